Background: an optimization exercise with open tools, aiming at small area. Do not read the settings as production practice.
Where RTL was checked, it was by simulation tests only, not by an equivalence proof against the original.
Runs are listed by start time; runs that overlapped did not see each other's results, and the first one shown may already differ from the original design.
Not every run is shown, and edits may drop behaviour that the tests do not exercise.
No functional check of the RTL was part of runs 1, 2 and 9.
In runs 7 to 11 the design's own scripts or RTL, not TritonCTS, make the clock network.
The clock input has no modelled driver; a real chip could not lean on it and would need a root buffer or a full tree.
Power is estimated from default activity; no workload was simulated.

==> flow/run.sh <==
#!/bin/bash
# synth_recipe.tcl (not shown) runs the flow's synth.tcl, then flattens the netlist and writes it again
# the make line also repeats each setting of config.mk as NAME=value (left out here)
make -C /OpenROAD-flow-scripts/flow DESIGN_CONFIG=/design/flow/config.mk WORK_HOME=/design/flow/orfs CLKGATE_MAP_FILE= SYNTH_SCRIPT=/design/flow/synth_recipe.tcl finish
==> flow/config.mk <==
export PLATFORM = sky130hd
export DESIGN_NAME = Watch
export DESIGN_NICKNAME = Watch
export VERILOG_FILES = /design/flow/design.v
export SDC_FILE = /design/flow/constraint.sdc
export NUM_CORES = 4
export LEC_CHECK = 0
export CAP_MARGIN = 20
export CORE_MARGIN = 2
export CORE_UTILIZATION = 40
export PLACE_DENSITY = 0.6
export SLEW_MARGIN = 20
==> flow/constraint.sdc <==
create_clock -name core_clock -period 10.0 [get_ports {CLK_IN}]
set_input_delay 2.0000 -clock core_clock [delete_from_list [all_inputs] [get_ports {CLK_IN}]]
set_output_delay 2.0000 -clock core_clock [all_outputs]
set_load 0.01 [all_outputs]
==> flow/design.v <==
module Prescaler (clk_in, rst, clk_1kHz, clk_100Hz, clk_10Hz, clk_1Hz, clk_c,
                  tick_1kHz, tick_100Hz, tick_10Hz, tick_1Hz, tick_c);
parameter main_clock = 32768;
parameter custom_clock = 4096;
reg [31:0] count_1kHz;
reg [31:0] count_100Hz;
reg [31:0] count_10Hz;
reg [31:0] count_1Hz;
reg [31:0] count_c;
input clk_in;
input rst;
output reg clk_1kHz;
output reg clk_100Hz;
output reg clk_10Hz;
output reg clk_1Hz;
output reg clk_c;
output tick_1kHz;
output tick_100Hz;
output tick_10Hz;
output tick_1Hz;
output tick_c;
wire wrap_1kHz  = (count_1kHz  == (main_clock/1000/2)-1);
wire wrap_100Hz = (count_100Hz == (main_clock/100/2)-1);
wire wrap_10Hz  = (count_10Hz  == (main_clock/10/2)-1);
wire wrap_1Hz   = (count_1Hz   == (main_clock/2)-1);
wire wrap_c     = (count_c     == (main_clock/custom_clock/2)-1);
assign tick_1kHz  = wrap_1kHz  & ~clk_1kHz;
assign tick_100Hz = wrap_100Hz & ~clk_100Hz;
assign tick_10Hz  = wrap_10Hz  & ~clk_10Hz;
assign tick_1Hz   = wrap_1Hz   & ~clk_1Hz;
assign tick_c     = wrap_c     & ~clk_c;
always @(posedge clk_in)
	begin
		if (~rst)
			begin
				count_1kHz <= 0;
				count_100Hz <= 0;
				count_10Hz <= 0;
				count_1Hz <= 0;
				count_c <= 0;
				clk_1kHz <= 0;
				clk_100Hz <= 0;
				clk_10Hz <= 0;
				clk_1Hz <= 0;
				clk_c <= 0;
			end
		else
			begin
				if (wrap_1kHz)
					begin
						clk_1kHz <= ~clk_1kHz;
						count_1kHz <= 0;
					end
				else
					count_1kHz <= count_1kHz + 1;
				if (wrap_100Hz)
					begin
						clk_100Hz <= ~clk_100Hz;
						count_100Hz <= 0;
					end
				else
					count_100Hz <= count_100Hz + 1;
				if (wrap_10Hz)
					begin
						clk_10Hz <= ~clk_10Hz;
						count_10Hz <= 0;
					end
				else
					count_10Hz <= count_10Hz + 1;
				if (wrap_1Hz)
					begin
						clk_1Hz <= ~clk_1Hz;
						count_1Hz <= 0;
					end
				else
					count_1Hz <= count_1Hz + 1;
				if (wrap_c)
					begin
						clk_c <= ~clk_c;
						count_c <= 0;
					end
				else
					count_c <= count_c + 1;
			end
	end
endmodule
module Mux_Prescaler (SEL, CLK_NORMAL, CLK_FAST, CLK_REL);
	input 				SEL;
	input 				CLK_NORMAL;
	input 				CLK_FAST;
	output reg			CLK_REL;
	always @(*) 
	begin
		if(~SEL)
			CLK_REL = CLK_FAST;			 
		else
			CLK_REL = CLK_NORMAL;    
	end
endmodule
module Mux_Display (SEG_A, SEG_B, SEG_C, SEG_D, SEG_E, SEG_F, SEG_G, EN_1, EN_2, EN_3, EN_4,
						  DISPLAY_S0, DISPLAY_S1, DISPLAY_M0, DISPLAY_M1, DISPLAY_H0, DISPLAY_H1, EN_S0, EN_S1, EN_M0, EN_M1, EN_H0, EN_H1,
						  S_HM, CLK_IN, EN, RST);
	input			[6:0]	DISPLAY_S0;
	input			[6:0]	DISPLAY_S1;
	input			[6:0]	DISPLAY_M0;
	input			[6:0]	DISPLAY_M1;
	input			[6:0]	DISPLAY_H0;
	input			[6:0]	DISPLAY_H1;
	input 				S_HM;
	input 				CLK_IN;
	input 				EN;
	input 				RST;
	input 				EN_S0;
	input 				EN_S1;
	input 				EN_M0;
	input 				EN_M1;
	input 				EN_H0;
	input 				EN_H1;
	output reg			SEG_A, SEG_B, SEG_C, SEG_D, SEG_E, SEG_F, SEG_G;
	output reg			EN_1, EN_2, EN_3, EN_4;
	reg	[1:0]	count;
	always @ (posedge CLK_IN)
	begin
		if(RST)
			begin
				EN_1 <= 1;
				EN_2 <= 1;
				EN_3 <= 1;
				EN_4 <= 1;
				{SEG_G, SEG_F, SEG_E, SEG_D, SEG_C, SEG_B, SEG_A} <= 7'b1111111;
				count <= 0;
			end
		else if(~EN)
			begin
			end
		else if(~S_HM)
			begin
				if(count == 2'd0)
					begin
						EN_1 <= EN_S0;
						EN_2 <= 1;
						EN_3 <= 1;
						EN_4 <= 1;
						SEG_A	<= DISPLAY_S0[0];
						SEG_B	<= DISPLAY_S0[1];
						SEG_C	<= DISPLAY_S0[2];
						SEG_D	<= DISPLAY_S0[3];
						SEG_E	<= DISPLAY_S0[4];
						SEG_F	<= DISPLAY_S0[5];
						SEG_G	<= DISPLAY_S0[6];
						count <= count + 1;
					end
				else
					begin
						EN_1 <= 1;
						EN_2 <= EN_S1;
						EN_3 <= 1;
						EN_4 <= 1;
						SEG_A	<= DISPLAY_S1[0];
						SEG_B	<= DISPLAY_S1[1];
						SEG_C	<= DISPLAY_S1[2];
						SEG_D	<= DISPLAY_S1[3];
						SEG_E	<= DISPLAY_S1[4];
						SEG_F	<= DISPLAY_S1[5];
						SEG_G	<= DISPLAY_S1[6];
						count <= 0;
					end
			end
		else
			begin
				if(count == 2'd0)
					begin
						EN_1 <= EN_M0;
						EN_2 <= 1;
						EN_3 <= 1;
						EN_4 <= 1;
						SEG_A	<= DISPLAY_M0[0];
						SEG_B	<= DISPLAY_M0[1];
						SEG_C	<= DISPLAY_M0[2];
						SEG_D	<= DISPLAY_M0[3];
						SEG_E	<= DISPLAY_M0[4];
						SEG_F	<= DISPLAY_M0[5];
						SEG_G	<= DISPLAY_M0[6];
						count <= count + 1;
					end
				else if(count == 2'd1)
					begin
						EN_1 <= 1;
						EN_2 <= EN_M1;
						EN_3 <= 1;
						EN_4 <= 1;
						SEG_A	<= DISPLAY_M1[0];
						SEG_B	<= DISPLAY_M1[1];
						SEG_C	<= DISPLAY_M1[2];
						SEG_D	<= DISPLAY_M1[3];
						SEG_E	<= DISPLAY_M1[4];
						SEG_F	<= DISPLAY_M1[5];
						SEG_G	<= DISPLAY_M1[6];
						count <= count + 1;
					end
				else if(count == 2'd2)
					begin
						EN_1 <= 1;
						EN_2 <= 1;
						EN_3 <= EN_H0;
						EN_4 <= 1;
						SEG_A	<= DISPLAY_H0[0];
						SEG_B	<= DISPLAY_H0[1];
						SEG_C	<= DISPLAY_H0[2];
						SEG_D	<= DISPLAY_H0[3];
						SEG_E	<= DISPLAY_H0[4];
						SEG_F	<= DISPLAY_H0[5];
						SEG_G	<= DISPLAY_H0[6];
						count <= count + 1;
					end
				else if(count == 2'd3)
					begin
						EN_1 <= 1;
						EN_2 <= 1;
						EN_3 <= 1;
						EN_4 <= EN_H1;
						SEG_A	<= DISPLAY_H1[0];
						SEG_B	<= DISPLAY_H1[1];
						SEG_C	<= DISPLAY_H1[2];
						SEG_D	<= DISPLAY_H1[3];
						SEG_E	<= DISPLAY_H1[4];
						SEG_F	<= DISPLAY_H1[5];
						SEG_G	<= DISPLAY_H1[6];
						count <= 0;
					end					
			end		
	end
	endmodule
module Counter_9 (CLK_IN, EN, CLK_OUT, RST, BCD_A, BCD_B, BCD_C, BCD_D);
	input 				CLK_IN;
	input 				EN;
	input 				RST;
	output				CLK_OUT;
	output				BCD_A;
	output				BCD_B;
	output				BCD_C;
	output				BCD_D;
	reg 			[3:0]	count;
	always @ (posedge CLK_IN)
	begin
		if (RST)
			count <= 0;
		else if (EN)
			begin
				if (count == 4'd9)
					count <= 0;
				else
					count <= count + 1;
			end
	end
	assign CLK_OUT = EN & (count == 4'd9);
	assign BCD_A = count[0];
	assign BCD_B = count[1];
	assign BCD_C = count[2];	
	assign BCD_D = count[3];
endmodule
module Counter_5 (CLK_IN, EN, CLK_OUT, RST, BCD_A, BCD_B, BCD_C, BCD_D);
	input 				CLK_IN;
	input 				EN;
	input 				RST;
	output				CLK_OUT;
	output				BCD_A;
	output				BCD_B;
	output				BCD_C;
	output				BCD_D;
	reg 			[3:0]	count;
	always @ (posedge CLK_IN)
	begin
		if (RST)
			count <= 0;
		else if (EN)
			begin
				if (count == 4'd5)
					count <= 0;
				else
					count <= count + 1;
			end
	end
	assign CLK_OUT = EN & (count == 4'd5);
	assign BCD_A = count[0];
	assign BCD_B = count[1];
	assign BCD_C = count[2];	
	assign BCD_D = count[3];
endmodule
module Display (A, B, C, D, SEG_A, SEG_B, SEG_C, SEG_D, SEG_E, SEG_F, SEG_G, EN_4);
	input				A, B, C, D;
	output reg			SEG_A, SEG_B, SEG_C, SEG_D, SEG_E, SEG_F, SEG_G;
	output				EN_4;
	always @ (*)
	begin
		case ({D, C, B, A})
			4'd0:    {SEG_G, SEG_F, SEG_E, SEG_D, SEG_C, SEG_B, SEG_A} = 7'b1000000;
			4'd1:    {SEG_G, SEG_F, SEG_E, SEG_D, SEG_C, SEG_B, SEG_A} = 7'b1111001;
			4'd2:    {SEG_G, SEG_F, SEG_E, SEG_D, SEG_C, SEG_B, SEG_A} = 7'b0100100;
			4'd3:    {SEG_G, SEG_F, SEG_E, SEG_D, SEG_C, SEG_B, SEG_A} = 7'b0110000;
			4'd4:    {SEG_G, SEG_F, SEG_E, SEG_D, SEG_C, SEG_B, SEG_A} = 7'b0011001;
			4'd5:    {SEG_G, SEG_F, SEG_E, SEG_D, SEG_C, SEG_B, SEG_A} = 7'b0010010;
			4'd6:    {SEG_G, SEG_F, SEG_E, SEG_D, SEG_C, SEG_B, SEG_A} = 7'b0000010;
			4'd7:    {SEG_G, SEG_F, SEG_E, SEG_D, SEG_C, SEG_B, SEG_A} = 7'b1111000;
			4'd8:    {SEG_G, SEG_F, SEG_E, SEG_D, SEG_C, SEG_B, SEG_A} = 7'b0000000;
			4'd9:    {SEG_G, SEG_F, SEG_E, SEG_D, SEG_C, SEG_B, SEG_A} = 7'b0010000;
			default: {SEG_G, SEG_F, SEG_E, SEG_D, SEG_C, SEG_B, SEG_A} = 7'b1111111;
		endcase
	end
	assign EN_4 = 1'b0;
endmodule
module Reset_24 (EN, BCD_H0, BCD_H1, BCD_M0, BCD_M1, BCD_S0, BCD_S1, RST);
	input 				EN;
	input	[3:0]			BCD_H0;
	input	[3:0]			BCD_H1;
	input	[3:0]			BCD_M0;
	input	[3:0]			BCD_M1;
	input	[3:0]			BCD_S0;
	input	[3:0]			BCD_S1;
	output reg			RST;
	always @ (*)
	begin
		RST = 0;
		if (EN)
		if (BCD_H1 == 4'd2)
			if (BCD_H0 == 4'd3)
				if (BCD_M1 == 4'd5)
					if (BCD_M0 == 4'd9)
						if (BCD_S1 == 4'd5)
							if (BCD_S0 == 4'd9)
								begin
									RST = 1;
								end
	end
endmodule
module Watch (CLK_IN, RST, N_F, S_HM, DISPLAY, DISPLAY_EN1, DISPLAY_EN2, DISPLAY_EN3, DISPLAY_EN4);
input 			CLK_IN;
input 			S_HM;
input 			N_F;
input 			RST;
output [6:0] 	DISPLAY;
output 		 	DISPLAY_EN1;
output 		 	DISPLAY_EN2;
output 		 	DISPLAY_EN3;
output 		 	DISPLAY_EN4;
wire 			clk_sel;
wire 			clk_sel_normal;
wire 			clk_sel_fast;
wire 			clk_display;
wire 			rst;
wire 			rst24;
wire	[3:0]	display_s0;
wire	[6:0]	Display_s0;
wire			En_S0;
wire 			seg1;
wire	[3:0]	display_s1;
wire	[6:0]	Display_s1;
wire			En_S1;
wire 			min0;
wire	[3:0]	display_m0;
wire	[6:0]	Display_m0;
wire			En_M0;
wire 			min1;
wire	[3:0]	display_m1;
wire	[6:0]	Display_m1;
wire			En_M1;
wire 			hor0;
wire	[3:0]	display_h0;
wire	[6:0]	Display_h0;
wire			En_H0;
wire 			hor1;
wire	[3:0]	display_h1;
wire	[6:0]	Display_h1;
wire			En_H1;
Prescaler pr1 (
	.clk_in(CLK_IN),
	.rst(RST),
	.tick_1Hz(clk_sel_normal),
	.tick_c(clk_sel_fast),	
	.tick_100Hz(clk_display)
	);
Mux_Prescaler mx1 (
	.SEL(N_F),
	.CLK_NORMAL(clk_sel_normal),
	.CLK_FAST(clk_sel_fast),
	.CLK_REL(clk_sel)	
	);
Mux_Display mx2 (
	.CLK_IN(CLK_IN),
	.EN(clk_display),
	.RST(~RST),
	.S_HM(S_HM),
	.DISPLAY_S0(Display_s0),
	.EN_S0(En_S0),
	.DISPLAY_S1(Display_s1),
	.EN_S1(En_S1),
	.DISPLAY_M0(Display_m0),
	.EN_M0(En_M0),
	.DISPLAY_M1(Display_m1),
	.EN_M1(En_M1),
	.DISPLAY_H0(Display_h0),
	.EN_H0(En_H0),
	.DISPLAY_H1(Display_h1),
	.EN_H1(En_H1),	
	.SEG_A(DISPLAY[0]), 
	.SEG_B(DISPLAY[1]), 
	.SEG_C(DISPLAY[2]), 
	.SEG_D(DISPLAY[3]), 
	.SEG_E(DISPLAY[4]), 
	.SEG_F(DISPLAY[5]), 
	.SEG_G(DISPLAY[6]),
	.EN_1(DISPLAY_EN1), 
	.EN_2(DISPLAY_EN2), 
	.EN_3(DISPLAY_EN3), 
	.EN_4(DISPLAY_EN4)
	);
Counter_9 ct1 (
	.CLK_IN(CLK_IN),
	.EN(clk_sel),
	.BCD_A(display_s0[0]),
	.BCD_B(display_s0[1]),
	.BCD_C(display_s0[2]),
	.BCD_D(display_s0[3]),	
	.CLK_OUT(seg1),
	.RST(rst)
	);
Display ds1 (
	.A(display_s0[0]),
	.B(display_s0[1]),
	.C(display_s0[2]),
	.D(display_s0[3]),
	.SEG_A(Display_s0[0]),
	.SEG_B(Display_s0[1]),
	.SEG_C(Display_s0[2]),
	.SEG_D(Display_s0[3]),
	.SEG_E(Display_s0[4]),
	.SEG_F(Display_s0[5]),
	.SEG_G(Display_s0[6]),
	.EN_4(En_S0)
	);
Counter_5 ct2 (
	.CLK_IN(CLK_IN),
	.EN(seg1),
	.BCD_A(display_s1[0]),
	.BCD_B(display_s1[1]),
	.BCD_C(display_s1[2]),
	.BCD_D(display_s1[3]),
	.CLK_OUT(min0),
	.RST(rst)	
	);
Display ds2 (
	.A(display_s1[0]),
	.B(display_s1[1]),
	.C(display_s1[2]),
	.D(display_s1[3]),
	.SEG_A(Display_s1[0]),
	.SEG_B(Display_s1[1]),
	.SEG_C(Display_s1[2]),
	.SEG_D(Display_s1[3]),
	.SEG_E(Display_s1[4]),
	.SEG_F(Display_s1[5]),
	.SEG_G(Display_s1[6]),
	.EN_4(En_S1)
	);
Counter_9 ct3 (
	.CLK_IN(CLK_IN),
	.EN(min0),
	.BCD_A(display_m0[0]),
	.BCD_B(display_m0[1]),
	.BCD_C(display_m0[2]),
	.BCD_D(display_m0[3]),
	.CLK_OUT(min1),
	.RST(rst)	
	);
Display ds3 (
	.A(display_m0[0]),
	.B(display_m0[1]),
	.C(display_m0[2]),
	.D(display_m0[3]),
	.SEG_A(Display_m0[0]),
	.SEG_B(Display_m0[1]),
	.SEG_C(Display_m0[2]),
	.SEG_D(Display_m0[3]),
	.SEG_E(Display_m0[4]),
	.SEG_F(Display_m0[5]),
	.SEG_G(Display_m0[6]),
	.EN_4(En_M0)
	);
Counter_5 ct4 (
	.CLK_IN(CLK_IN),
	.EN(min1),
	.BCD_A(display_m1[0]),
	.BCD_B(display_m1[1]),
	.BCD_C(display_m1[2]),
	.BCD_D(display_m1[3]),
	.CLK_OUT(hor0),
	.RST(rst)	
	);
Display ds4 (
	.A(display_m1[0]),
	.B(display_m1[1]),
	.C(display_m1[2]),
	.D(display_m1[3]),
	.SEG_A(Display_m1[0]),
	.SEG_B(Display_m1[1]),
	.SEG_C(Display_m1[2]),
	.SEG_D(Display_m1[3]),
	.SEG_E(Display_m1[4]),
	.SEG_F(Display_m1[5]),
	.SEG_G(Display_m1[6]),
	.EN_4(En_M1)
	);
Counter_9 ct5 (
	.CLK_IN(CLK_IN),
	.EN(hor0),
	.BCD_A(display_h0[0]),
	.BCD_B(display_h0[1]),
	.BCD_C(display_h0[2]),
	.BCD_D(display_h0[3]),
	.CLK_OUT(hor1),
	.RST(rst)	
	);
Display ds5 (
	.A(display_h0[0]),
	.B(display_h0[1]),
	.C(display_h0[2]),
	.D(display_h0[3]),
	.SEG_A(Display_h0[0]),
	.SEG_B(Display_h0[1]),
	.SEG_C(Display_h0[2]),
	.SEG_D(Display_h0[3]),
	.SEG_E(Display_h0[4]),
	.SEG_F(Display_h0[5]),
	.SEG_G(Display_h0[6]),
	.EN_4(En_H0)
	);
Counter_5 ct6 (
	.CLK_IN(CLK_IN),
	.EN(hor1),
	.BCD_A(display_h1[0]),
	.BCD_B(display_h1[1]),
	.BCD_C(display_h1[2]),
	.BCD_D(display_h1[3]),
	.RST(rst)
	);
Display ds6 (
	.A(display_h1[0]),
	.B(display_h1[1]),
	.C(display_h1[2]),
	.D(display_h1[3]),
	.SEG_A(Display_h1[0]),
	.SEG_B(Display_h1[1]),
	.SEG_C(Display_h1[2]),
	.SEG_D(Display_h1[3]),
	.SEG_E(Display_h1[4]),
	.SEG_F(Display_h1[5]),
	.SEG_G(Display_h1[6]),
	.EN_4(En_H1)
	);
Reset_24 rs1 (
	.EN(clk_sel), 
	.BCD_H0(display_h0), 
	.BCD_H1(display_h1), 
	.BCD_M0(display_m0), 
	.BCD_M1(display_m1), 
	.BCD_S0(display_s0), 
	.BCD_S1(display_s1), 
	.RST(rst24)
	);
assign rst = ~RST | rst24;
endmodule
==> results.txt, run 1 <==
STA classifies the critical path endpoint as a flip-flop. The initial core utilization came out at 0.404. The final count of hold timing violations came to 0. The final count of negative-setup-slack endpoints came out at 0.

Routability-driven placement finished with a final weighted congestion of 0.873. The total power density per cell area is 141 nW/um^2. STA classifies the critical path startpoint as an input pin. The H-tree generated during clock tree synthesis spans 4 levels.

In this run, the number of DRC markers left after iteration 0 of detailed routing was 406. Yosys attributes the largest share of cell area to dfxtp_1, nor2_1, ha_1, xor2_1, nand2_1. Traced cell by cell, the critical path runs through clkdlybuf4s50_1 > nand4b_1 > nor4_4 > o2111ai_2 > nor3_1 > a21oi_1 > nor2_1 > inv_1 > ha_1 > o31a_1 > o221a_2 > o21a_1. The number of buffers and inverters on the critical path is 2.

The placeable core region came out at 22400 sq um. For this run, design rule violations remaining after detail routing come to 0. Setup total negative slack on the finished layout was measured at 0 ns. The total leakage power came out at 0.00371 uW.

The async set-or-reset flop fraction in the synthesized netlist is 0. The number of cells in the design after placement came out at 1322. The synthesized instance count is 1065. The maximum net fanout on the critical path came out at 17. The slowest cell on the critical path is clkdlybuf4s50_1. The post-CTS repair timing setup buffer count is 0. The die covers 23900 sq um. The required arrival time at the worst endpoint is 10.32 ns. TritonCTS built the clock tree. The share of post-route cells with drive strength above 1 came out at 0.0598. The routed design could run at a clock period as short as 4.94 ns. The number of rows in the core area is 55. The total clock buffers created by CTS is 17.

The number of vias per cell after detailed routing came out at 5.26. The total global routing track utilization is 0.156. Among all cell types in the netlist, the one instantiated most often is dfxtp_1. The number of nets with antenna violations after routing came out at 0. The relative slew slack is 0.338. After detailed routing, the total wire length is 18.4 mm.

The number of enable flip-flop cells after synthesis came out at 0. Summed over all nets, the half-perimeter wirelength after detailed placement is 13.1 mm. After synthesis the cells add up to 9050 sq um.

The flow ran to the end and the layout has no timing, DRC or antenna violations. The leading area contributor after synthesis is dfxtp_1. The detailed-router iteration count before antenna repair is 5.

The worst vdd rail ir drop came out at 105 uV. The wire length of the first global-routing pass is 30.9 mm. The number of global-route vias before repair came out at 6459.

Broken down by cell family, the worst path's largest delay share belongs to simple AND/OR/NAND/NOR gates. The final period utilization came out at 0.494. Setup repair after global routing left no endpoint under its margin. The quantity of gates resized following cts came out at 0. The count of yosys warnings during synthesis came out at 7. The later pin in the worst-skew pair is clocked with a latency of 0.43 ns. The layout-stage area growth over the synthesis result is 10.4%. After detailed routing, the average wire length per cell comes to 13.5 microns. The largest buffer count on any clock path came out at 2.

The worst path arrival time is 5.26 ns. On the worst path, the slowest cell contributes a delay of 0.54 ns. The portion of the post-synthesis area used by sequential elements is 0.394. The number of register bits inferred by synthesis came out at 178. The max-slew violation total from the final report is 0. The class of the most critical hold timing path is reg2reg. The number of top-level pins came out at 15.

Max-cap violations in this run came to 0. The horizontal die dimension came out at 154 microns. The total overflow reported by the global router came out at 0. The number of nets handed over by synthesis was 1109. Based on the critical path, the design can be clocked at up to 0.203 GHz.

The total number of clock tree sinks is 178. The clock-pin slew reported for the worst setup and hold paths after clock tree synthesis is 0.07 ns. Sorting the synthesized cells by how often they occur yields dfxtp_1, nor2_1, nand2_1. The tree is rooted in a clkbuf_16. The worst setup path is of the in2reg kind.

Yosys mapped the design onto 70 distinct sky130hd cell types. After the last flow step, the layout net total stands at 1101. The dominant synthesized flop cell is dfxtp_1. The mean instance size in the synthesized netlist is 8.50 sq um. The count of hold-fix buffers inserted at cts is 0.

The initial antenna violation count came out at 0. The final setup skew came out at 0.0135 ns. The actual slew at the worst max-slew pin is 0.990 ns. The number of cells in the finished layout apart from fillers came out at 1356.

The die is 154 microns tall. The pin count of the biggest net entering global routing came out at 40. The portion of synthesized cell area occupied by the leading cell type came out at 0.394. The count of buffers inserted at the top-level ports came out at 14.

The number of vias in the routed layout came out at 7129.
metrics by stage:
step	total power, uW	worst slack, ns	area (sq um)	hold slack [ns]	utilization
after floorplan	766	5.54	9050	0.413	-
after global placement	777	4.76	9400	0.423	0.419
after detailed placement	777	4.65	9400	0.432	0.419
after CTS	1430	5.11	9980	0.450	0.445
after global routing	1460	4.74	9990	0.477	0.445
final	1410	5.06	9990	0.444	0.445
logic make-up after synthesis:
family | Yosys count | share of synthesized area
mux | 32 | 0.0453
flops | 178 | 0.394
simple gates | 441 | 0.245
buf+inv | 102 | 0.0460
fa+ha+maj | 40 | 0.0553
xor+xnor | 92 | 0.0890
compound gates | 180 | 0.126
sequential cells by signal, indices dropped and copies added, names as in the netlist, 2 cells and up:
register and cells:
pr1.count_100Hz 32, pr1.count_1Hz 32, pr1.count_c 32, mx2.DISPLAY_H0 7, mx2.DISPLAY_H1 7, mx2.DISPLAY_M0 7, mx2.DISPLAY_M1 7, mx2.DISPLAY_S0 7
mx2.DISPLAY_S1 7, ct1.count 4, ct2.count 4, ct3.count 4, ct4.count 4, ct5.count 4, ct6.count 4, mx2.count 2
path summary, 6_finish.rpt:
| check | slack [ns] | start | end | cells past startpoint |
|---|---|---|---|---|
| worst max-delay path | 5.06 | N_F | mx2.DISPLAY_H1[3]$_DFF_P_ | 12 |
| worst min-delay path | 0.44 | pr1.count_c[0]$_SDFF_PP0_ | pr1.count_c[0]$_SDFF_PP0_ | 1 |
| worst max register to register | 5.73 | ct1.count[3]$_SDFFE_PP0N_ | mx2.DISPLAY_H1[3]$_DFF_P_ | 12 |
| worst min register to register | 0.44 | pr1.count_c[0]$_SDFF_PP0_ | pr1.count_c[0]$_SDFF_PP0_ | 1 |
metal layers:
layer	global-route usage	up-vias	wire length [microns]
met5	0	-	0
met4	0.0613	0	399
met3	0.0258	27	619
met2	0.250	126	8210
met1	0.212	3292	9140
li1	-	3684	-
layout make-up:
type,instances,area (sq um)
sequential,178,3560
multi-input combinational,785,5090
inverter,54,203
timing repair buffer,21,196
tap,285,357
fill,2191,12400
clock inverter,14,141
clock buffer,18,439
antenna,1,2.50
report_power, final:
group          internal, uW  switching (uW)  total (uW)  leakage, uW
combinational          14.1            25.2        39.3      0.00199
sequential              715            5.64         721      0.00144
clock                   338             308         645     0.000280
total                  1070             339        1410      0.00371
layout by cell type, fill, tap and decap left out, types with 4 or more instances in the layout:
cell type and instances:
dfxtp_1 178, nor2_1 140, nand2_1 88, xor2_1 55, inv_1 54, o21ai_0 51, a21oi_1 48, nand3_1 47
ha_1 40, xnor2_1 37, and3_1 27, nor3_1 26, mux2i_1 23, nand4_1 18, nor4_1 17, clkbuf_16 17
or3_1 16, and2_1 14, clkdlybuf4s50_1 14, o211ai_1 9, nand2b_1 8, nor2b_1 8, o22ai_1 8, and4_1 7
mux4_2 7, a21o_1 6, buf_4 6, o21a_1 5, or4_1 4, nor3b_1 4, o2111ai_1 4, o31ai_1 4
inv_8 4
worst reg2reg max path: stages (launching register included):
cell and delay, ns:
dfxtp_1 0.46, nor4bb_1 0.80, nand2_1 0.21, nor4b_2 0.62, o2111ai_2 0.45, nor3_1 0.33, a21oi_1 0.08, nor2_1 0.22
inv_1 0.12, ha_1 0.24, o31a_1 0.28, o221a_2 0.25, o21a_1 0.10
==> run 2: changes to the inputs <==
==> flow/design.v (replaced) <==
module Watch (CLK_IN, RST, N_F, S_HM, DISPLAY, DISPLAY_EN1, DISPLAY_EN2, DISPLAY_EN3, DISPLAY_EN4);
input 			CLK_IN;
input 			S_HM;
input 			N_F;
input 			RST;
output [6:0] 	DISPLAY;
output 		 	DISPLAY_EN1;
output 		 	DISPLAY_EN2;
output 		 	DISPLAY_EN3;
output 		 	DISPLAY_EN4;
reg [14:0] pre;
reg [7:0]  ref_cnt;
wire tick_1hz  = &pre;
wire tick_fast = (pre[2:0] == 3'd3);
wire sec_tick  = N_F ? tick_1hz : tick_fast;
wire ref_wrap  = (ref_cnt == 8'd162);
wire ref_tick  = ref_wrap & ~pre[0];
always @(posedge CLK_IN) begin
	if (~RST) begin
		pre <= 15'h4000;
		ref_cnt <= 0;
	end else begin
		pre <= pre + 1'b1;
		ref_cnt <= ref_wrap ? 8'd0 : ref_cnt + 1'b1;
	end
end
reg [3:0] s0, m0, h0;
reg [2:0] s1, m1;
reg [1:0] h1;
wire c1 = sec_tick & s0[3] & s0[0];           
wire c2 = c1 & s1[2] & s1[0];                 
wire c3 = c2 & m0[3] & m0[0];                 
wire c4 = c3 & m1[2] & m1[0];                 
wire mid = c4 & h1[1] & h0[1] & h0[0];        
wire c5 = c4 & h0[3] & h0[0];                 
always @(posedge CLK_IN) begin
	if (~RST | mid) begin
		s0 <= 0; s1 <= 0; m0 <= 0; m1 <= 0; h0 <= 0; h1 <= 0;
	end else begin
		if (sec_tick) s0 <= c1 ? 4'd0 : s0 + 1'b1;
		if (c1) s1 <= c2 ? 3'd0 : s1 + 1'b1;
		if (c2) m0 <= c3 ? 4'd0 : m0 + 1'b1;
		if (c3) m1 <= c4 ? 3'd0 : m1 + 1'b1;
		if (c4) h0 <= c5 ? 4'd0 : h0 + 1'b1;
		if (c5) h1 <= h1 + 1'b1;
	end
end
reg [2:0] st;
reg [3:0] dig;
wire [1:0] cnt = (st == 3'd1) ? 2'd1 : (st == 3'd3) ? 2'd2 : (st == 3'd4) ? 2'd3 : 2'd0;
reg [2:0] st_n;
reg [3:0] dig_n;
always @(*) begin
	if (~S_HM) begin
		if (cnt == 2'd0) begin st_n = 3'd1; dig_n = s0; end
		else             begin st_n = 3'd2; dig_n = {1'b0, s1}; end
	end else begin
		case (cnt)
			2'd0: begin st_n = 3'd1; dig_n = m0; end
			2'd1: begin st_n = 3'd3; dig_n = {1'b0, m1}; end
			2'd2: begin st_n = 3'd4; dig_n = h0; end
			default: begin st_n = 3'd5; dig_n = {2'b0, h1}; end
		endcase
	end
end
always @(posedge CLK_IN) begin
	if (~RST)
		st <= 3'd0;
	else if (ref_tick)
		st <= st_n;
end
always @(posedge CLK_IN) begin
	if (ref_tick)
		dig <= dig_n;
end
wire [6:0] seg =
	(dig == 4'd0) ? 7'b1000000 :
	(dig == 4'd1) ? 7'b1111001 :
	(dig == 4'd2) ? 7'b0100100 :
	(dig == 4'd3) ? 7'b0110000 :
	(dig == 4'd4) ? 7'b0011001 :
	(dig == 4'd5) ? 7'b0010010 :
	(dig == 4'd6) ? 7'b0000010 :
	(dig == 4'd7) ? 7'b1111000 :
	(dig == 4'd8) ? 7'b0000000 : 7'b0010000;
assign DISPLAY = (st == 3'd0) ? 7'b1111111 : seg;
assign DISPLAY_EN1 = ~(st == 3'd1);
assign DISPLAY_EN2 = ~(st == 3'd2 || st == 3'd3);
assign DISPLAY_EN3 = ~(st == 3'd4);
assign DISPLAY_EN4 = ~(st == 3'd5);
endmodule
--- a/flow/config.mk
+++ b/flow/config.mk
@@ -5,6 +5,7 @@
 export SDC_FILE = /design/flow/constraint.sdc
 export NUM_CORES = 4
 export LEC_CHECK = 0
+export ABC_AREA = 1
 export CAP_MARGIN = 20
 export CORE_MARGIN = 2
 export CORE_UTILIZATION = 40
==> run 2 against run 1 <==
Effect of this change: final area shrank 71%; critical endpoint is now h0[1]$_SDFFE_PP0N_; still clean; setup slack gained 0.90 ns; largest power group unchanged; wire length shrank 74%; clock power shrank about 80%.
==> results.txt, run 2 <==
The arithmetic-cell share of the synthesized area counting full adders, half adders and majority gates came out at 0.0438. The clock-pin slew reported for the worst setup and hold paths after clock tree synthesis came out at 0.10 ns. The die covers 7090 sq um. The simple-gate share of the synthesized area is 0.292. The startpoint type of the worst setup path is an input pin. The worst slack on hold paths is 0.460 ns. The shortest period the worst path allows is 4.04 ns. The placeable core region came out at 6280 sq um.

The reported max-cap violation count came out at 0. From synthesis to final layout, the design area changed by 11.9%. Internal power comes to 272 uW. Of the total power, the share spent switching nets is 0.220. The number of nets with antenna violations after routing is 0. The final layout net count came out at 367. The count of buffers inserted at the top-level ports is 14.

Ranked by flip-flop count, first place goes to pre. The worst path arrival time is 4.24 ns. The quantity of gates resized following cts came out at 0. In this run the power density over the cells is 121 nW/um^2. The async set-or-reset flop fraction in the synthesized netlist came out at 0. The die span in y came out at 84.2 microns. The final setup skew came out at 0.00941 ns.

The wire length of the first global-routing pass came out at 9.07 mm. For this run, the total global-route usage over all layers was measured as 0.154. In the synthesized netlist, the cells that appear most often are nand2_1, inv_1, dfxtp_1. The post-CTS repair timing setup buffer count came out at 0. STA puts the critical path data required time at 10.20 ns. The synthesized instance count came out at 338. The setup path with the least slack is of type in2reg. The leading area contributor after synthesis is dfxtp_1. The number of antenna diodes in the final layout is 0. The largest buffer count on any clock path is 2.

Of the post-synthesis cell area, the dominant cell type holds 0.358. For this configuration, the core starts out at a cell density of 0.410. In this run the horizontal extent of the chip is 84.2 microns. Measured against its own limit, the worst slew margin works out to 0.574.

The total leakage power is 0.00114 uW. By area, the combinational part of the netlist is dominated by simple AND/OR/NAND/NOR gates. In the post-synthesis netlist, the biggest area contributors are dfxtp_1, nand2_1, inv_1, nor2_1, edfxtp_1. The fraction of synthesized cell area in xor and xnor cells came out at 0.0136. STA classifies the critical path endpoint as a flip-flop.

After synthesis the cells add up to 2570 sq um. Leaving out fill and tap cells, the most frequent cells in the layout are nand2_1, inv_1, dfxtp_1, nor2_1, a21oi_1. The mean instance size in the synthesized netlist came out at 7.61 sq um. The count of routing violations after the opening detailed-route iteration is 87. The number of cells in the finished layout apart from fillers is 432.

The share of power burned in combinational logic is 0.036. The final count of hold timing violations came out at 0. The post-synthesis compound-gate area fraction is 0.156. The share of post-route cells with drive strength above 1 is 0.0901.

For this run, the number of Yosys warnings is 1. The number of rows in the core area is 29. The pin count of the biggest net entering global routing came out at 18. Based on the critical path, the design can be clocked at up to 0.248 GHz. The flip-flop count of the largest register after layout came out at 15. The detail-routed net length per standard cell is 11.1 microns.

The first TritonRoute pass finished after 4 iterations. The total overflow reported by the global router is 0. The final weighted congestion in routability-driven placement is 0.806. The synthesized net count is 351. The number of enable flip-flop cells after synthesis is 4. The net switching power of the design is 76.8 uW. The share of total power in sequential cells is 0.589. The final count of negative-setup-slack endpoints is 0. TritonCTS built the clock tree. The detailed-placement wirelength estimate came out at 3.65 mm. The number of top-level pins came out at 15.

For this design, the sink count on the clock tree is 50. The H-tree generated during clock tree synthesis spans 2 levels. The count of hold-fix buffers inserted at cts is 0.

After synthesis the netlist holds a flip-flop and latch count of 50. Of the total power, the clock network draws 0.376. The initial antenna violation count came out at 0. The flow ran to the end and the layout has no timing, DRC or antenna violations. The number of vias in the routed layout is 2135.

In the final timing run, aggregate negative setup slack is 0 ns. The count of unique library cells instantiated by Yosys is 37. The number of global-route vias before repair came out at 2055.

The most frequent standard cell in the layout excluding fill and tap cells is nand2_1. The total clock buffers created by CTS came out at 5. The max-slew violation total from the final report came out at 0. The actual slew at the worst max-slew pin is 0.637 ns.

Yosys instantiated no cell more often than nand2_1. The largest registers in the layout are pre (15), ref_cnt (8). CTS placed an instance of clkbuf_8 at the clock tree root. Setup repair after global routing left no endpoint under its margin. In the synthesized netlist the dominant register cell turns out to be dfxtp_1. The path class of the tightest hold or removal check is reg2reg. The DRC violations left came out at 0. The maximum net fanout on the critical path is 17. The clock latency on the worst-skew pair came out at 0.30 ns. The worst vdd rail ir drop came out at 60.6 uV.

The fraction of synthesized area in multiplexers is 0. The share of the Yosys chip area taken by registers is 0.405. The total routed wirelength came out at 4.79 mm. The number of cells in the design after placement is 424. The number of vias per cell after detailed routing came out at 4.94. In the finished design, the share of the clock period the worst path needs comes to 0.404.
==> run 2: cell count changes after synthesis, moves of 27 or more <==
cell      change
a21oi_1      -29
and3_1       -27
clkbuf_1     -33
dfxtp_1     -132
ha_1         -31
nand3_1      -29
nor2_1      -102
o21ai_0      -35
xnor2_1      -37
xor2_1       -51
==> run 2: per-layer routing <==
metal  GRT usage  up-vias  share of wire
met2       0.240       26           0.43
met3      0.0354        5          0.032
li1            -     1145              -
met5           0        -              0
met4      0.0469        0          0.013
met1       0.213      959           0.52
==> run 2: area by class of cell <==
class | count | area (sq um)
fillers | 646 | 3400
multi-input cells | 231 | 1300
flip-flops and latches | 50 | 1040
inverters | 52 | 195
repair buffers | 14 | 140
well taps | 77 | 96.3
clock buffers | 6 | 93.8
clock inverters | 2 | 10.0
==> run 2: logic make-up (layout without fill, tap and decap cells) <==
family | after synthesis | in the layout
and+or+nand+nor | 157 | 157
buffers and inverters | 57 | 74
DFF | 50 | 50
adders and majority gates | 9 | 9
AOI/OAI and AO/OA | 61 | 61
xor gates and xnor gates | 4 | 4
==> run 2: power groups by stage <==
stage	Combinational, uW	Clock, uW	Sequential, uW
after floorplan	9.89	0	210
after CTS	12.6	135	205
final	12.4	131	205
after global routing	14.5	143	206
after detailed placement	12.5	0	210
after global placement	12.5	0	210
==> run 2: worst paths after layout <==
kind         slack (ns)         startpoint  cells after the start                  to
max                5.96                N_F                     12  h0[1]$_SDFFE_PP0N_
min                0.46  pre[0]$_SDFF_PN0_                      1   pre[0]$_SDFF_PN0_
max reg2reg        7.49  pre[0]$_SDFF_PN0_                     12  h0[1]$_SDFFE_PP0N_
min reg2reg        0.46  pre[0]$_SDFF_PN0_                      1   pre[0]$_SDFF_PN0_
==> run 2: per-stage QoR <==
step           utilization  total power, uW  setup WS [ns]  instance area [sq um]
6_report             0.458              349           5.96                   2880
5_1_grt              0.458              363           5.75                   2880
4_1_cts              0.458              353           5.95                   2880
3_5_place_dp         0.442              223           5.63                   2770
3_3_place_gp         0.442              222           5.67                   2770
2_1_floorplan            -              219           6.58                   2570
==> run 2: worst max-delay path, stage by stage <==
cell and delay (ns):
clkdlybuf4s50_1 0.48, nand2_1 0.05, nor2_1 0.09, nand2_1 0.09, o21ai_4 0.22, nand4_4 0.21, nor2_8 0.18, nand3_4 0.13
o21ai_4 0.53, inv_2 0.07, nand2_1 0.12, nor2_1 0.05
==> run 3: changes to the inputs <==
==> flow/design.v (replaced) <==
module Prescaler (clk_in, rst, tick_1Hz, tick_c, even);
input clk_in;
input rst;
output tick_1Hz;
output tick_c;
output even;
reg [14:0] pre;
wire [15:0] c;
assign c[0] = 1'b1;
genvar i;
generate for (i = 0; i < 15; i = i + 1) begin : g
	assign c[i+1] = c[i] & pre[i];
end endgenerate
always @(posedge clk_in)
	if (~rst) pre <= 15'h4000;
	else pre <= pre ^ c[14:0];
assign tick_1Hz = c[15];
assign tick_c = ~pre[2] & pre[1] & pre[0];    
assign even = ~pre[0];
endmodule
module Refresh (CLK_IN, RST, even, tick);
input CLK_IN;
input RST;
input even;
output tick;
reg [7:0] sr;
wire last = sr[0] & sr[1] & sr[3] & sr[6] & sr[7];
wire load = ~RST | last;
always @(posedge CLK_IN)
	if (load) sr <= 8'h03;
	else sr <= {sr[6:0], sr[4] ^ sr[7]};
assign tick = last & even;
endmodule
module Mux_Display (CLK_IN, RST, EN, S_HM, s0, s1, m0, m1, h0, h1, DISPLAY, EN_1, EN_2, EN_3, EN_4);
input CLK_IN;
input RST;
input EN;
input S_HM;
input [3:0] s0, m0, h0;
input [2:0] s1, m1;
input [1:0] h1;
output [6:0] DISPLAY;
output EN_1, EN_2, EN_3, EN_4;
reg [1:0] t;
reg [3:0] dig;
wire [1:0] cnt = (t == 2'd0) ? 2'd1 : (t == 2'd1) ? 2'd3 : (t == 2'd2 && dig[3]) ? 2'd2 : 2'd0;
reg [1:0] t_n;
reg [3:0] dig_n;
always @(*) begin
	if (~S_HM) begin
		if (cnt == 2'd0) begin t_n = 2'd0; dig_n = s0; end
		else             begin t_n = 2'd2; dig_n = {1'b0, s1}; end
	end else begin
		case (cnt)
			2'd0: begin t_n = 2'd0; dig_n = m0; end
			2'd1: begin t_n = 2'd2; dig_n = {1'b1, m1}; end
			2'd2: begin t_n = 2'd1; dig_n = h0; end
			default: begin t_n = 2'd3; dig_n = {2'b0, h1}; end
		endcase
	end
end
always @(posedge CLK_IN) begin
	if (~RST) begin
		t <= 2'd3;
		dig <= 4'd8;
	end else if (EN) begin
		t <= t_n;
		dig <= dig_n;
	end
end
wire blank = (t == 2'd3) & dig[3];
Display ds1 (.dig({dig[3] & ~t[1], dig[2:0]}), .blank(blank), .seg(DISPLAY));
assign EN_1 = ~(t == 2'd0);
assign EN_2 = ~(t == 2'd2);
assign EN_3 = ~(t == 2'd1);
assign EN_4 = ~((t == 2'd3) & ~dig[3]);
endmodule
module Timekeeper (CLK_IN, RST, tick, s0, s1, m0, m1, h0, h1);
input CLK_IN;
input RST;
input tick;
output reg [3:0] s0, m0, h0;
output reg [2:0] s1, m1;
output reg [1:0] h1;
wire c1 = tick & s0[3] & s0[0];           
wire c2 = c1 & s1[2] & s1[0];             
wire c3 = c2 & m0[3] & m0[0];             
wire c4 = c3 & m1[2] & m1[0];             
wire mid = c4 & h1[1] & h0[1] & h0[0];    
wire c5 = c4 & h0[3] & h0[0];             
wire clr = ~RST | mid;
always @(posedge CLK_IN) begin
	if (clr) begin
		s0 <= 0; s1 <= 0; m0 <= 0; m1 <= 0; h0 <= 0; h1 <= 0;
	end else begin
		if (tick) s0 <= c1 ? 4'd0 : s0 + 1'b1;
		if (c1) s1 <= c2 ? 3'd0 : s1 + 1'b1;
		if (c2) m0 <= c3 ? 4'd0 : m0 + 1'b1;
		if (c3) m1 <= c4 ? 3'd0 : m1 + 1'b1;
		if (c4) h0 <= c5 ? 4'd0 : h0 + 1'b1;
		if (c5) h1 <= h1 + 1'b1;
	end
end
endmodule
module Display (dig, blank, seg);
input [3:0] dig;
input blank;
output [6:0] seg;
wire [6:0] s =
	(dig == 4'd0) ? 7'b1000000 :
	(dig == 4'd1) ? 7'b1111001 :
	(dig == 4'd2) ? 7'b0100100 :
	(dig == 4'd3) ? 7'b0110000 :
	(dig == 4'd4) ? 7'b0011001 :
	(dig == 4'd5) ? 7'b0010010 :
	(dig == 4'd6) ? 7'b0000010 :
	(dig == 4'd7) ? 7'b1111000 :
	(dig == 4'd8) ? 7'b0000000 : 7'b0010000;
assign seg = blank ? 7'b1111111 : s;
endmodule
module Watch (CLK_IN, RST, N_F, S_HM, DISPLAY, DISPLAY_EN1, DISPLAY_EN2, DISPLAY_EN3, DISPLAY_EN4);
input 			CLK_IN;
input 			S_HM;
input 			N_F;
input 			RST;
output [6:0] 	DISPLAY;
output 		 	DISPLAY_EN1;
output 		 	DISPLAY_EN2;
output 		 	DISPLAY_EN3;
output 		 	DISPLAY_EN4;
wire tick_1hz, tick_fast, even, ref_tick;
wire [3:0] s0, m0, h0;
wire [2:0] s1, m1;
wire [1:0] h1;
Prescaler pr1 (.clk_in(CLK_IN), .rst(RST), .tick_1Hz(tick_1hz), .tick_c(tick_fast), .even(even));
Refresh rf1 (.CLK_IN(CLK_IN), .RST(RST), .even(even), .tick(ref_tick));
Timekeeper tk1 (.CLK_IN(CLK_IN), .RST(RST), .tick(N_F ? tick_1hz : tick_fast),
	.s0(s0), .s1(s1), .m0(m0), .m1(m1), .h0(h0), .h1(h1));
Mux_Display mx2 (.CLK_IN(CLK_IN), .RST(RST), .EN(ref_tick), .S_HM(S_HM),
	.s0(s0), .s1(s1), .m0(m0), .m1(m1), .h0(h0), .h1(h1),
	.DISPLAY(DISPLAY), .EN_1(DISPLAY_EN1), .EN_2(DISPLAY_EN2), .EN_3(DISPLAY_EN3), .EN_4(DISPLAY_EN4));
endmodule
==> flow/flow/run.sh (new file) <==
#!/bin/bash
# Own flow: the standard layout, with an area-only ABC mapping script for the
# combinational logic and single-strength port buffers.
set -euo pipefail
here=$(pwd)
rm -rf "$here/scripts_area"
cp -r "$FLOW_HOME/scripts" "$here/scripts_area"
cp "$here/flow/abc_area.script" "$here/scripts_area/abc_area.script"
bash standard.sh SCRIPTS_DIR="$here/scripts_area" ADDER_MAP_FILE= synth > "$here/synth.log" 2>&1
bash standard.sh BUFFER_PORTS_ARGS="-buffer_cell sky130_fd_sc_hd__buf_1" CTS_ARGS="$(cat "$here/flow/cts_args")" > "$here/layout.log" 2>&1
==> flow/flow/abc_area.script (new file) <==
strash
dch -f
map -a
mfs2
amap
topo
==> flow/flow/cts_args (new file) <==
-sink_clustering_enable -repair_clock_nets -dont_use_dummy_load -buf_list sky130_fd_sc_hd__clkbuf_8
==> flow/standard.sh (new file) <==
#!/bin/bash
# synth_recipe.tcl (not shown) runs the flow's synth.tcl, then flattens the netlist and writes it again
# the make line also repeats each setting of config.mk as NAME=value (left out here)
make -C /OpenROAD-flow-scripts/flow DESIGN_CONFIG=/design/flow/config.mk WORK_HOME=/design/flow/orfs CLKGATE_MAP_FILE= SYNTH_SCRIPT=/design/flow/synth_recipe.tcl "${@:-finish}"
removed: flow/run.sh
==> run 3 against run 2 <==
Effect of this change: sequential share of layout area grew 8.4 points; global-route usage fell by 0.25 points; setup slack lost 0.54 ns; still clean; clock skew increased by 0.0082 ns; sequential power down 3%; largest cell class is now sequential cells; flip-flop and latch count is 1 lower.
==> results.txt, run 3 <==
The first global-routing pass estimated 6.50 mm of wire. The max-slew violation total from the final report was 0. The worst stage delay on the critical path came out at 0.45 ns. The synthesized design contains 0 enable-type register cells. The number of top-level pins is 15. Averaged over all synthesized cells, the footprint is 8.11 sq um. The worst register-to-register path has a depth of 19. The analysis attributes to cell leakage a power of 0.000729 uW. The flip-flop count of the largest register after layout is 15. The number of nets with antenna violations after routing came out at 0.

The largest buffer count on any clock path came out at 2. For this design, the CTS-stage hold fixing added 0 buffers. The die span in y is 74.5 microns. The final count of hold timing violations is 0. The most critical setup path has its startpoint at N_F. The required arrival time at the worst endpoint came out at 10.15 ns. The final count of negative-setup-slack endpoints came out at 0.

The floorplan has 25 rows. The total clock buffers created by CTS is 5. The launch instance of the worst register-to-register path is pr1.pre[0]$_SDFF_PN0_. The portion of the post-synthesis area used by sequential elements is 0.494. The number of H-tree branching levels came out at 2.

The core region is 4750 sq um. The total global routing track utilization came out at 0.151. The detailed router finished its first iteration with 112 violations. In the final layout, the registers with the most flip-flops are pr1.pre (15), rf1.sr (8). The detailed-placement wirelength estimate came out at 2.82 mm. The worst vdd rail ir drop is 96.5 uV.

The switching part of the total is 0.205. The endpoint identified for the worst register-to-register timing path is tk1.m0[2]$_SDFFE_PP0N_. The count of buffers inserted at the top-level ports is 14. Counting distinct cell types in the post-synthesis netlist gives 29.

The kind of critical path is in2reg. The worst hold path was traced through 2 stages. The critical path goes through buf_1 > clkinv_1 > o21ai_0 > o21a_1 > nand3_1 > nor3_1 > clkinv_1 > nor3_1 > nand3_1 > clkinv_1 > nand3_1 > o21ai_1 > buf_4 > nor4b_1. At the pin with the least slew margin, the transition time is 0.519 ns. The number of global-route vias before repair came to 1490. Dividing total power by cell area gives a power density of 141 nW/um^2. After layout, the minimum clock period comes to 4.58 ns. The most frequent standard cell in the layout excluding fill and tap cells is dfxtp_1. The synthesized area came out at 1990 sq um. The reported max-cap violation count is 0. The number of register bits inferred by synthesis is 49. The number of vias per cell after detailed routing is 5.08. The total routed wirelength came out at 3.65 mm. The overall power after layout is 309 uW. In the final routed layout, each cell accounts on average for 11.0 microns.

The internal portion of total power is 246 uW. Setup repair after global routing left no endpoint under its margin. The clock-pin slew reported for the worst setup and hold paths after clock tree synthesis is 0.07 ns. The worst hold path belongs to the class reg2reg.

The destination of the worst hold path is rf1.sr[7]$_SDFF_PP0_. After synthesis, the share of flip-flops with an asynchronous set or reset is 0. Ranked by total cell area, the synthesized netlist is headed by dfxtp_1, nor2_1, clkinv_1, nor3_1, and3_1. Of the total power, the clock network draws 0.327. The synthesized instance count came out at 245. TritonCTS built the clock tree. The final instance area is 2200 sq um. The synthesized net count came out at 249. The final layout net count is 271. The commonest cells after synthesis are dfxtp_1, nor2_1, clkinv_1. The origin of the worst min-delay path is rf1.sr[6]$_SDFF_PP0_. The slowest cell on the critical path is o21ai_1. The top cell types in the final layout, fill and taps aside, are dfxtp_1, nor2_1, clkinv_1, nor3_1, buf_1. Yosys instantiated no cell more often than dfxtp_1.

The initial antenna violation count was 0. The detailed-router iteration count before antenna repair is 4. The pin count of the biggest net entering global routing is 17.

The relative slew slack is 0.652. Setup slack on the critical path of the routed design comes to 5.42 ns. The quantity of gates resized following cts came out at 0. Data on the critical path arrives at its endpoint at 4.73 ns. STA classifies the critical path endpoint as a flip-flop. The clock root buffer is clkbuf_8. The analysis attributes to net switching a power of 63.5 uW.

The share of total power dissipated in sequential elements is 0.644. Of the cells placed in the final design, the portion with a size suffix greater than 1 is 0.0226. Summing over every cut layer, the via total after detailed routing is 1687. The setup slack of the most critical reg-to-reg path came out at 5.45 ns. The final period utilization is 0.458. The maximum net fanout on the critical path is 11. The final setup skew came out at 0.0176 ns. The clock latency on the worst-skew pair came out at 0.30 ns.

The dominant synthesized flop cell is dfxtp_1. The horizontal die dimension came out at 74.5 microns. The diode insertion count for antenna repair came out at 0.

The die footprint is 5550 sq um. The final weighted congestion in routability-driven placement is 0.769. The portion of synthesized cell area occupied by the leading cell type came out at 0.494. The leading area contributor after synthesis is dfxtp_1. The DRC violations left is 0.

For this configuration, the core starts out at a cell density of 0.418. The instance area after placement came out at 2130 sq um. The layout-stage area growth over the synthesis result came out at 10.7%.

The worst slack on hold paths came out at 0.423 ns. The post-CTS repair timing setup buffer count came out at 0. The worst setup path is launched from an input pin. CTS saw 49 sinks. The flow ran to the end and the layout has no timing, DRC or antenna violations. Of the total power, combinational logic draws 0.029. The total overflow reported by the global router came out at 0.

The final setup TNS is 0 ns. The register name with the most flops is pr1.pre. The count of yosys warnings during synthesis came out at 4. Timing would allow up to 0.218 GHz. The worst slack at placement is 5.08 ns. The filler cells instantiated in the layout total 504.
run 3: cell count changes after synthesis, sizes merged, moves of 5 or more:
cell	change
nand3	-13
nor3	+12
clkinv	+35
nand4	-5
o21ai	-5
ha	-9
a21oi	-24
and3	+12
nor3b	-5
a31oi	+5
inv	-52
nand2	-54
run 3: cells by family (layout without fill, tap and decap cells):
group	Yosys count	in the layout	synth area share
DFF	49	49	0.494
and+or+nand+nor	113	113	0.268
AOI/OAI and AO/OA	48	48	0.172
buffers and inverters	35	55	0.0661
run 3: worst max path at each step:
stage / end / slack [ns] / depth (start not counted)
3_3_place_gp: tk1.h0[2]$_SDFFE_PP0N_ / 4.82 / 13
3_5_place_dp: tk1.m0[2]$_SDFFE_PP0N_ / 5.08 / 14
4_1_cts: tk1.m0[2]$_SDFFE_PP0N_ / 5.39 / 14
6_report: tk1.m0[2]$_SDFFE_PP0N_ / 5.42 / 14
5_1_grt: tk1.m0[2]$_SDFFE_PP0N_ / 4.84 / 19
2_1_floorplan: tk1.h0[2]$_SDFFE_PP0N_ / 5.09 / 12
run 3: layout make-up:
| type | instances | area [sq um] | share of cell area |
|---|---|---|---|
| Multi-Input combinational cell | 161 | 875 | 0.398 |
| Clock buffer | 5 | 68.8 | 0.0313 |
| Timing Repair Buffer | 15 | 60.1 | 0.0273 |
| Inverter | 35 | 131 | 0.0597 |
| Tap cell | 67 | 83.8 | 0.0381 |
| Sequential cell | 49 | 981 | 0.446 |
run 3: per-layer routing:
metal | routed length [microns] | vias to the layer above | part of all wire | global-route usage
li1 | - | 912 | - | -
met1 | 1870 | 739 | 0.51 | 0.202
met2 | 1540 | 32 | 0.42 | 0.240
met3 | 201 | 4 | 0.055 | 0.0407
met4 | 36 | 0 | 0.0099 | 0.0476
met5 | 0 | - | 0 | 0
run 3: power by group through the flow:
stage	registers [uW]	logic [uW]	clock network, uW
after floorplan	204	6.06	0
after global routing	200	10.3	113
final	199	8.97	101
after CTS	199	9.11	107
after detailed placement	204	9.07	0
after global placement	204	8.79	0
run 3: critical path, delay by kind of cell:
| kind | cells | cell delay [ns] |
|---|---|---|
| AO/OA/AOI/OAI | 3 | 0.72 |
| buffers and inverters | 5 | 0.67 |
| AND/OR/NAND/NOR | 6 | 1.33 |
run 3: per-stage QoR:
| stage | cells | utilization |
|---|---|---|
| 4_1_cts | 332 | 0.463 |
| 6_report | 332 | 0.463 |
| 3_5_place_dp | 327 | 0.448 |
| 2_1_floorplan | 245 | - |
| 3_3_place_gp | 326 | 0.447 |
| 5_1_grt | 332 | 0.463 |
==> run 4: changes to the inputs <==
==> flow/flow/run.sh (replaced) <==
#!/bin/bash
set -euo pipefail
here=$(pwd)
rm -rf "$here/scripts_area"
cp -r "$FLOW_HOME/scripts" "$here/scripts_area"
cp "$here/flow/abc_area.script" "$here/scripts_area/abc_area.script"
bash standard.sh SCRIPTS_DIR="$here/scripts_area" ADDER_MAP_FILE= synth > "$here/synth.log" 2>&1
knobs=(BUFFER_PORTS_ARGS="-buffer_cell sky130_fd_sc_hd__buf_1" CTS_ARGS="$(cat "$here/flow/cts_args")")
bash standard.sh "${knobs[@]}" cts > "$here/layout_to_cts.log" 2>&1
res="$here/orfs/results/$FLOW_PLATFORM/Watch/base"
IN_DB="$res/4_cts.odb" OUT_DB="$res/4_cts_unrooted.odb" CLK_PORT=CLK_IN \
  openroad -no_init -exit "$here/flow/unroot.tcl" > "$here/unroot.log" 2>&1
mv "$res/4_cts_unrooted.odb" "$res/4_cts.odb"
bash standard.sh "${knobs[@]}" > "$here/layout_from_cts.log" 2>&1
==> flow/flow/unroot.tcl (new file) <==
read_db $::env(IN_DB)
set block [ord::get_db_block]
set clk [$block findNet $::env(CLK_PORT)]
set loads {}
foreach it [$clk getITerms] { lappend loads $it }
if {[llength $loads] != 1} { puts "UNROOT: clock port has [llength $loads] loads, left as is"; write_db $::env(OUT_DB); exit }
set root [[lindex $loads 0] getInst]
set master [[$root getMaster] getName]
if {![string match "*clkbuf*" $master]} { puts "UNROOT: root is $master, left as is"; write_db $::env(OUT_DB); exit }
set out_net ""
foreach it [$root getITerms] {
  if {[$it isOutputSignal]} { set out_net [$it getNet] }
}
set leaves {}
foreach it [$out_net getITerms] {
  if {[$it getInst] != $root} { lappend leaves $it }
}
set ok 1
foreach it $leaves {
  if {![string match "*clkbuf*" [[[$it getInst] getMaster] getName]]} { set ok 0 }
}
if {!$ok || [llength $leaves] > 4} { puts "UNROOT: [llength $leaves] loads after the root, left as is"; write_db $::env(OUT_DB); exit }
foreach it $leaves {
  $it disconnect
  $it connect $clk
}
puts "UNROOT: removed root [$root getName] ($master), [llength $leaves] leaf buffers on the clock port"
odb::dbInst_destroy $root
odb::dbNet_destroy $out_net
write_db $::env(OUT_DB)
==> run 4 against run 3 <==
Effect of this change: still clean on timing, DRC and antenna; hold slack hardly changed; cell count decreased by 0.30%; via count is 0.12% lower; clock skew grew 0.00053 ns; die area unchanged; synthesized cell count unchanged; area after synthesis unchanged; flip-flop and latch count is the same; setup slack got worse by 0.16 ns; non-clock buffer count unchanged; wire length decreased by 0.63%; largest cell class unchanged.
==> results.txt, run 4 <==
The initial antenna violation count came out at 0. The reported max-cap violation count came out at 0. The number of vias in the routed layout is 1685.

The final count of hold timing violations was 0. The worst path meets setup with 5.26 ns of slack. The flow ran to the end and the layout has no timing, DRC or antenna violations. The shortest period the worst path allows came out at 4.74 ns. In the synthesized netlist the dominant register cell turns out to be dfxtp_1. After the first detailed-routing iteration, the DRC count stood at 120. The worst vdd rail ir drop is 96.8 uV. The mean instance size in the synthesized netlist came out at 8.11 sq um. The post-CTS repair timing setup buffer count came out at 0. The worst setup path is captured at a flip-flop. Yosys mapped a number of flops with a built-in enable equal to 0.

The number of global-route vias before repair is 1479. The worst path arrival time is 4.74 ns. The layout-stage area growth over the synthesis result came out at 10.0%.

After synthesis, the most frequently instantiated cells are dfxtp_1, nor2_1, clkinv_1. Entering global routing, the biggest net connects 17 pins. The detailed-placement wirelength estimate is 2.82 mm. The internal portion of total power came out at 237 uW. The clock power share came out at 0.286. The maximum net fanout on the critical path is 11.

The portion of the post-synthesis area used by sequential elements came out at 0.494. In the final layout, the share of cells above drive strength 1 is 0.0189. The die is 74.5 microns wide.

The kind of critical path is in2reg. The final period utilization came out at 0.474. The library cell used most frequently in the layout, excluding fill and tap cells, is dfxtp_1.

After synthesis, the cell types taking the most area are dfxtp_1, nor2_1, clkinv_1, nor3_1, and3_1. The min-delay analysis places its worst path in the category reg2reg. The detailed-router iteration count before antenna repair came out at 4.

The relative slew slack came out at 0.640. The actual slew at the worst max-slew pin came out at 0.537 ns. The number of antenna diodes in the final layout is 0.

The final count of negative-setup-slack endpoints is 0. The synthesized net count is 249. The required arrival time at the worst endpoint is 10.00 ns.

The number of top-level pins is 15. After global routing the overflow that remains totals 0. On the final layout, the worst clock skew is 0.0181 ns.

The startpoint type of the worst setup path is an input pin. The placeable core region is 4750 sq um. The die footprint came out at 5550 sq um.

In the layout the commonest cells are dfxtp_1, nor2_1, clkinv_1, nor3_1, buf_1. The initial utilization of the core area, before any placement, comes to 0.418. The maximum achievable frequency is 0.211 GHz. The first global-routing pass estimated 6.47 mm of wire. Yosys printed 4 warnings. The max-slew violation total from the final report is 0. The total leakage power is 0.000722 uW.

The register name with the most flops is pr1.pre. The net switching power of the design is 54.4 uW. The synthesized design spends more area on one cell type than any other, namely dfxtp_1. The count of unique library cells instantiated by Yosys came out at 29. The number of rows in the core area is 25. The final standard cell utilization of the core is 0.460. The filler cells instantiated in the layout total 505.

In the global route stage, overall resource usage came out at 0.148. The clock-pin slew reported for the worst setup and hold paths after clock tree synthesis came out at 0.07 ns. The die span in y came out at 74.5 microns. The detail route stage leaves a number of antenna-violating nets equal to 0. The share of power burned in combinational logic is 0.031.

The detail-routed net length per standard cell is 11.0 microns. The final setup TNS came out at 0 ns. Hold repair after CTS inserted 0 buffers. The portion of synthesized cell area occupied by the leading cell type came out at 0.494.

Setup repair after global routing left no endpoint under its margin. Prior to clock tree synthesis, the placed netlist has a worst setup slack of 5.08 ns. The synthesized area is 1990 sq um. The async set-or-reset flop fraction in the synthesized netlist is 0.

The quantity of gates resized following cts is 0. Synthesis produced 245 cells. The final weighted congestion in routability-driven placement came out at 0.769. The count of buffers inserted at the top-level ports is 14. The DRC violations left came out at 0. In the final design database the tool counted 270 nets. The register with the most flip-flops in the layout has 15 of them.

In the final layout, the registers with the most flip-flops are pr1.pre (15), rf1.sr (8). The later pin in the worst-skew pair is clocked with a latency of 0.15 ns. The total power density per cell area is 133 nW/um^2. In the post-synthesis netlist, the cell with the most instances is dfxtp_1. Of the total power, the share spent switching nets is 0.186. Counting every sink on the clock net gives 49. For this block, the routed nets add up to 3.63 mm of wire. Dividing the detail-routed via count by the number of cells gives 5.09. The number of register bits inferred by synthesis came out at 49. The share of total power dissipated in sequential elements is 0.684.
[run 4: cell counts after synthesis]
No cell type changed its count.
[run 4: final cells by class]
cell class	count	area, sq um	area share
flip-flops and latches	49	981	0.449
multi-input cells	161	875	0.400
well taps	67	83.8	0.0384
inverters	35	131	0.0601
repair buffers	15	60.1	0.0275
clock buffers	4	55.1	0.0252
[run 4: cell families (layout without fill, tap and decap cells)]
family / Yosys count / after routing / share of synthesized area
buffers and inverters: 35 / 54 / 0.0661
AO/OA/AOI/OAI: 48 / 48 / 0.172
AND/OR/NAND/NOR: 113 / 113 / 0.268
flip-flops: 49 / 49 / 0.494
[run 4: critical path, stage by stage]
cell,delay (ns)
buf_1,0.08
clkinv_1,0.06
o21ai_0,0.07
o21a_1,0.20
nand3_1,0.16
nor3_1,0.35
clkinv_1,0.14
nor3_1,0.41
nand3_1,0.20
clkinv_1,0.12
nand3_1,0.13
o21ai_1,0.47
buf_4,0.28
nor4b_1,0.07
[run 4: per-layer routing]
metal  GRT usage  up-vias  wire length [microns]  part of all wire
met4      0.0357        0                     42             0.012
met1       0.202      739                   1900              0.52
met5           0        -                      0                 0
met2       0.240       30                   1520              0.42
li1            -      912                      -                 -
met3      0.0325        4                    169             0.047
[run 4: final timing paths]
check	from	slack [ns]	end	cells after the start
hold / removal	rf1.sr[6]$_SDFF_PP0_	0.42	rf1.sr[7]$_SDFF_PP0_	2
setup reg to reg	pr1.pre[0]$_SDFF_PN0_	5.44	tk1.m0[2]$_SDFFE_PP0N_	19
setup / recovery	N_F	5.26	tk1.m0[2]$_SDFFE_PP0N_	14
hold reg to reg	rf1.sr[6]$_SDFF_PP0_	0.42	rf1.sr[7]$_SDFF_PP0_	2
[run 4: power groups by stage]
stage / logic, uW / registers, uW / clock network, uW
6_report: 8.97 / 199 / 83.3
5_1_grt: 10.3 / 200 / 94.0
4_1_cts: 9.11 / 199 / 107
3_5_place_dp: 9.07 / 204 / 0
3_3_place_gp: 8.79 / 204 / 0
2_1_floorplan: 6.06 / 204 / 0
[run 4: per-stage QoR]
step,instances,power (uW),area [sq um],hold slack [ns]
global placement,326,213,2120,0.415
global route,331,304,2190,0.463
detailed placement,327,213,2130,0.424
finish,331,292,2190,0.423
floorplan,245,210,1990,0.404
CTS,332,315,2200,0.431
==> run 5: changes to the inputs <==
--- a/flow/config.mk
+++ b/flow/config.mk
@@ -9,5 +9,6 @@
 export CAP_MARGIN = 20
 export CORE_MARGIN = 2
 export CORE_UTILIZATION = 40
+export GPL_TIMING_DRIVEN = 0
 export PLACE_DENSITY = 0.6
 export SLEW_MARGIN = 20
==> run 5 against run 4 <==
Effect of this change: power is 0.24% lower; cell count is 0.30% lower; still clean on timing, DRC and antenna; setup slack worse by 0.096 ns; global-route usage is 0.080 points higher; highest routed layer unchanged; via count is 0.18% lower; combinational power is 1% lower.
==> results.txt, run 5 <==
The DRC violations left is 0. The number of nets with antenna violations after routing is 0. The shortest period the worst path allows came out at 4.84 ns. The post-CTS repair timing setup buffer count came out at 0. Entering global routing, the biggest net connects 19 pins. The maximum achievable frequency is 0.207 GHz.

The diode insertion count for antenna repair is 0. dfxtp_1 takes more of the synthesized area than any other cell. The detailed-router iteration count before antenna repair is 4. The final period utilization came out at 0.484. The total number of clock tree sinks is 49. The number of vias in the routed layout is 1682. At the end of routability-driven placement, the weighted congestion stood at 0.808. The length in cells of the worst reg-to-reg path is 18. The critical path ends at tk1.h0[2]$_SDFFE_PP0N_. After clock tree synthesis, the clock-pin slew on the worst setup and hold paths is 0.07 ns.

The initial antenna violation count is 0. The number of enable flip-flop cells after synthesis is 0. The most frequent standard cell in the layout excluding fill and tap cells is dfxtp_1. The number of fill cells is 501. The final instance area came out at 2180 sq um.

Counting every net in the synthesized netlist gives 249. The worst slack at placement is 4.93 ns. The worst hold path belongs to the class reg2reg.

Yosys printed 4 warnings. The worst vdd rail ir drop is 82.8 uV. Counting flops with an async set or reset pin after synthesis yields a share of 0.

The worst setup path is launched from an input pin. The instance area after placement came out at 2130 sq um. The most common cell in the synthesized netlist is dfxtp_1.

In this run the worst setup path begins at N_F. The mean instance size in the synthesized netlist came out at 8.11 sq um. The final count of negative-setup-slack endpoints came out at 0. The number of top-level pins is 15. The final count of hold timing violations came to 0.

The portion of synthesized cell area occupied by the leading cell type is 0.494. The final setup skew is 0.0310 ns. The placeable core region came out at 4750 sq um. Counting flops per register, the top entry is pr1.pre.

The relative slew slack came out at 0.520. At the worst endpoint, the arrival time is 4.82 ns. In this run the critical register-to-register path is launched from pr1.pre[0]$_SDFF_PN0_. Max-cap violations in this run came to 0. The net count of the finished layout is 269.

The die span in y is 74.5 microns. Setup repair after global routing left no endpoint under its margin. The initial core utilization is 0.418. The worst-case setup margin in the final layout is 5.16 ns. The count of hold-fix buffers inserted at cts is 0. The first global-routing pass estimated 6.49 mm of wire. In the final timing run, aggregate negative setup slack is 0 ns. The detailed-placement wirelength estimate is 2.79 mm. The number of rows in the core area came out at 25. The required arrival time at the worst endpoint is 9.98 ns. In the final layout, the registers with the most flip-flops are pr1.pre (15), rf1.sr (8). The layout-stage area growth over the synthesis result is 9.82%. The share of the Yosys chip area taken by registers is 0.494. Overall power consumption after layout is estimated at 291 uW. For flop-to-flop paths, the worst setup slack is 5.33 ns. The endpoint identified for the worst register-to-register timing path is tk1.h0[2]$_SDFFE_PP0N_. The max-slew violation total from the final report is 0. The number of register bits inferred by synthesis is 49. The flip-flop count of the largest register after layout is 15.

The total overflow left after global routing is 0. The actual slew at the worst max-slew pin came out at 0.721 ns. In this run the worst path has a maximum fanout of 18. After detailed routing, the number of vias per cell comes to 5.10. The synthesized area is 1990 sq um. The total power density per cell area is 133 nW/um^2.

Counting every instance in the synthesized netlist gives 245. The dominant synthesized flop cell is dfxtp_1. The worst setup path is of the in2reg kind. The count of routing violations after the opening detailed-route iteration is 117.

The number of global-route vias before repair came out at 1479. Port buffering added 14 buffers. In the post-synthesis netlist, the biggest area contributors are dfxtp_1, nor2_1, clkinv_1, nor3_1, and3_1. The later pin in the worst-skew pair is clocked with a latency of 0.15 ns. The total global routing track utilization is 0.149.

For this block, the routed nets add up to 3.67 mm of wire. Summed over all cells, the static leakage comes to 0.000719 uW. In the layout the commonest cells are dfxtp_1, nor2_1, clkinv_1, nor3_1, buf_1.

The share of post-route cells with drive strength above 1 is 0.0190. STA classifies the critical path endpoint as a flip-flop. The count of unique library cells instantiated by Yosys came out at 29.

The quantity of gates resized following cts came out at 0. Once layout is complete, the utilization of the core stands at 0.459. By count the netlist is led by dfxtp_1, nor2_1, clkinv_1. The detail-routed net length per standard cell came out at 11.1 microns. The horizontal die dimension is 74.5 microns. The die footprint came out at 5550 sq um. The run finished with no timing, DRC or antenna violations.
-- run 5: cell count changes in the layout (fill, tap and decap cells not counted), sizes merged --
cell  change
buf       -1
-- run 5: per-layer routing --
metal,part of all wire,up-vias,global-route usage
met5,0,-,0
met4,0.019,0,0.0595
met3,0.034,6,0.0244
met2,0.44,22,0.238
met1,0.51,757,0.201
li1,-,897,-
-- run 5: kinds of logic (layout without fill, tap and decap cells) --
group / Yosys count / count (layout) / share of synthesized area
flops: 49 / 49 / 0.494
buf+inv: 35 / 53 / 0.0661
simple gates: 113 / 113 / 0.268
compound gates: 48 / 48 / 0.172
-- run 5: how the worst min path moves through the flow --
stage | end | depth (start not counted) | slack (ns) | start
2_1_floorplan | rf1.sr[7]$_SDFF_PP0_ | 2 | 0.40 | rf1.sr[6]$_SDFF_PP0_
6_report | rf1.sr[7]$_SDFF_PP0_ | 2 | 0.43 | rf1.sr[6]$_SDFF_PP0_
3_3_place_gp | rf1.sr[7]$_SDFF_PP0_ | 2 | 0.41 | rf1.sr[6]$_SDFF_PP0_
4_1_cts | rf1.sr[7]$_SDFF_PP0_ | 2 | 0.43 | rf1.sr[6]$_SDFF_PP0_
3_5_place_dp | rf1.sr[7]$_SDFF_PP0_ | 2 | 0.42 | rf1.sr[6]$_SDFF_PP0_
5_1_grt | rf1.sr[6]$_SDFF_PP0_ | 1 | 0.45 | rf1.sr[5]$_SDFF_PP0_
-- run 5: report_power, final --
part / internal [uW] / switching (uW)
clock: 36.6 / 46.1
sequential: 198 / 1.67
combinational: 2.78 / 6.11
total: 237 / 53.9
-- run 5: per-stage QoR --
stage,std cells,hold WS [ns]
floorplan,245,0.404
global placement,326,0.414
global route,330,0.445
detailed placement,326,0.417
finish,330,0.426
CTS,331,0.430
-- run 5: layout make-up --
| class | count | area, sq um | share of cell area |
|---|---|---|---|
| tap | 67 | 83.8 | 0.0384 |
| sequential | 49 | 981 | 0.450 |
| multi-input combinational | 161 | 878 | 0.403 |
| timing repair buffer | 14 | 52.6 | 0.0241 |
| inverter | 35 | 131 | 0.0602 |
| clock buffer | 4 | 55.1 | 0.0252 |
-- run 5: critical path, stage by stage --
cell       delay (ns)
buf_1            0.08
clkinv_1         0.08
o21ai_0          0.09
o21a_1           0.20
nand3_1          0.16
nor3_1           0.35
clkinv_1         0.15
nor3_1           0.46
nand3_1          0.20
clkinv_1         0.13
nand3_1          0.15
o21ai_2          0.60
a2111oi_0        0.15
==> run 6: changes to the inputs <==
--- a/flow/design.v
+++ b/flow/design.v
@@ -62,14 +62,13 @@
 always @(posedge CLK_IN) begin
 	if (~RST) begin
 		t <= 2'd3;
-		dig <= 4'd8;
+		dig <= 4'd12;
 	end else if (EN) begin
 		t <= t_n;
 		dig <= dig_n;
 	end
 end
-wire blank = (t == 2'd3) & dig[3];
-Display ds1 (.dig({dig[3] & ~t[1], dig[2:0]}), .blank(blank), .seg(DISPLAY));
+Display ds1 (.dig({dig[3] & (t != 2'd2), dig[2:0]}), .seg(DISPLAY));
 assign EN_1 = ~(t == 2'd0);
 assign EN_2 = ~(t == 2'd2);
 assign EN_3 = ~(t == 2'd1);
@@ -102,11 +101,10 @@
 	end
 end
 endmodule
-module Display (dig, blank, seg);
+module Display (dig, seg);
 input [3:0] dig;
-input blank;
 output [6:0] seg;
-wire [6:0] s =
+assign seg =
 	(dig == 4'd0) ? 7'b1000000 :
 	(dig == 4'd1) ? 7'b1111001 :
 	(dig == 4'd2) ? 7'b0100100 :
@@ -115,8 +113,8 @@
 	(dig == 4'd5) ? 7'b0010010 :
 	(dig == 4'd6) ? 7'b0000010 :
 	(dig == 4'd7) ? 7'b1111000 :
-	(dig == 4'd8) ? 7'b0000000 : 7'b0010000;
-assign seg = blank ? 7'b1111111 : s;
+	(dig == 4'd8) ? 7'b0000000 :
+	(dig == 4'd9) ? 7'b0010000 : 7'b1111111;
 endmodule
 module Watch (CLK_IN, RST, N_F, S_HM, DISPLAY, DISPLAY_EN1, DISPLAY_EN2, DISPLAY_EN3, DISPLAY_EN4);
 input 			CLK_IN;
==> run 6 against run 5 <==
Effect of this change: largest power group unchanged; power rose by 0.58%; non-clock buffer count did not move; hold slack improved by 0.0093 ns; die area fell by 0.19%; critical endpoint is now tk1.m0[0]$_SDFFE_PP0N_; clock power rose by 2%; fmax fell by 10%.
==> results.txt, run 6 <==
The reported max-cap violation count is 0. The relative slew slack is 0.505. The total routed wirelength came out at 3.72 mm. The dominant synthesized flop cell is dfxtp_1.

Setup repair after global routing left no endpoint under its margin. The setup slack of the most critical reg-to-reg path came out at 4.77 ns. The launch instance of the worst register-to-register path is pr1.pre[0]$_SDFF_PN0_. The wire length of the first global-routing pass came out at 6.50 mm.

The portion of synthesized cell area occupied by the leading cell type came out at 0.495. In this design, the largest share of critical-path delay is due to simple AND/OR/NAND/NOR gates. Dividing the final minimum period by the clock period gives 0.539. The commonest cells after synthesis are dfxtp_1, nor2_1, clkinv_1.

The most frequent standard cell in the layout excluding fill and tap cells is dfxtp_1. From bottom edge to top edge, the die measures 74.4 microns. On the critical path, the stage with the largest delay is an instance of o21ai_2.

The most critical setup path has its startpoint at N_F. The count of unique library cells instantiated by Yosys came out at 28. The total power density per cell area is 134 nW/um^2. The number of nets with antenna violations after routing came out at 0. The detail-routed net length per standard cell is 11.3 microns.

The final standard cell utilization of the core is 0.458. The die footprint is 5540 sq um. The clock-pin slew reported for the worst setup and hold paths after clock tree synthesis is 0.09 ns. The max-slew violation total from the final report came out at 0. The number of top-level pins came out at 15.

The diode insertion count for antenna repair came out at 0. The maximum net fanout on the critical path came out at 18. The count of cell instances traversed by the critical path is 13. The critical path in this run is classified as in2reg. The total global routing track utilization is 0.151. The total leakage power is 0.000756 uW. The maximum achievable frequency came out at 0.185 GHz. After layout, the worst setup slack is 4.61 ns. The synthesized instance count came out at 244. More flip-flops sit in one register than any other, and that register is pr1.pre. Dividing the detail-routed via count by the number of cells gives 5.19. In the layout the commonest cells are dfxtp_1, nor2_1, clkinv_1, nor3_1, and3_1. The final count of negative-setup-slack endpoints is 0. The portion of the post-synthesis area used by sequential elements is 0.495.

Averaged over all synthesized cells, the footprint is 8.13 sq um. The actual slew at the worst max-slew pin is 0.742 ns. The worst setup path is captured at a flip-flop.

The largest registers in the layout are pr1.pre (15), rf1.sr (8). The die is 74.4 microns wide. In the synthesized netlist the async set-or-reset flop fraction comes to 0. The worst vdd rail ir drop is 83.7 uV.

The worst stage delay on the critical path came out at 0.61 ns. The number of enable flip-flop cells after synthesis came out at 0. The clock latency on the worst-skew pair is 0.15 ns. The detailed-placement wirelength estimate came out at 2.82 mm. The most common cell in the synthesized netlist is dfxtp_1.

The share of post-route cells with drive strength above 1 is 0.0191. Of all cell types, the one taking the most synthesized area is dfxtp_1. The placeable core region is 4750 sq um. The final count of hold timing violations is 0.

The worst slack at placement is 4.45 ns. The post-CTS repair timing setup buffer count is 0. Entering global routing, the biggest net connects 19 pins. Yosys printed 4 warnings. The number of rows in the core area came out at 25. The synthesized design contains 49 register bits. The final setup TNS came out at 0 ns. The total number of clock tree sinks is 49.

The final weighted congestion in routability-driven placement came out at 0.739. Port buffering added 14 buffers. Global routing finished with a remaining overflow of 0. The initial antenna violation count came out at 0. The flip-flop count of the largest register after layout came out at 15. The synthesized area came out at 1980 sq um. Walking the worst path, the cells encountered are buf_1 > clkinv_1 > o21ai_0 > o21ai_0 > nor3_1 > clkinv_1 > nor3_1 > clkinv_1 > nor3_1 > and3_1 > nand3_1 > o21ai_2 > a221oi_1.

The number of buffers and inverters on the critical path is 4. The required arrival time at the worst endpoint is 9.98 ns. The endpoint identified for the worst register-to-register timing path is tk1.m0[0]$_SDFFE_PP0N_. The layout-stage area growth over the synthesis result came out at 9.84%. The flow ran to the end and the layout has no timing, DRC or antenna violations.

The detailed-router iteration count before antenna repair is 5. The number of vias in the routed layout came out at 1707. The class of the most critical hold timing path is reg2reg.

The initial core utilization came out at 0.417. The worst setup path is launched from an input pin. The count of routing violations after the opening detailed-route iteration came out at 118. The count of hold-fix buffers inserted at cts came out at 0.

Yosys attributes the largest share of cell area to dfxtp_1, nor2_1, clkinv_1, nor3_1, and3_1. The synthesized net count came out at 248. The final layout net count came out at 268.

The length in cells of the worst reg-to-reg path is 18. The number of global-route vias before repair came out at 1497. The final setup skew is 0.0210 ns. The DRC violations left is 0. The shortest period the worst path allows came out at 5.39 ns. The critical path ends at tk1.m0[0]$_SDFFE_PP0N_.

The worst path arrival time came out at 5.38 ns. Gates resized during post-CTS repair numbered 0.
[run 6: how the worst min path moves through the flow]
stage	startpoint	end	slack (ns)	cells after the start
floorplan	rf1.sr[6]$_SDFF_PP0_	rf1.sr[7]$_SDFF_PP0_	0.40	2
CTS	rf1.sr[3]$_SDFF_PP0_	rf1.sr[4]$_SDFF_PP0_	0.44	2
finish	rf1.sr[3]$_SDFF_PP0_	rf1.sr[4]$_SDFF_PP0_	0.44	2
global route	rf1.sr[6]$_SDFF_PP0_	rf1.sr[7]$_SDFF_PP0_	0.47	2
detailed placement	rf1.sr[6]$_SDFF_PP0_	rf1.sr[7]$_SDFF_PP0_	0.42	2
global placement	rf1.sr[5]$_SDFF_PP0_	rf1.sr[6]$_SDFF_PP0_	0.42	1
[run 6: cell families (layout without fill, tap and decap cells)]
logic type,after synthesis,after routing,synth area share
AOI/OAI and AO/OA,50,50,0.180
buffers and inverters,38,56,0.0719
DFF,49,49,0.495
and+or+nand+nor,107,107,0.253
[run 6: through the flow]
step	hold WS (ns)	std cells	total power (uW)	instance area, sq um
3_5_place_dp	0.423	325	213	2120
6_report	0.436	329	293	2180
5_1_grt	0.465	329	306	2180
2_1_floorplan	0.404	244	210	1980
4_1_cts	0.444	330	317	2190
3_3_place_gp	0.421	325	213	2120
[run 6: per-layer routing]
metal / share of wire / vias to the layer above / track usage
li1: - / 906 / -
met1: 0.50 / 774 / 0.197
met2: 0.46 / 24 / 0.253
met3: 0.035 / 3 / 0.0379
met4: 0.0083 / 0 / 0.0357
met5: 0 / - / 0
[run 6: final cells by class]
| class | count | area [sq um] |
|---|---|---|
| inverters | 38 | 143 |
| well taps | 67 | 83.8 |
| fillers | 493 | 2580 |
| repair buffers | 14 | 52.6 |
| multi-input cells | 157 | 863 |
| clock buffers | 4 | 55.1 |
| flip-flops and latches | 49 | 981 |
[run 6: report_power, final]
part / total, uW / leakage, uW / internal, uW / switching, uW
clock: 84.4 / 0.0000288 / 36.6 / 47.8
sequential: 199 / 0.000397 / 198 / 1.73
combinational: 8.86 / 0.000330 / 2.70 / 6.16
[run 6: worst min-delay path: cells and delay by family, from the launching register on]
kind	cells	cell delay, ns
flip-flops	1	0.31
buffers and inverters	1	0.05
AND/OR/NAND/NOR	1	0.04
==> run 7: changes to the inputs <==
==> flow/flow/run.sh (replaced) <==
#!/bin/bash
# Own flow: the standard layout, with
#  - an area-only ABC mapping script for the combinational logic (and no
#    half/full-adder cells, which the mapper cannot resize away),
#  - single-strength port buffers,
#  - the clock tree rebuilt after CTS as one level of leaf buffers driven by the
#    clock port (flow/reclk.tcl), falling back to CTS's tree without its root
#    buffer (flow/unroot.tcl).
set -euo pipefail
here=$(pwd)
rm -rf "$here/scripts_area"
cp -r "$FLOW_HOME/scripts" "$here/scripts_area"
cp "$here/flow/abc_area.script" "$here/scripts_area/abc_area.script"
bash standard.sh SCRIPTS_DIR="$here/scripts_area" ADDER_MAP_FILE= synth > "$here/synth.log" 2>&1
knobs=(BUFFER_PORTS_ARGS="-buffer_cell sky130_fd_sc_hd__buf_1" CTS_ARGS="$(cat "$here/flow/cts_args")")
bash standard.sh "${knobs[@]}" cts > "$here/layout_to_cts.log" 2>&1
res="$here/orfs/results/$FLOW_PLATFORM/Watch/base"
plat="$FLOW_HOME/platforms/$FLOW_PLATFORM"
if LIB="$plat/lib/sky130_fd_sc_hd__tt_025C_1v80.lib" PLATFORM_DIR="$plat" \
   IN_DB="$res/4_cts.odb" IN_SDC="$res/4_cts.sdc" OUT_DB="$res/4_cts_new.odb" CLK_PORT=CLK_IN \
   LEAF_BUFS="sky130_fd_sc_hd__clkbuf_4 sky130_fd_sc_hd__clkbuf_8 sky130_fd_sc_hd__clkbuf_16" SLEW_LIMIT=0.120 \
   openroad -no_init -exit "$here/flow/reclk.tcl" > "$here/reclk.log" 2>&1; then
  mv "$res/4_cts_new.odb" "$res/4_cts.odb"
else
  IN_DB="$res/4_cts.odb" OUT_DB="$res/4_cts_new.odb" CLK_PORT=CLK_IN \
    openroad -no_init -exit "$here/flow/unroot.tcl" > "$here/unroot.log" 2>&1
  mv "$res/4_cts_new.odb" "$res/4_cts.odb"
fi
bash standard.sh "${knobs[@]}" > "$here/layout_from_cts.log" 2>&1
==> flow/flow/reclk.tcl (new file) <==
read_liberty $::env(LIB)
read_db $::env(IN_DB)
read_sdc $::env(IN_SDC)
source $::env(PLATFORM_DIR)/setRC.tcl
set block [ord::get_db_block]
set clk [$block findNet $::env(CLK_PORT)]
set limit $::env(SLEW_LIMIT)

# the tree CTS built: buffers reached from the clock port, and the register pins
proc tree {net} {
  set bufs {}; set sinks {}
  foreach it [$net getITerms] {
    if {[$it isOutputSignal]} continue
    set inst [$it getInst]
    if {[string match "*clkbuf*" [[$inst getMaster] getName]]} {
      lappend bufs $inst
      foreach o [$inst getITerms] {
        if {[$o isOutputSignal]} {
          lassign [tree [$o getNet]] b s
          set bufs [concat $bufs $b]; set sinks [concat $sinks $s]
        }
      }
    } else {
      lappend sinks $it
    }
  }
  return [list $bufs $sinks]
}
lassign [tree $clk] oldbufs sinks
set oldarea 0
foreach b $oldbufs { set oldarea [expr {$oldarea + [[$b getMaster] getWidth] * [[$b getMaster] getHeight]}] }
puts "RECLK: CTS tree has [llength $oldbufs] buffers, [llength $sinks] register clock pins"

proc kmeans {pts k} {
  # pts: list of {x y}; deterministic start: spread along the sorted x order
  set n [llength $pts]
  set sorted [lsort -real -index 0 $pts]
  set cs {}
  for {set i 0} {$i < $k} {incr i} { lappend cs [lindex $sorted [expr {int(($i + 0.5) * $n / $k)}]] }
  for {set it 0} {$it < 50} {incr it} {
    set asg {}
    foreach p $pts {
      set best -1; set bd 1e30
      for {set j 0} {$j < $k} {incr j} {
        lassign [lindex $cs $j] cx cy
        set d [expr {abs([lindex $p 0] - $cx) + abs([lindex $p 1] - $cy)}]
        if {$d < $bd} { set bd $d; set best $j }
      }
      lappend asg $best
    }
    set ncs {}
    for {set j 0} {$j < $k} {incr j} {
      set sx 0; set sy 0; set c 0
      foreach p $pts a $asg { if {$a == $j} { set sx [expr {$sx + [lindex $p 0]}]; set sy [expr {$sy + [lindex $p 1]}]; incr c } }
      if {$c == 0} { lappend ncs [lindex $cs $j] } else { lappend ncs [list [expr {$sx / $c}] [expr {$sy / $c}]] }
    }
    set cs $ncs
  }
  return [list $asg $cs]
}

set pts {}
foreach s $sinks {
  set inst [$s getInst]
  lassign [$inst getLocation] x y
  lappend pts [list [expr {$x + [[$inst getMaster] getWidth] / 2.0}] [expr {$y + [[$inst getMaster] getHeight] / 2.0}]]
}

# tear down the CTS tree, keep the register pins on the clock net for now
proc teardown {clk bufs sinks} {
  foreach s $sinks { $s disconnect; $s connect $clk }
  foreach b $bufs {
    foreach o [$b getITerms] {
      if {[$o isOutputSignal]} { set n [$o getNet]; $o disconnect; if {$n ne "NULL" && $n ne ""} { odb::dbNet_destroy $n } }
    }
    odb::dbInst_destroy $b
  }
}
proc build {block clk bufm sinks pts k} {
  lassign [kmeans $pts $k] asg cs
  set made {}
  for {set j 0} {$j < $k} {incr j} {
    set inst [odb::dbInst_create $block $bufm "clkleaf_$j"]
    lassign [lindex $cs $j] cx cy
    $inst setLocation [expr {int($cx - [$bufm getWidth] / 2.0)}] [expr {int($cy - [$bufm getHeight] / 2.0)}]
    $inst setPlacementStatus PLACED
    set net [odb::dbNet_create $block "clknet_leaf_$j"]
    $net setSigType CLOCK
    [$inst findITerm A] connect $clk
    [$inst findITerm X] connect $net
    foreach s $sinks a $asg { if {$a == $j} { $s disconnect; $s connect $net } }
    lappend made $inst
  }
  return $made
}
proc worst_slew {sinks} {
  estimate_parasitics -placement
  set w 0
  foreach s $sinks {
    set pin [get_pins [[$s getInst] getName]/[[$s getMTerm] getName]]
    set v [get_property $pin slew_max]
    if {$v > $w} { set w $v }
  }
  return $w
}

# candidate trees, smallest buffer area first
set cands {}
foreach name $::env(LEAF_BUFS) {
  set m [[ord::get_db] findMaster $name]
  for {set k 1} {$k <= 4} {incr k} {
    lappend cands [list [expr {$k * [$m getWidth] * [$m getHeight]}] $m $k]
  }
}
set cands [lsort -real -index 0 $cands]
set done 0
teardown $clk $oldbufs $sinks
foreach c $cands {
  lassign $c area m k
  if {$area >= $oldarea} break
  set made [build $block $clk $m $sinks $pts $k]
  detailed_placement
  set w [worst_slew $sinks]
  puts "RECLK: $k x [$m getName], worst register clock slew [format %.1f [expr {$w * 1e3}]] ps"
  if {$w <= $limit} { set done 1; break }
  teardown $clk $made $sinks
}
if {!$done} {
  puts "RECLK: no smaller tree under the slew limit; keeping the CTS tree"
  exit 1
}
detailed_placement
check_placement
write_db $::env(OUT_DB)
puts "RECLK: wrote [llength $made] leaf buffers"
==> run 7 against run 6 <==
Effect of this change: synthesized cell count unchanged; first-iteration DRC count is 3.4% lower; fmax up 0.20%; critical path type unchanged; critical endpoint unchanged; largest cell class unchanged.
==> results.txt, run 7 <==
Among all flip-flop cells after synthesis, the most frequent one is dfxtp_1. After synthesis, the mean cell area works out to 8.13 sq um. The worst hold path begins at rf1.sr[3]$_SDFF_PP0_. The worst vdd rail ir drop came out at 95.4 uV. Setup repair after global routing left no endpoint under its margin. Summed over all instances, the cell type with the most area after synthesis is dfxtp_1. The net switching power of the design came out at 54.8 uW. The total number of clock tree sinks came out at 49. Leaving out fill and tap cells, the most frequent cell in the layout is dfxtp_1.

The portion of synthesized cell area occupied by the leading cell type came out at 0.495. The number of nets with antenna violations after routing is 0. The count of hold-fix buffers inserted at cts is 0. The shortest period the worst path allows came out at 5.38 ns.

Derived from the worst setup path, the maximum achievable clock frequency is 0.186 GHz. The total leakage power is 0.000749 uW. The die covers 5540 sq um.

The total routed wirelength came out at 3.73 mm. The routed layout has 1701 vias. Clock-pin slew was measured on the worst setup and hold paths at 0.10 ns. The initial antenna violation count came out at 0.

In this run, placement finished with an instance count of 325. In this run the critical register-to-register path is launched from pr1.pre[0]$_SDFF_PN0_. The die span in y came out at 74.4 microns.

The later pin in the worst-skew pair is clocked with a latency of 0.15 ns. The die is 74.4 microns wide. The share of total power dissipated in sequential elements is 0.705. The detail-routed net length per standard cell came out at 11.4 microns. The required arrival time at the worst endpoint is 10.00 ns. Of all nets on the critical path, the largest fanout is 18. The class of the most critical hold timing path is reg2reg. The final setup skew is 0.00560 ns. The total overflow reported by the global router came out at 0. Synthesis produced 244 cells. The post-CTS repair timing setup buffer count is 0. The most common cell in the synthesized netlist is dfxtp_1. The detailed-placement wirelength estimate is 2.82 mm. The internal portion of total power came out at 228 uW.

The switching part of the total is 0.194. The net count of the finished layout is 267. The number of top-level pins is 15. The number of cells in the finished layout apart from fillers came out at 328.

The pin count of the biggest net entering global routing came out at 19. The synthesized net count is 248. The share of total power dissipated in the clock network is 0.264.

The total global routing track utilization is 0.150. The final count of hold timing violations came out at 0. The quantity of gates resized following cts is 0. The placeable core region is 4750 sq um.

Of all flip-flops after synthesis, the portion carrying an async set or reset was 0. The number of antenna diodes in the final layout is 0. The DRC violations left came out at 0.

The max-slew violation total from the final report was 0. The number of fill cells is 485. The type of destination of the critical path is a flip-flop.

The share of power burned in combinational logic came out at 0.031. The portion of the post-synthesis area used by sequential elements is 0.495. The final weighted congestion in routability-driven placement is 0.739. Across the run, the number of max-cap violations was 0.

The initialized floorplan defines 25 standard-cell rows. The worst setup path is launched from an input pin. The worst setup path is of the in2reg kind. At the worst endpoint, the arrival time is 5.38 ns. The initial utilization of the core area, before any placement, comes to 0.417. Relative to the synthesized area, the layout overhead comes to 9.15%. The count of yosys warnings during synthesis came out at 4.

By count the netlist is led by dfxtp_1, nor2_1, clkinv_1. The count of routing violations after the opening detailed-route iteration is 114. The register with the most flip-flops in the layout has 15 of them.

The share of post-route cells with drive strength above 1 came out at 0.0153. Dividing the final minimum period by the clock period gives 0.538. By area the synthesized netlist is led by dfxtp_1, nor2_1, clkinv_1, nor3_1, and3_1. The count of unique library cells instantiated by Yosys is 28. The relative slew slack came out at 0.508. The number of global-route vias before repair is 1486. In the layout the commonest cells are dfxtp_1, nor2_1, clkinv_1, nor3_1, and3_1. Tracing the worst setup path back leads to its startpoint at N_F. The actual slew at the worst max-slew pin is 0.737 ns. The largest registers in the layout are pr1.pre (15), rf1.sr (8). The final setup TNS came out at 0 ns.

The final count of negative-setup-slack endpoints is 0. The wire length of the first global-routing pass came out at 6.50 mm. The detailed-router iteration count before antenna repair is 7. The number of enable flip-flop cells after synthesis came out at 0. The number of register bits inferred by synthesis came out at 49. The count of buffers inserted at the top-level ports is 14. The synthesized area came out at 1980 sq um. The number of vias per cell after detailed routing is 5.19. The register name with the most flops is pr1.pre. The total power density per cell area is 131 nW/um^2. The run finished with no timing, DRC or antenna violations.
-- run 7: cell counts after synthesis --
No cell type changed its count.
-- run 7: cell families after synthesis --
family / share of synthesized area
flops: 0.495
simple gates: 0.253
buf+inv: 0.0719
compound gates: 0.180
-- run 7: metrics by stage --
stage | area (sq um) | hold slack, ns | util | total power [uW] | worst slack (ns)
floorplan | 1980 | 0.404 | - | 210 | 4.83
global placement | 2120 | 0.421 | 0.446 | 213 | 3.56
detailed placement | 2120 | 0.423 | 0.447 | 213 | 4.45
CTS | 2190 | 0.444 | 0.461 | 317 | 4.73
global route | 2160 | 0.467 | 0.455 | 297 | 4.07
finish | 2160 | 0.441 | 0.455 | 283 | 4.62
-- run 7: worst max-delay path, cell delays in order --
cell      delay, ns
buf_1          0.08
clkinv_1       0.07
o21ai_0        0.07
o21ai_0        0.19
nor3_1         0.49
clkinv_1       0.22
nor3_1         0.39
clkinv_1       0.20
nor3_1         0.45
and3_1         0.36
nand3_1        0.15
o21ai_2        0.60
a221oi_1       0.11
-- run 7: worst paths after layout --
kind                            slack [ns]  cells past startpoint                     end
worst max-delay path                  4.62                     13  tk1.m0[0]$_SDFFE_PP0N_
worst min-delay path                  0.44                      2    rf1.sr[4]$_SDFF_PP0_
worst max register to register        4.76                     18  tk1.m0[0]$_SDFFE_PP0N_
worst min register to register        0.44                      2    rf1.sr[4]$_SDFF_PP0_
-- run 7: power groups by stage --
stage	logic, uW	clock network, uW	registers, uW
2_1_floorplan	6.01	0	204
3_3_place_gp	8.87	0	204
3_5_place_dp	9.02	0	204
4_1_cts	9.03	108	199
5_1_grt	10.2	86.6	200
6_report	8.84	74.7	200
-- run 7: area by class of cell --
type | count | area [sq um] | area share
Buffer | 3 | 41.3 | 0.0191
Inverter | 38 | 143 | 0.0659
Tap cell | 67 | 83.8 | 0.0387
Timing Repair Buffer | 14 | 52.6 | 0.0243
Sequential cell | 49 | 981 | 0.453
Multi-Input combinational cell | 157 | 863 | 0.399
-- run 7: routing by layer --
layer,GRT usage,vias up,part of all wire
li1,-,904,-
met5,0,-,0
met1,0.204,768,0.50
met2,0.246,26,0.46
met3,0.0257,3,0.031
met4,0.0417,0,0.0078
==> run 8: changes to the inputs <==
--- a/flow/design.v
+++ b/flow/design.v
@@ -104,17 +104,27 @@
 module Display (dig, seg);
 input [3:0] dig;
 output [6:0] seg;
-assign seg =
-	(dig == 4'd0) ? 7'b1000000 :
-	(dig == 4'd1) ? 7'b1111001 :
-	(dig == 4'd2) ? 7'b0100100 :
-	(dig == 4'd3) ? 7'b0110000 :
-	(dig == 4'd4) ? 7'b0011001 :
-	(dig == 4'd5) ? 7'b0010010 :
-	(dig == 4'd6) ? 7'b0000010 :
-	(dig == 4'd7) ? 7'b1111000 :
-	(dig == 4'd8) ? 7'b0000000 :
-	(dig == 4'd9) ? 7'b0010000 : 7'b1111111;
+reg [6:0] s;
+always @(*)
+	case (dig)
+		4'd0: s = 7'b1000000;
+		4'd1: s = 7'b1111001;
+		4'd2: s = 7'b0100100;
+		4'd3: s = 7'b0110000;
+		4'd4: s = 7'b0011001;
+		4'd5: s = 7'b0010010;
+		4'd6: s = 7'b0000010;
+		4'd7: s = 7'b1111000;
+		4'd8: s = 7'b0000000;
+		4'd9: s = 7'b0010000;
+		4'd10: s = 7'b1111110;
+		4'd11: s = 7'b1111110;
+		4'd12: s = 7'b1111111;
+		4'd13: s = 7'b1111110;
+		4'd14: s = 7'b1111111;
+		4'd15: s = 7'b1111110;
+	endcase
+assign seg = s;
 endmodule
 module Watch (CLK_IN, RST, N_F, S_HM, DISPLAY, DISPLAY_EN1, DISPLAY_EN2, DISPLAY_EN3, DISPLAY_EN4);
 input 			CLK_IN;
==> run 8 against run 7 <==
Effect of this change: area after synthesis decreased by 0.19%; largest power group unchanged; die area down 0.17%; wire length increased by 2.0%; synthesized cell count is the same; clock skew grew 0.0015 ns; global-route usage hardly changed; final area is essentially flat; flip-flop and latch count stayed put.
==> results.txt, run 8 <==
The flow ran to the end and the layout has no timing, DRC or antenna violations. The die span in y is 74.3 microns. The number of vias in the routed layout came out at 1665. The library cells used most frequently in the layout, excluding fill and tap cells, are dfxtp_1, nor2_1, clkinv_1, nor3_1, nand2_1. At the worst endpoint, the arrival time is 4.69 ns. The portion of the post-synthesis area used by sequential elements came out at 0.496.

The total power density per cell area came out at 131 nW/um^2. The synthesized net count came out at 248. The clock-pin slew reported for the worst setup and hold paths after clock tree synthesis is 0.10 ns. The share of total power dissipated in sequential elements is 0.705. The relative slew slack is 0.464. The total global routing track utilization is 0.150. In the finished design, the share of the clock period the worst path needs comes to 0.468.

The number of fill cells came out at 504. The initial core utilization came out at 0.416. The share of power burned in combinational logic came out at 0.030.

Dividing the detail-routed via count by the number of cells gives 5.08. The diode insertion count for antenna repair is 0. The startpoint type of the worst setup path is an input pin. Tracing the worst setup path back leads to its startpoint at N_F.

By count the netlist is led by dfxtp_1, nor2_1, clkinv_1. The total leakage power is 0.000745 uW. The post-CTS repair timing setup buffer count is 0. The worst register-to-register path ends at tk1.m0[2]$_SDFFE_PP0N_. The horizontal die dimension is 74.3 microns. The leading area contributor after synthesis is dfxtp_1. The final standard cell utilization of the core is 0.455. The max-slew violation total from the final report is 0. The DRC violations left came out at 0. The setup path with the least slack is of type in2reg.

Buffers placed on the I/O ports in this run total 14. The die footprint is 5530 sq um. The synthesized netlist contains 28 unique library cells. At the worst endpoint, the required time is 10.01 ns. The shortest period the worst path allows is 4.68 ns. The setup slack of the most critical reg-to-reg path came out at 5.36 ns. The quantity of gates resized following cts is 0.

The async set-or-reset flop fraction in the synthesized netlist is 0. The number of cells on the worst reg-to-reg path is 19. The final instance area is 2160 sq um. The count of hold-fix buffers inserted at cts came out at 0. The most frequent standard cell in the layout excluding fill and tap cells is dfxtp_1. The flip-flop count of the largest register after layout is 15. The maximum net fanout on the critical path is 17. The total routed wirelength came out at 3.81 mm.

At the pin with the least slew margin, the transition time is 0.797 ns. The synthesized instance count came out at 244. The number of global-route vias before repair was 1509. Each instance of the synthesized netlist takes up on average 8.11 sq um. The type of destination of the critical path is a flip-flop. The timing endpoint of the critical path is tk1.m0[2]$_SDFFE_PP0N_. The number of nets with antenna violations after routing came out at 0.

The number of cells in the design after placement is 325. The net switching power of the design is 54.7 uW. Setup violations remaining at the end of the flow were counted as 0. The reported max-cap violation count came out at 0. The largest registers in the layout are pr1.pre (15), rf1.sr (8). The maximum achievable frequency came out at 0.214 GHz. In this run the worst hold path is classified as reg2reg.

The share of post-route cells with drive strength above 1 is 0.0153. The final setup TNS is 0 ns. The detail-routed net length per standard cell came out at 11.6 microns.

The number of rows in the core area came out at 25. The switching part of the total came out at 0.193. The detailed-placement wirelength estimate came out at 2.84 mm. The internal portion of total power came out at 228 uW. In this run the cell area of the synthesized design comes to 1980 sq um.

The final layout net count is 267. The count of routing violations after the opening detailed-route iteration came out at 113. The clock power share is 0.264. The layout-stage area growth over the synthesis result came out at 9.29%.

The total overflow reported by the global router is 0. The floorplan step defined a core boundary enclosing 4750 sq um. The clock latency on the worst-skew pair is 0.16 ns. The final count of hold timing violations came to 0. The total number of clock tree sinks came out at 49.

The worst vdd rail ir drop is 87.0 uV. On the final layout, the worst clock skew is 0.00712 ns. Of the post-synthesis cell area, the dominant cell type holds 0.496. The count of yosys warnings during synthesis came out at 5. The launch instance of the worst register-to-register path is pr1.pre[0]$_SDFF_PN0_. The number of register bits inferred by synthesis is 49.

The final weighted congestion in routability-driven placement came out at 0.801. The first global-routing pass estimated 6.44 mm of wire. The most used flip-flop cell after synthesis is dfxtp_1. More flip-flops sit in one register than any other, and that register is pr1.pre. The instance area after placement came out at 2120 sq um. Yosys mapped a number of flops with a built-in enable equal to 0. Entering global routing, the biggest net connects 18 pins. Among all cell types in the netlist, the one instantiated most often is dfxtp_1. Yosys attributes the largest share of cell area to dfxtp_1, nor2_1, clkinv_1, nor3_1, and3_1. The first detailed-routing pass ran for 4 iterations.

The worst slack on hold paths came out at 0.449 ns. The initial antenna violation count is 0. After the flow finishes, the layout carries non-filler instances totaling 328.

Setup repair after global routing left no endpoint under its margin. The number of top-level pins is 15. The worst hold path begins at rf1.sr[2]$_SDFF_PP0_.
## run 8: cell types whose count changed in the layout (fill, tap and decap cells not counted), moves of 4 or more
cell / change
clkinv_1: -7
a21oi_1: +4
nand2_1: +4
or2_0: +4
## run 8: how the worst min path moves through the flow
| stage | endpoint | slack, ns | cells past startpoint |
|---|---|---|---|
| finish | rf1.sr[3]$_SDFF_PP0_ | 0.45 | 1 |
| global route | rf1.sr[3]$_SDFF_PP0_ | 0.47 | 1 |
| CTS | rf1.sr[3]$_SDFF_PP0_ | 0.45 | 1 |
| detailed placement | rf1.sr[3]$_SDFF_PP0_ | 0.43 | 1 |
| global placement | rf1.sr[6]$_SDFF_PP0_ | 0.42 | 1 |
| floorplan | rf1.sr[3]$_SDFF_PP0_ | 0.41 | 1 |
## run 8: critical path: stages
cell	delay (ns)
buf_1	0.07
clkinv_1	0.07
o21ai_0	0.07
o21a_1	0.25
nand3_1	0.18
nor3_1	0.38
clkinv_1	0.20
nor3_1	0.53
nand3_1	0.18
nor2_1	0.25
a21oi_1	0.12
clkinv_1	0.29
nor4b_1	0.10
## run 8: final cells by class
class / count / area, sq um / share of cell area
Sequential cell: 49 / 981 / 0.453
Multi-Input combinational cell: 164 / 888 / 0.411
Tap cell: 67 / 83.8 / 0.0388
Buffer: 3 / 41.3 / 0.0191
Inverter: 31 / 116 / 0.0538
Timing Repair Buffer: 14 / 52.6 / 0.0243
## run 8: kinds of logic after synthesis
group,Yosys count,share of synthesized area
AO/OA/AOI/OAI,49,0.171
AND/OR/NAND/NOR,115,0.275
flip-flops,49,0.496
buffers and inverters,31,0.0588
## run 8: routing by layer
metal  share of wire  GRT usage
met4           0.017     0.0635
met3           0.033     0.0244
met2            0.43      0.232
met1            0.52      0.207
met5               0          0
## run 8: power by group through the flow
stage          sequential, uW  combinational, uW  clock [uW]
2_1_floorplan             204               6.07           0
3_3_place_gp              204               8.67           0
3_5_place_dp              204               8.69           0
4_1_cts                   199               8.68         108
5_1_grt                   200               9.94        86.8
6_report                  200               8.62        74.8
## run 8: stage by stage
step,total power [uW],setup WS (ns)
2_1_floorplan,210,5.87
3_3_place_gp,213,5.12
3_5_place_dp,213,5.12
4_1_cts,316,5.35
5_1_grt,297,4.78
6_report,283,5.32
==> run 9: changes to the inputs <==
--- a/flow/design.v
+++ b/flow/design.v
@@ -43,32 +43,28 @@
 output EN_1, EN_2, EN_3, EN_4;
 reg [1:0] t;
 reg [3:0] dig;
-wire [1:0] cnt = (t == 2'd0) ? 2'd1 : (t == 2'd1) ? 2'd3 : (t == 2'd2 && dig[3]) ? 2'd2 : 2'd0;
-reg [1:0] t_n;
-reg [3:0] dig_n;
-always @(*) begin
-	if (~S_HM) begin
-		if (cnt == 2'd0) begin t_n = 2'd0; dig_n = s0; end
-		else             begin t_n = 2'd2; dig_n = {1'b0, s1}; end
-	end else begin
-		case (cnt)
-			2'd0: begin t_n = 2'd0; dig_n = m0; end
-			2'd1: begin t_n = 2'd2; dig_n = {1'b1, m1}; end
-			2'd2: begin t_n = 2'd1; dig_n = h0; end
-			default: begin t_n = 2'd3; dig_n = {2'b0, h1}; end
-		endcase
-	end
+wire k1 = (t == 2'd0);
+wire k3 = (t == 2'd1);
+wire k2 = (t == 2'd2) & dig[3];
+wire k0 = ~(k1 | k2 | k3);
+wire ld_s0 = EN & ~S_HM & k0;
+wire ld_s1 = EN & ~S_HM & ~k0;
+wire ld_m0 = EN & S_HM & k0;
+wire ld_m1 = EN & S_HM & k1;
+wire ld_h0 = EN & S_HM & k2;
+wire ld_h1 = EN & S_HM & k3;
+wire hold = ~EN;
+wire [3:0] dig_n = ({4{ld_s0}} & s0) | ({4{ld_s1}} & {1'b0, s1}) |
+                   ({4{ld_m0}} & m0) | ({4{ld_m1}} & {1'b1, m1}) |
+                   ({4{ld_h0}} & h0) | ({4{ld_h1}} & {2'b0, h1}) |
+                   ({4{hold}} & dig);
+wire [1:0] t_n = ({2{ld_s1 | ld_m1}} & 2'd2) | ({2{ld_h0}} & 2'd1) |
+                 ({2{ld_h1}} & 2'd3) | ({2{hold}} & t);
+always @(posedge CLK_IN) begin
+	t <= RST ? t_n : 2'd3;
+	dig <= RST ? dig_n : 4'd12;
 end
-always @(posedge CLK_IN) begin
-	if (~RST) begin
-		t <= 2'd3;
-		dig <= 4'd12;
-	end else if (EN) begin
-		t <= t_n;
-		dig <= dig_n;
-	end
-end
-Display ds1 (.dig({dig[3] & (t != 2'd2), dig[2:0]}), .seg(DISPLAY));
+Display ds1 (.dig({dig[3] & ~(t == 2'd2), dig[2:0]}), .seg(DISPLAY));
 assign EN_1 = ~(t == 2'd0);
 assign EN_2 = ~(t == 2'd2);
 assign EN_3 = ~(t == 2'd1);
==> flow/flow/run.sh (replaced) <==
#!/bin/bash
# Own flow: the standard layout, with
#  - synthesis tried with each area-only ABC script in flow/abc_scripts.txt (one
#    script per line, commands separated by ';'), and no half/full-adder cells;
#    the script giving the smallest cell area is then used for the synthesis
#    the layout is made from,
#  - single-strength port buffers,
#  - the clock tree rebuilt after CTS as one level of leaf buffers driven by the
#    clock port (flow/reclk.tcl), falling back to CTS's tree without its root
#    buffer (flow/unroot.tcl).
set -euo pipefail
here=$(pwd)
res="$here/orfs/results/$FLOW_PLATFORM/Watch/base"
plat="$FLOW_HOME/platforms/$FLOW_PLATFORM"

# one copy of the ORFS scripts per ABC script, differing only in abc_area.script
i=0
while IFS= read -r scr; do
  [[ -z "$scr" ]] && continue
  i=$((i + 1))
  rm -rf "$here/scripts_$i" "$here/try_$i"
  cp -r "$FLOW_HOME/scripts" "$here/scripts_$i"
  echo "$scr" | tr ';' '\n' | sed 's/^ *//' > "$here/scripts_$i/abc_area.script"
  sed "s#WORK_HOME=$here/orfs #WORK_HOME=$here/try_$i #" standard.sh > "$here/try_$i.sh"
done < "$here/flow/abc_scripts.txt"
n=$i
for ((i = 1; i <= n; i++)); do
  bash "$here/try_$i.sh" SCRIPTS_DIR="$here/scripts_$i" ADDER_MAP_FILE= synth > "$here/synth_try_$i.log" 2>&1 &
  if (( i % NUM_CORES == 0 )); then wait; fi
done
wait
best=0; best_area=""
for ((i = 1; i <= n; i++)); do
  a=$(sed -n "s/.*Chip area for module '\\\\Watch': \([0-9.]*\).*/\1/p" \
      "$here/try_$i/reports/$FLOW_PLATFORM/Watch/base/synth_stat.txt" 2>/dev/null | head -1)
  echo "script $i: ${a:-failed}" >> "$here/synth_tries.log"
  [[ -z "$a" ]] && continue
  if [[ -z "$best_area" ]] || awk -v a="$a" -v b="$best_area" 'BEGIN { exit !(a < b) }'; then
    best=$i; best_area=$a
  fi
done
echo "best: script $best, area $best_area" >> "$here/synth_tries.log"
(( best > 0 ))
bash standard.sh SCRIPTS_DIR="$here/scripts_$best" ADDER_MAP_FILE= synth > "$here/synth.log" 2>&1
for ((i = 1; i <= n; i++)); do rm -rf "$here/try_$i"; done

knobs=(BUFFER_PORTS_ARGS="-buffer_cell sky130_fd_sc_hd__buf_1" CTS_ARGS="$(cat "$here/flow/cts_args")")
bash standard.sh "${knobs[@]}" cts > "$here/layout_to_cts.log" 2>&1
if LIB="$plat/lib/sky130_fd_sc_hd__tt_025C_1v80.lib" PLATFORM_DIR="$plat" \
   IN_DB="$res/4_cts.odb" IN_SDC="$res/4_cts.sdc" OUT_DB="$res/4_cts_new.odb" CLK_PORT=CLK_IN \
   LEAF_BUFS="sky130_fd_sc_hd__clkbuf_4 sky130_fd_sc_hd__clkbuf_8 sky130_fd_sc_hd__clkbuf_16" SLEW_LIMIT=0.120 \
   openroad -no_init -exit "$here/flow/reclk.tcl" > "$here/reclk.log" 2>&1; then
  mv "$res/4_cts_new.odb" "$res/4_cts.odb"
else
  IN_DB="$res/4_cts.odb" OUT_DB="$res/4_cts_new.odb" CLK_PORT=CLK_IN \
    openroad -no_init -exit "$here/flow/unroot.tcl" > "$here/unroot.log" 2>&1
  mv "$res/4_cts_new.odb" "$res/4_cts.odb"
fi
bash standard.sh "${knobs[@]}" > "$here/layout_from_cts.log" 2>&1
==> flow/flow/abc_scripts.txt (new file) <==
strash; dch -f; map -a; mfs2; amap; topo
strash; dch -f; map -a; mfs2; amap; strash; dch -f; map -a; mfs2; amap; topo
strash; dc2; strash; dch -f; map -a; mfs2; amap; topo
strash; dch -f; amap; mfs2; amap; topo
strash; dc2; strash; dch -f; map -a; mfs2; amap; strash; dch -f; map -a; mfs2; amap; strash; dch -f; map -a; mfs2; amap; topo
strash; dch -f; map -a; mfs2; amap; strash; dch -f; map -a; mfs2; amap; strash; dch -f; map -a; mfs2; amap; strash; dch -f; map -a; mfs2; amap; strash; dch -f; map -a; mfs2; amap; topo
strash; &get -n; &dch -f; &nf -R 1000; &put; mfs2; amap; topo
strash; dc2; strash; dch -f; map -a; mfs2; amap; strash; dch -f; map -a; mfs2; amap; topo
removed: flow/flow/abc_area.script
==> run 9 against run 8 <==
Effect of this change: still clean on timing, DRC and antenna; via count down 1.2%; die area down 2.3%; hold slack worse by 0.021 ns; clock skew increased by 0.0084 ns; register-to-register slack improved by 0.06 ns; final area is 3.1% lower; combinational power down 23%; critical endpoint is now tk1.h0[2]$_SDFFE_PP0N_; largest cell class unchanged; largest power group unchanged; highest routed layer unchanged.
==> results.txt, run 9 <==
Detailed placement ended at an HPWL of 2.71 mm. Dividing the synthesized area by the synthesized cell count gives 8.04 sq um. Of the total power, combinational logic draws 0.024. The horizontal die dimension is 73.5 microns. The number of vias per cell after detailed routing is 5.29. The largest registers in the layout are pr1.pre (15), rf1.sr (8).

The die covers 5400 sq um. The initial core utilization is 0.411. The synthesized net count came out at 244. The maximum achievable frequency came out at 0.210 GHz. The diode insertion count for antenna repair came out at 0. The maximum net fanout on the critical path is 17. Across the routed clock network, the largest skew measured is 0.0155 ns. For the pin with the worst max-slew slack, the measured transition is 0.691 ns. Setup repair after global routing left no endpoint under its margin.

The count of routing violations after the opening detailed-route iteration is 91. The final period utilization is 0.477. The number of fill cells is 485. Traced cell by cell, the critical path runs through buf_1 > nor3_1 > a31oi_1 > nor2_1 > clkinv_1 > nor2b_1 > nand2_1 > nor2_1 > nand2_1 > clkinv_1 > nand2_1 > clkinv_1 > and3_1 > nand3_1 > o21ai_2 > a2111oi_0.

The number of register bits inferred by synthesis is 49. For this run, the total global-route usage over all layers was measured as 0.147. The number of global-route vias before repair came out at 1386. In this run the standard cell core region covers 4690 sq um. The share of the Yosys chip area taken by registers is 0.508.

The count of yosys warnings during synthesis is 5. The quantity of gates resized following cts came out at 0. In this run the core area contains 25 standard-cell rows. The reported max-cap violation count came out at 0. The post-CTS repair timing setup buffer count is 0. Leaving out fill and tap cells, the most frequent cell in the layout is nor2_1. Ranked by total cell area, the synthesized netlist is headed by dfxtp_1, nor2_1, clkinv_1, nor3_1, and3_1. Leaving out fill and tap cells, the most frequent cells in the layout are nor2_1, dfxtp_1, clkinv_1, nor3_1, nand2_1. The required arrival time at the worst endpoint is 10.01 ns. The total overflow reported by the global router is 0.

The switching part of the total came out at 0.188. Clock tree synthesis found a total of 49 sinks. The shortest period the worst path allows is 4.77 ns. The layout-stage area growth over the synthesis result is 8.55%.

The synthesized instance count came out at 240. The largest single stage delay on the critical path is 0.59 ns. The number of buffers and inverters on the critical path is 4.

STA classifies the critical path endpoint as a flip-flop. The wire length of the first global-routing pass came out at 6.15 mm. The worst slack on hold paths is 0.428 ns. The final setup TNS is 0 ns. Counting flops with a built-in enable in the synthesized netlist gives 0. nor2_1 is the most common cell in the netlist.

The relative slew slack came out at 0.540. The cell area that synthesis handed to floorplanning was 1930 sq um. The pre-antenna-repair detailed-routing pass consisted of 4 iterations.

The flip-flop count of the largest register after layout came out at 15. For this design the ratio of total power to cell area is 133 nW/um^2. The flow ran to the end and the layout has no timing, DRC or antenna violations. The number of vias in the routed layout is 1645. After synthesis, the most frequently instantiated cells are nor2_1, dfxtp_1, clkinv_1. The portion of synthesized cell area occupied by the leading cell type is 0.508. The worst path arrival time came out at 4.78 ns. The clock power share is 0.266.

The total routed wirelength came out at 3.59 mm. After detailed routing, the average wire length per cell comes to 11.5 microns. The most used flip-flop cell after synthesis is dfxtp_1. Entering global routing, the biggest net connects 22 pins. Among cell families on the critical path, the largest total delay comes from simple AND/OR/NAND/NOR gates. The register name with the most flops is pr1.pre. The count of buffers inserted at the top-level ports came out at 14. The share of total power in sequential cells came out at 0.711.

The class of the most critical hold timing path is reg2reg. The initial antenna violation count is 0. Across the VDD grid, the largest voltage drop is 74.2 uV. The final count of hold timing violations is 0.

Measured along the y axis, the die boundary spans 73.5 microns. For this design the static power due to leakage is 0.000710 uW. Setup violations remaining at the end of the flow were counted as 0. The number of top-level pins came out at 15.

The final weighted congestion in routability-driven placement came out at 0.767. The clock-pin slew reported for the worst setup and hold paths after clock tree synthesis came out at 0.10 ns. The slowest cell on the critical path is o21ai_2. Counting flops with an async set or reset pin after synthesis yields a share of 0. The internal portion of total power came out at 227 uW. Summed over all instances, the cell type with the most area after synthesis is dfxtp_1.

By startpoint and endpoint, the worst setup path is classified as in2reg. The number of nets with antenna violations after routing came out at 0. The final layout net count came out at 263.

For this design, the CTS-stage hold fixing added 0 buffers. The net switching power of the design is 52.5 uW. The count of unique library cells instantiated by Yosys came out at 25. The max-slew violation total from the final report came to 0.

In the routed design, unresolved DRC markers number 0. The startpoint type of the worst setup path is an input pin. The share of post-route cells with drive strength above 1 is 0.0156. The later pin in the worst-skew pair is clocked with a latency of 0.16 ns.
==> run 9: worst min-delay path, stage by stage, from the launching register on <==
cell and delay [ns]:
dfxtp_1 0.31, clkinv_1 0.05, nor2_1 0.04
==> run 9: area by class of cell <==
| class | instances | area, sq um | area share |
|---|---|---|---|
| sequential | 49 | 981 | 0.468 |
| multi-input combinational | 162 | 845 | 0.403 |
| buffer | 3 | 41.3 | 0.0197 |
| timing repair buffer | 14 | 52.6 | 0.0251 |
| tap | 54 | 67.6 | 0.0322 |
| inverter | 29 | 109 | 0.0519 |
==> run 9: logic make-up (layout without fill, tap and decap cells) <==
logic type	Yosys count	in the layout	share of synthesized area
flops	49	49	0.508
buf+inv	29	46	0.0564
simple gates	120	120	0.280
compound gates	42	42	0.156
==> run 9: layer usage <==
layer	wire, microns	part of all wire	vias to the layer above	GRT usage
li1	-	-	877	-
met2	1520	0.42	35	0.223
met1	1800	0.50	724	0.195
met5	0	0	-	0
met3	184	0.051	9	0.0439
met4	83	0.023	0	0.0586
==> run 9: through the flow <==
stage | cells | instance area [sq um] | total power (uW) | util | setup WS [ns]
after floorplan | 240 | 1930 | 207 | - | 5.16
after global placement | 308 | 2050 | 210 | 0.437 | 4.14
after detailed placement | 308 | 2050 | 210 | 0.438 | 5.02
after CTS | 313 | 2120 | 314 | 0.453 | 5.34
after global routing | 311 | 2100 | 291 | 0.447 | 4.79
final | 311 | 2100 | 280 | 0.447 | 5.23
==> run 9: final timing paths <==
path | to | from | slack (ns) | depth (start not counted)
max | tk1.h0[2]$_SDFFE_PP0N_ | N_F | 5.23 | 16
min | rf1.sr[7]$_SDFF_PP0_ | rf1.sr[6]$_SDFF_PP0_ | 0.43 | 2
max reg2reg | tk1.h0[2]$_SDFFE_PP0N_ | pr1.pre[0]$_SDFF_PN0_ | 5.42 | 22
min reg2reg | rf1.sr[7]$_SDFF_PP0_ | rf1.sr[6]$_SDFF_PP0_ | 0.43 | 2
==> run 9: power groups by stage <==
stage,clock [uW],sequential [uW],combinational [uW]
floorplan,0,203,4.31
global placement,0,203,6.72
detailed placement,0,203,6.83
CTS,109,199,6.81
global route,84.1,199,7.70
finish,74.2,199,6.66
==> run 10: changes to the inputs <==
--- a/flow/design.v
+++ b/flow/design.v
@@ -23,12 +23,12 @@
 input RST;
 input even;
 output tick;
-reg [7:0] sr;
-wire last = sr[0] & sr[1] & sr[3] & sr[6] & sr[7];
+reg [7:0] q;
+wire last = q[0] & ~q[1] & ~q[3] & q[6] & ~q[7];
 wire load = ~RST | last;
 always @(posedge CLK_IN)
-	if (load) sr <= 8'h03;
-	else sr <= {sr[6:0], sr[4] ^ sr[7]};
+	if (load) q <= 8'ha9;
+	else q <= {~q[6:0], ~(q[4] ^ q[7])};
 assign tick = last & even;
 endmodule
 module Mux_Display (CLK_IN, RST, EN, S_HM, s0, s1, m0, m1, h0, h1, DISPLAY, EN_1, EN_2, EN_3, EN_4);
@@ -85,13 +85,19 @@
 wire c5 = c4 & h0[3] & h0[0];             
 wire clr = ~RST | mid;
 always @(posedge CLK_IN) begin
-	if (clr) begin
-		s0 <= 0; s1 <= 0; m0 <= 0; m1 <= 0; h0 <= 0; h1 <= 0;
+	if (~RST) begin
+		s0 <= 0; s1 <= 0; m0 <= 0; m1 <= 0;
 	end else begin
 		if (tick) s0 <= c1 ? 4'd0 : s0 + 1'b1;
 		if (c1) s1 <= c2 ? 3'd0 : s1 + 1'b1;
 		if (c2) m0 <= c3 ? 4'd0 : m0 + 1'b1;
 		if (c3) m1 <= c4 ? 3'd0 : m1 + 1'b1;
+	end
+end
+always @(posedge CLK_IN) begin
+	if (clr) begin
+		h0 <= 0; h1 <= 0;
+	end else begin
 		if (c4) h0 <= c5 ? 4'd0 : h0 + 1'b1;
 		if (c5) h1 <= h1 + 1'b1;
 	end
@@ -100,27 +106,14 @@
 module Display (dig, seg);
 input [3:0] dig;
 output [6:0] seg;
-reg [6:0] s;
-always @(*)
-	case (dig)
-		4'd0: s = 7'b1000000;
-		4'd1: s = 7'b1111001;
-		4'd2: s = 7'b0100100;
-		4'd3: s = 7'b0110000;
-		4'd4: s = 7'b0011001;
-		4'd5: s = 7'b0010010;
-		4'd6: s = 7'b0000010;
-		4'd7: s = 7'b1111000;
-		4'd8: s = 7'b0000000;
-		4'd9: s = 7'b0010000;
-		4'd10: s = 7'b1111110;
-		4'd11: s = 7'b1111110;
-		4'd12: s = 7'b1111111;
-		4'd13: s = 7'b1111110;
-		4'd14: s = 7'b1111111;
-		4'd15: s = 7'b1111110;
-	endcase
-assign seg = s;
+wire [3:0] d = dig;
+assign seg[0] = (~d[3] & ~d[2] & ~d[1] & d[0]) | (d[2] & ~d[1] & ~d[0]);
+assign seg[1] = (d[3] & d[2]) | (d[2] & ~d[1] & d[0]) | (d[2] & d[1] & ~d[0]);
+assign seg[2] = (d[3] & d[2]) | (~d[2] & d[1] & ~d[0]);
+assign seg[3] = (~d[3] & ~d[2] & ~d[1] & d[0]) | (d[2] & ~d[1] & ~d[0]) | (d[2] & d[1] & d[0]);
+assign seg[4] = (d[2] & ~d[1]) | (d[0]);
+assign seg[5] = (~d[3] & ~d[2] & d[0]) | (d[3] & d[2]) | (~d[2] & d[1]) | (d[1] & d[0]);
+assign seg[6] = (~d[3] & ~d[2] & ~d[1]) | (d[3] & d[2]) | (d[2] & d[1] & d[0]);
 endmodule
 module Watch (CLK_IN, RST, N_F, S_HM, DISPLAY, DISPLAY_EN1, DISPLAY_EN2, DISPLAY_EN3, DISPLAY_EN4);
 input 			CLK_IN;
==> run 10 against run 9 <==
Effect of this change: critical path depth shrank 3; sequential power is essentially flat; first-iteration DRC count grew 24%; via count shrank 3.3%; sequential share of layout area grew 0.59 points; wire length shrank 0.25%; global-route usage shrank 0.61 points; combinational power shrank 0.8%; fmax shrank 0.72%; utilization shrank 0.26 points; flip-flop and latch count is the same; area after synthesis shrank 1.2%.
==> results.txt, run 10 <==
The register with the most flip-flops in the layout has 15 of them. The class of the most critical hold timing path is reg2reg. The reported max-cap violation count came out at 0. At the pin with the least slew margin, the transition time is 0.873 ns. Setup repair after global routing left no endpoint under its margin.

For the finished layout, the period the worst path requires is 4.81 ns. Sorting the synthesized cells by area gives the leading types as dfxtp_1, nor2_1, nor3_1, and3_1, clkinv_1. The synthesized area is 1910 sq um.

The total leakage power is 0.000743 uW. The detailed-placement wirelength estimate came out at 2.65 mm. The detailed-router iteration count before antenna repair is 4. Dividing total power by cell area gives a power density of 136 nW/um^2. For this run, the number of standard cells in the final layout without fillers is 300. Post-CTS repair changed the size of 0 cells. The share of synthesized area in the top cell type comes to 0.514.

The total overflow reported by the global router came out at 0. The initialized floorplan defines 25 standard-cell rows. Buffers added to address setup during post-CTS repair amount to 0.

The average instance in the mapped netlist occupies 8.33 sq um. The share of total power in sequential cells is 0.707. After the first detailed-routing iteration, the DRC count stood at 113. The max-slew violation total from the final report is 0. The share of post-route cells with drive strength above 1 is 0.0122. In this run the tightest slew margin relative to its limit is 0.414.

In the synthesized netlist the dominant register cell turns out to be dfxtp_1. The number of register bits inferred by synthesis came out at 49. The pin count of the biggest net entering global routing is 33. The number of global-route vias before repair is 1377. At the end of the flow the core is filled with cells to 0.444. The DRC violations left came out at 0. Of all cell types, the one taking the most synthesized area is dfxtp_1.

The kind of critical path is in2reg. The number of enable flip-flop cells after synthesis is 0. The first global-routing pass estimated 5.93 mm of wire.

Pin placement for this block handled 15 I/O pins. The clock-pin slew reported for the worst setup and hold paths after clock tree synthesis came out at 0.10 ns. The maximum achievable frequency came out at 0.208 GHz. Setup total negative slack on the finished layout was measured at 0 ns.

The library cells used most frequently in the layout, excluding fill and tap cells, are nor2_1, dfxtp_1, nor3_1, clkinv_1, buf_1. The floorplan step set the die height to 73.1 microns. The switching part of the total came out at 0.192. The worst vdd rail ir drop came out at 58.9 uV.

The synthesized instance count is 229. In this run, distinct cell masters in the synthesized netlist total 27. The synthesized net count came out at 233. Ranked by flip-flop count, first place goes to pr1.pre. Compared with the post-synthesis result, the final layout area differs by 8.46%.

The setup slack of the most critical reg-to-reg path came out at 5.38 ns. The worst setup path is captured at a flip-flop. Counting every sink on the clock net gives 49. The net switching power of the design came out at 54.0 uW.

The clock latency on the worst-skew pair is 0.16 ns. The final count of negative-setup-slack endpoints came out at 0. The final period utilization came out at 0.481.

After detailed routing, the number of vias per cell comes to 5.30. For this run, the post-layout net count is 252. In the final layout, the registers with the most flip-flops are pr1.pre (15), rf1.q (8). The worst setup path is launched from an input pin. On the final layout, the worst hold slack is 0.392 ns. The initial antenna violation count came out at 0. The congestion estimate from routability-driven global placement came to 0.748.

The flow ran to the end and the layout has no timing, DRC or antenna violations. The share of power burned in combinational logic is 0.024. Timing analysis after detailed placement gives a worst setup slack of 5.00 ns.

The final count of hold timing violations is 0. The die covers 5340 sq um. The final setup skew came out at 0.00896 ns. The worst path arrival time came out at 4.86 ns. The count of buffers inserted at the top-level ports is 14. Data on the critical path is required at its endpoint by 10.05 ns. The diode insertion count for antenna repair is 0. The detail-routed net length per standard cell came out at 11.9 microns. The total area inside the core boundary comes to 4660 sq um.

Summing over every cut layer, the via total after detailed routing is 1590. Once placement completed, the tool counted placed cells totaling 297. Wires add up to 3.58 mm. After synthesis, the most frequently instantiated cells are dfxtp_1, nor2_1, nor3_1. The internal portion of total power came out at 227 uW. The count of yosys warnings during synthesis came out at 4. The portion of the post-synthesis area used by sequential elements is 0.514. The async set-or-reset flop fraction in the synthesized netlist is 0.

From left edge to right edge, the die measures 73.1 microns. Across every metal layer, demand over resource in global routing totals 0.141. The worst-case setup margin in the final layout came out at 5.19 ns. Of the total power, the clock network draws 0.270.

The number of nets with antenna violations after routing is 0. For this configuration, the core starts out at a cell density of 0.409. Of all nets on the critical path, the largest fanout is 7. The count of hold-fix buffers inserted at cts came out at 0.
run 10: critical path: stages:
cell and delay, ns:
buf_1 0.08, o31ai_1 0.29, and2_0 0.25, and2_0 0.26
nand2_1 0.14, nor2_1 0.24, and3_1 0.35, nand2_1 0.10
nor2_1 0.26, nand3_1 0.20, a21oi_1 0.39, nor2_1 0.09
o22a_1 0.20
run 10: power groups by stage:
| stage | Clock [uW] | Combinational [uW] | Sequential (uW) |
|---|---|---|---|
| floorplan | 0 | 4.29 | 203 |
| global route | 87.5 | 7.63 | 199 |
| global placement | 0 | 6.71 | 203 |
| CTS | 109 | 6.70 | 199 |
| finish | 75.8 | 6.61 | 199 |
| detailed placement | 0 | 6.72 | 203 |
run 10: final timing paths:
| check | startpoint | end | cells past startpoint |
|---|---|---|---|
| max | N_F | tk1.h1[1]$_SDFFE_PP0N_ | 13 |
| min | rf1.q[5]$_SDFF_PP1_ | rf1.q[6]$_SDFF_PP0_ | 1 |
| max reg2reg | pr1.pre[0]$_SDFF_PN0_ | tk1.h1[1]$_SDFFE_PP0N_ | 21 |
| min reg2reg | rf1.q[5]$_SDFF_PP1_ | rf1.q[6]$_SDFF_PP0_ | 1 |
run 10: stage by stage:
stage | power, uW | area, sq um
2_1_floorplan | 207 | 1910
3_3_place_gp | 210 | 2030
3_5_place_dp | 210 | 2030
4_1_cts | 314 | 2100
5_1_grt | 294 | 2070
6_report | 281 | 2070
run 10: routing by layer:
layer | GRT usage | share of wire | up-vias
li1 | - | - | 853
met1 | 0.178 | 0.51 | 710
met2 | 0.239 | 0.45 | 23
met3 | 0.0345 | 0.031 | 4
met4 | 0.0370 | 0.011 | 0
met5 | 0 | 0 | -
run 10: layout make-up:
cell class | instances | area (sq um)
repair buffers | 14 | 52.6
well taps | 54 | 67.6
inverters | 20 | 75.1
multi-input cells | 160 | 852
flip-flops and latches | 49 | 981
plain buffers | 3 | 41.3
fillers | 464 | 2590
run 10: logic make-up (layout without fill, tap and decap cells):
kind of cell           count (synthesis)  after routing  synth area share
and+or+nand+nor                      119            119             0.289
DFF                                   49             49             0.514
AOI/OAI and AO/OA                     41             41             0.157
buffers and inverters                 20             37            0.0393
==> run 11: changes to the inputs <==
--- a/flow/design.v
+++ b/flow/design.v
@@ -41,8 +41,10 @@
 input [1:0] h1;
 output [6:0] DISPLAY;
 output EN_1, EN_2, EN_3, EN_4;
-reg [1:0] t;
-reg [3:0] dig;
+reg [1:0] tq;
+reg [3:0] digq;
+wire [1:0] t = tq ^ 2'd1;
+wire [3:0] dig = digq ^ 4'd4;
 wire k1 = (t == 2'd0);
 wire k3 = (t == 2'd1);
 wire k2 = (t == 2'd2) & dig[3];
@@ -61,8 +63,8 @@
 wire [1:0] t_n = ({2{ld_s1 | ld_m1}} & 2'd2) | ({2{ld_h0}} & 2'd1) |
                  ({2{ld_h1}} & 2'd3) | ({2{hold}} & t);
 always @(posedge CLK_IN) begin
-	t <= RST ? t_n : 2'd3;
-	dig <= RST ? dig_n : 4'd12;
+	tq <= RST ? t_n ^ 2'd1 : 2'd2;
+	digq <= RST ? dig_n ^ 4'd4 : 4'd8;
 end
 Display ds1 (.dig({dig[3] & ~(t == 2'd2), dig[2:0]}), .seg(DISPLAY));
 assign EN_1 = ~(t == 2'd0);
==> run 11 against run 10 <==
Effect of this change: sequential power is essentially flat; die area shrank 0.93%; global-route usage is essentially flat; synthesized cell count shrank 2.2%; utilization shrank 0.11 points; via count shrank 0.63%; highest routed layer unchanged; flip-flop and latch count is the same; first-iteration DRC count shrank 19%; critical path depth is the same.
==> results.txt, run 11 <==
The flow ran to the end and the layout has no timing, DRC or antenna violations. Setup repair after global routing left no endpoint under its margin. Yosys attributes the largest share of cell area to dfxtp_1, nor2_1, nor3_1, and3_1, clkinv_1. The total global routing track utilization came out at 0.141. Counting instances, the worst hold path has a depth of 1. The shortest period the worst path allows is 4.91 ns. Yosys instantiated no cell more often than dfxtp_1. The cell area that synthesis handed to floorplanning was 1890 sq um.

The clock-pin slew reported for the worst setup and hold paths after clock tree synthesis came out at 0.10 ns. The number of register bits inferred by synthesis is 49. Measured in cells, the most critical reg-to-reg path has a length of 19. The worst slack on hold paths is 0.386 ns.

The detailed-placement wirelength estimate came out at 2.56 mm. Of the post-synthesis cell area, the part taken by muxes is 0. The initial antenna violation count was 0. The largest registers in the layout are pr1.pre (15), rf1.q (8). The most used flip-flop cell after synthesis is dfxtp_1. In this run, distinct cell masters in the synthesized netlist total 25. The start point of the critical path is N_F. The final count of negative-setup-slack endpoints is 0. The placeable core region is 4630 sq um. The number of nets with antenna violations after routing is 0.

Dividing total power by cell area gives a power density of 137 nW/um^2. The number of enable flip-flop cells after synthesis came out at 0. The mean instance size in the synthesized netlist is 8.43 sq um. The number of rows in the core area is 25. The library cell used most frequently in the layout, excluding fill and tap cells, is dfxtp_1. In the post-route analysis, the smallest setup slack over all paths is 5.09 ns.

The relative slew slack came out at 0.440. The largest total area in the synthesized netlist belongs to dfxtp_1. Hold repair after CTS inserted 0 buffers. The number of cells in the finished layout apart from fillers came out at 295. The worst slack at placement is 4.93 ns.

The flip-flop count of the largest register after layout is 15. The worst register-to-register path has a setup slack of 5.34 ns. The DRC violations left is 0. The final route contains 1580 vias.

The arithmetic-cell share of the synthesized area counting full adders, half adders and majority gates is 0. The layout-stage area growth over the synthesis result is 8.54%. The max-slew violation total from the final report is 0.

The number of top-level pins came out at 15. The final period utilization is 0.491. The startpoint identified for the worst hold timing path is rf1.q[5]$_SDFF_PP1_.

At the end of routability-driven placement, the weighted congestion stood at 0.786. The register name with the most flops is pr1.pre. The destination of the worst hold path is rf1.q[6]$_SDFF_PP0_. The final setup TNS came out at 0 ns. After detailed routing, the number of vias per cell comes to 5.36. The worst register-to-register path begins at pr1.pre[0]$_SDFF_PN0_. The critical path is of the in2reg type.

During synthesis, Yosys emitted a total of 4 warnings. The synthesized instance count came out at 224. The total routed wirelength came out at 3.47 mm. The final setup skew came out at 0.0108 ns. In the final layout, the share of cells above drive strength 1 is 0.0124.

For this run, the post-layout net count is 247. The number of cells in the design after placement is 292. The die footprint came out at 5290 sq um. The total number of clock tree sinks is 49. The post-synthesis compound-gate area fraction is 0.175. The detailed-router iteration count before antenna repair is 4. The final count of hold timing violations came out at 0.

The wire length of the first global-routing pass came out at 5.87 mm. Synthesis produced a netlist with a net count of 228. The maximum net fanout on the critical path came out at 6. The actual slew at the worst max-slew pin came out at 0.836 ns. Dividing the detail-routed wire length by the instance count gives 11.8 microns.

The total leakage power came out at 0.000725 uW. At the worst endpoint, the arrival time is 4.96 ns. The top cell types in the final layout, fill and taps aside, are dfxtp_1, nor2_1, nor3_1, clkinv_1, buf_1.

The worst vdd rail ir drop is 105 uV. The horizontal die dimension is 72.7 microns. The post-CTS repair timing setup buffer count is 0.

Buffers placed on the I/O ports in this run total 14. The portion of the post-synthesis area used by sequential elements came out at 0.519. Based on the critical path, the design can be clocked at up to 0.204 GHz. The startpoint type of the worst setup path is an input pin. By area, the combinational part of the netlist is dominated by simple AND/OR/NAND/NOR gates. The endpoint identified for the worst register-to-register timing path is tk1.h1[1]$_SDFFE_PP0N_. STA classifies the critical path endpoint as a flip-flop.

Data on the critical path is required at its endpoint by 10.05 ns. The pin count of the biggest net entering global routing came out at 32. The diode insertion count for antenna repair is 0. The detailed router finished its first iteration with 92 violations.

Sorting the synthesized cells by how often they occur yields dfxtp_1, nor2_1, nor3_1. The class of the most critical hold timing path is reg2reg. The fraction of synthesized cell area in xor and xnor cells came out at 0. The async set-or-reset flop fraction in the synthesized netlist is 0.

Of the post-synthesis cell area, the dominant cell type holds 0.519. The clock reaches the later pin of the worst-skew pair after 0.16 ns. The die span in y came out at 72.7 microns. The number of gates resized after CTS was 0.

The number of global-route vias before repair was 1364. Of the total synthesized cell area, the portion taken by AND, OR, NAND and NOR gates is 0.266. The reported max-cap violation count came out at 0. For this run the aggregate overflow at the end of global routing stands at 0. The initial core utilization came out at 0.408.
==> run 11: cell count changes after synthesis, moves of 2 or more <==
cell / previous run / this run
a22o_1: 0 / 2
nor3_1: 27 / 25
o21ai_0: 8 / 11
a21oi_1: 5 / 7
a211oi_1: 1 / 4
nor2_1: 49 / 44
==> run 11: through the flow <==
step           total power (uW)   util  area, sq um
2_1_floorplan               207      -         1890
3_3_place_gp                210  0.434         2010
5_1_grt                     292  0.443         2050
6_report                    281  0.443         2050
3_5_place_dp                210  0.434         2010
4_1_cts                     311  0.449         2080
==> run 11: where the power goes <==
| group | switching [uW] | internal (uW) |
|---|---|---|
| sequential | 1.28 | 197 |
| clock | 47.5 | 27.8 |
| combinational | 4.91 | 1.95 |
==> run 11: cells by family after synthesis <==
logic type             after synthesis
AND/OR/NAND/NOR                    108
buffers and inverters               20
AO/OA/AOI/OAI                       47
flip-flops                          49
==> run 11: cell type report <==
cell class,count,area [sq um]
buffer,3,41.3
fill,494,2580
inverter,20,75.1
multi-input combinational,155,833
sequential,49,981
tap,54,67.6
timing repair buffer,14,52.6
==> run 11: routing by layer <==
layer | GRT usage | routed length [microns]
met1 | 0.181 | 1720
met5 | 0 | 0
met4 | 0.0535 | 66
met3 | 0.0331 | 143
met2 | 0.229 | 1540
==> run 11: how the worst max path moves through the flow <==
stage	end	slack [ns]	depth (start not counted)
after global routing	tk1.h1[1]$_SDFFE_PP0N_	4.64	13
after global placement	tk1.h1[1]$_SDFFE_PP0N_	4.92	13
after floorplan	tk1.h1[1]$_SDFFE_PP0N_	5.53	12
after detailed placement	tk1.h1[1]$_SDFFE_PP0N_	4.93	13
final	tk1.h1[1]$_SDFFE_PP0N_	5.09	13
after CTS	tk1.h1[1]$_SDFFE_PP0N_	5.23	13
==> run 11: worst max-delay path, cell delays in order <==
cell	delay [ns]
buf_1	0.08
nor3_1	0.17
a31oi_1	0.08
nor2_1	0.21
and2_0	0.32
and3_1	0.26
and2_0	0.27
nand2_1	0.14
nor3_1	0.50
nand3_1	0.25
a21oi_1	0.39
nor2_1	0.09
o22a_1	0.20

## static timing again, ports no longer ideal
The results above use ideal ports. As a check the final layouts listed here were re-extracted and re-timed, cells and wires unchanged. Step 1 (the two cells are an assumption about what drives the block):
set clk [get_ports {CLK_IN}]
set_driving_cell -lib_cell sky130_fd_sc_hd__clkbuf_16 $clk
set_driving_cell -lib_cell sky130_fd_sc_hd__buf_2 [delete_from_list [all_inputs] $clk]
Step 2 times the ports against the registers' clock, not the clock port: input delays grow and output delays shrink by t, the midpoint of the rising clock arrivals with the driver on. Three values: ideal, step 1, step 2; two values: the first two.
run | t (ns) | setup slack, ns | worst hold slack (ns) | slew at the worst register clock pin (ns)
run 1 | 0.473 | 5.065 / 5.047 / 4.575 | 0.444 / 0.444 / 0.444 | 0.08 / 0.08
run 2 | 0.330 | 5.961 / 5.966 / 5.636 | 0.460 / 0.460 / 0.460 | 0.10 / 0.10
run 3 | 0.314 | 5.422 / 5.427 / 5.113 | 0.423 / 0.423 / 0.423 | 0.09 / 0.09
run 4 | 0.189 | 5.260 / 5.289 / 5.100 | 0.423 / 0.423 / 0.423 | 0.09 / 0.09
run 5 | 0.192 | 5.165 / 5.196 / 5.005 | 0.426 / 0.426 / 0.426 | 0.10 / 0.10
run 6 | 0.189 | 4.608 / 4.636 / 4.447 | 0.436 / 0.436 / 0.436 | 0.09 / 0.09
run 7 | 0.196 | 4.619 / 4.640 / 4.445 | 0.441 / 0.441 / 0.441 | 0.10 / 0.10
run 8 | 0.200 | 5.320 / 5.345 / 5.145 | 0.449 / 0.449 / 0.449 | 0.10 / 0.10
run 9 | 0.198 | 5.228 / 5.254 / 5.057 | 0.428 / 0.428 / 0.428 | 0.10 / 0.10
run 10 | 0.197 | 5.194 / 5.216 / 5.019 | 0.392 / 0.392 / 0.392 | 0.10 / 0.10
run 11 | 0.197 | 5.091 / 5.114 / 4.917 | 0.386 / 0.386 / 0.386 | 0.10 / 0.10
After both steps setup and hold are still met in every run listed. The setup slack of run 1, which loses most, moves by -0.018 ns with the drivers and by -0.490 ns with both steps.
